From an optimization exercise on the open Yosys and OpenROAD flow, aimed at small area; shortcuts taken in it are not production practice. At most, simulation tests tie the RTL to the original design; equivalence was not proved. Order is by start time. A run may have started before the one above it ended, and the first run may already hold edits. Some runs may be left out. An edit can pass the tests and still lose a function that they never use. No functional check of the RTL was part of run 1.

`config.mk`:
```
export PLATFORM = sky130hd
export DESIGN_NAME = memGame_Top
export DESIGN_NICKNAME = memGame_Top
export VERILOG_FILES = /design/flow/design.v
export SDC_FILE = /design/flow/constraint.sdc
export NUM_CORES = 4
export LEC_CHECK = 0
export CAP_MARGIN = 20
export CORE_MARGIN = 2
export CORE_UTILIZATION = 40
export SLEW_MARGIN = 20
```
`constraint.sdc`:
```
create_clock -name core_clock -period 20.0 [get_ports {Clk}]
set_input_delay 4.0000 -clock core_clock [delete_from_list [all_inputs] [get_ports {Clk}]]
set_output_delay 4.0000 -clock core_clock [all_outputs]
set_load 0.01 [all_outputs]
```
`design.v`:
```
module buttonShaper(Clk, Rst, b_in, out);
   input Clk, Rst, b_in;
   output reg out;
   parameter S_Init = 0, S_Pulse = 1,
              S_Wait = 2;
	reg [1:0] State, StateNext;
	always @ (State, b_in) begin
		out <= 0;
		StateNext <= S_Init;
		case(State)
			S_Init: begin
				out <= 0;
				if (b_in == 0)
					StateNext <= S_Wait;
				else
					StateNext <= S_Init;
			end
      	S_Pulse: begin
				out <= 1;
				StateNext <= S_Init;
			end
			S_Wait: begin
				out <= 0;
				if (b_in == 1)
					StateNext <= S_Pulse;
				else
					StateNext <= S_Wait;
			end
			default: begin
				out <= 0;
				StateNext <= S_Init;
			end
		endcase
	end
	always @ (posedge Clk) begin
		if (Rst == 0)
			State <= S_Init;
		else
			State <= StateNext;
	end
endmodule
module counter(Clk, Rst, start, count);
	input Clk, Rst, start;
	output reg [3:0] count;
	always @ (posedge Clk)
	begin
		if(Rst == 0)
			count <= 0;
		else if(start == 1)
		begin
			if (count > 15)
				count<=1;
			count <= count + 1;
		end
	end
endmodule
module rng(Clk, Rst, button, numOut);
	input Clk, Rst, button;
	output [3:0] numOut;
	wire[3:0] numOut;
	wire B_inverted;
	assign B_inverted = ~button;
	counter countRNG(Clk, Rst, B_inverted, numOut);
endmodule
module oneMS(Clk, Rst, enable, pulseOut);
   input Clk, Rst, enable;
   output reg pulseOut;
   reg[15:0] count;
   always @ (posedge Clk)
   begin
      if ( (Rst == 0) || (enable != 1) )
         begin
         count <= 1;
         pulseOut <= 0;
         end
      else if(count < 5)
         begin
         count <= count + 1;
         pulseOut <= 0;
         end
      else if(count >= 5)
         begin
         pulseOut <= 1;
         count <= 1;
         end
   end
endmodule
module countTo100(Clk, Rst, pulseIn, pulseOut);
   input Clk, Rst, pulseIn;
   output reg pulseOut;
   reg [6:0] count;
   always @ (posedge Clk)
   begin
      if (Rst == 0)
      begin
        count <= 1;
        pulseOut <= 0;
      end
		else if (pulseIn == 1)
		begin
			if(count == 4)
			begin
				pulseOut <= 1;
				count <= 1;
			end
			else if(count < 4)
				count <= count + 1;
		end
		else
			pulseOut <= 0;
	end
endmodule
module countTo10(Clk, Rst, pulseIn, pulseOut);
   input Clk, Rst, pulseIn;
   output reg pulseOut;
   reg [3:0] count;
   always @ (posedge Clk)
   begin
      if (Rst == 0)
      begin
        count <= 1;
        pulseOut <= 0;
      end
		else if (pulseIn == 1)
		begin
			if(count == 2)
			begin
				pulseOut <= 1;
				count <= 1;
			end
			else if(count < 2)
				count <= count + 1;
		end
		else
			pulseOut <= 0;
	end
endmodule
module timer100ms(Clk, Rst, enable, pulseOut);
   input Clk, Rst, enable;
   output pulseOut;
   wire pulse1ms;
   oneMS oneMsTimer(Clk, Rst, enable, pulse1ms);
   countTo100 ct100(Clk, Rst, pulse1ms, pulseOut);
endmodule
module timerOneSecond(Clk, Rst, enable, pulseOut);
   input Clk, Rst, enable;
   output pulseOut;
   wire pulse1ms;
   timer100ms hunnitMsTimer(Clk, Rst, enable, pulse1ms);
   countTo10 ct10(Clk, Rst, pulse1ms, pulseOut);
endmodule
module sevenSegDecoder (
  decoder_in,
  decoder_out);
  input [4:0] decoder_in;
  output [6:0] decoder_out;
  reg [6:0] decoder_out;
  always @ (decoder_in)
    begin
      case(decoder_in)
        4'b0000 :  decoder_out = 7'b1000000;
        4'b0001 :  decoder_out = 7'b1111001;
        4'b0010 :  decoder_out = 7'b0100100;
        4'b0011 :  decoder_out = 7'b0110000;
        4'b0100 :  decoder_out = 7'b0011001;
        4'b0101 :  decoder_out = 7'b0010010;
        4'b0110 :  decoder_out = 7'b0000010;
        4'b0111 :  decoder_out = 7'b1111000;
        4'b1000 :  decoder_out = 7'b0000000;
        4'b1001 :  decoder_out = 7'b0011000;
        4'b1010 :  decoder_out = 7'b0100000;
        4'b1011 :  decoder_out = 7'b0000011;
        4'b1100 :  decoder_out = 7'b0100111;
        4'b1101 :  decoder_out = 7'b0100001;
        4'b1110 :  decoder_out = 7'b0000110;
        4'b1111 :  decoder_out = 7'b0001110;
        5'b10000 :  decoder_out = 7'b1111111;
        default : decoder_out = 7'b1111111;
      endcase
    end
endmodule
module gameController(
  Clk, Rst, gameButton_in, randNum, p_button, p_input, pulse1sTimer,
  p1_numOut, enableTimer, points, level, num2display, r_LED, g_LED);
  input Clk, Rst, gameButton_in, p_button, pulse1sTimer;
  input [3:0] randNum, p_input;
  output reg enableTimer;
  output [4:0] num2display, points, level, p1_numOut;
  reg [4:0] num2display, points, level, p1_numOut;
  output [17:0] r_LED;
  reg [17:0] r_LED;
  output [3:0] g_LED;
  reg [3:0] g_LED;
  reg [3:0] State, inputCt, prevNum;
  reg [63:0] verify, p_seq;  
  reg [31:0] stage1, stage2, stage3, stage4;  
  parameter S_Init = 0, S_GetNum = 1, S_Shift = 2, S_Stage1 = 3, S_Generate = 4, S_WaitForPush = 5, S_Mod = 6, 
            S_InputSeq = 7, S_Verify= 8, S_Add = 9;
  always @ (posedge Clk)
  begin 
    if (Rst == 0) begin
      p1_numOut <= 5'b10000;  
        stage1 <= 32'b01110001100111010100101001011110;
		  stage2 <= 32'b01101111001100101001100011001011;
		  stage3 <= 32'b10101001010010110111000010011110;
		  stage4 <= 32'b01100100001100011001001101111011;
      r_LED <= 18'b010101010101010101;
      g_LED <= 4'b0000;
      num2display <= 5'b10000;  
      level <= 1;
      inputCt <= 1;  
      prevNum <= 0; 
      verify <= 0;  
      p_seq <= 0;  
      points <= 0;  
      enableTimer <= 0;  
      State <= S_Init;
    end
    else begin
      case(State)
        S_Init:  begin
            stage1 <= 32'b01110010100111010100101001011110;
		      stage2 <= 32'b01101111001100100001100011001011;
		      stage3 <= 32'b10101001010010110111000010011110;
		      stage4 <= 32'b01100100001100011001001101111011;
          p_seq <= 0; 
          verify <= 0;
			 if(points < 15) begin
            level <= points + 1;  
          end                    
			 else
			   level <= 15;
          inputCt <= level;  
          if(gameButton_in == 1) begin  
            State <= S_GetNum;
          end
        end
        S_GetNum: begin  
          if(randNum != 0)
            State <= S_Shift;
        end
        S_Shift: begin  
			    stage1 <= (stage1 >> (randNum*10));
			    stage2 <= stage2 >> (randNum*4);
			    stage3 <= stage3 >> (randNum*4);
			    stage4 <= stage4 >> (randNum*8);
          r_LED <= 18'b000000000000000000;
			    g_LED <= 4'b0000;  
          verify <= 0;
          enableTimer <= 1;  
          State <= S_Stage1;
        end
        S_Stage1: begin
          prevNum <= num2display;
          if(inputCt == 0)begin
            State <= S_WaitForPush;
          end
          else if(pulse1sTimer == 1) begin  
            r_LED <= (r_LED * 2) + 1;  
			      if(stage1 == 0) begin   
              if(stage2 != 0)begin  
                stage1 <= stage2;
                stage2 <= 0;
              end
              else if(stage3 != 0)begin
                stage1 <= stage3;
                stage3 <= 0;
              end
              else if(stage4 != 0)begin
                stage1 <= stage4;
                stage4 <= 0;
              end
            end 
            State <= S_Mod;
          end
			  end
        S_Mod: begin  
          num2display <= stage1 % 16;  
          State <= S_Generate;
        end
        S_Generate: begin
          if(num2display == prevNum)  
            num2display <= num2display + level;
          else if(num2display == 0)  
            num2display <= ((points * level * inputCt) % 15) + 1;
				  stage1 <= (stage1 >> ((randNum%3)+1));
          inputCt <= inputCt - 1;
          State <= S_Add;
        end
        S_Add: begin  
          verify <= (verify * 16) + num2display;  
          State <= S_Stage1;
        end
        S_WaitForPush: begin  
          if(pulse1sTimer == 1) begin
            num2display <= 5'b10000;  
            g_LED <= 4'b0001; 
            inputCt <= level;  
            p1_numOut <= p_input;
            State <= S_InputSeq; 
          end
        end 
        S_InputSeq: begin
		      p1_numOut <= p_input;  
          enableTimer <= 0;  
          if(inputCt == 0)  
            State <= S_Verify;
          else if(p_button == 1) begin
            if(g_LED == 4'b1111)  
              g_LED <= 4'b0001;
            else
              g_LED <= (g_LED * 2) + 1;  
            p_seq <= (p_seq * 16) + p_input;  
            inputCt <= inputCt - 1;
          end
        end
        S_Verify: begin
          p1_numOut <= 5'b10000;  
          if(p_seq == verify) begin   
				    g_LED <= 4'b1111;
				    r_LED <= 18'b000000000000000000;
            points <= points + 1;
            State <= S_Init;
          end
          else begin   
				    g_LED <= 4'b0000; 
				    r_LED <= 18'b111111111111111111;
				    points <= points - 1;
            State <= S_Init;
          end
        end  
        default: begin
          State <= S_Init;
        end
      endcase
    end 
  end
endmodule
module memGame_Top(Clk, Rst, game_b, p1_b, p1_inputNum, seqDisp, p1Disp, pointDisp, r_LED, g_LED);
  input Clk, Rst, 
        game_b,  
        p1_b;  
  input [3:0] p1_inputNum;  
  output [17:0] r_LED;  
  output [3:0] g_LED;  
  output [6:0] seqDisp,  
               p1Disp,  
               pointDisp;  
  wire game_b_shaped,  
       p1__shaped,   
       enable,  
       timerPulse;  
  wire [3:0] randNum;  
  wire [4:0] num2display,  
             points,  
             level,  
             p1_numOut;  
  buttonShaper simon_button(Clk, Rst, game_b, game_b_shaped);
  buttonShaper p1_button(Clk, Rst, p1_b, p1__shaped);
  rng generateSeed(Clk, Rst, game_b, randNum);
  gameController controller(
    Clk, Rst, game_b_shaped, randNum, p1__shaped, p1_inputNum, timerPulse,
    p1_numOut, enable, points, level, num2display, r_LED, g_LED);
  timerOneSecond timerSequence(Clk, Rst, enable, timerPulse);
  sevenSegDecoder disp_Sequence(num2display,seqDisp);
  sevenSegDecoder disp_p1(p1_numOut,p1Disp);
  sevenSegDecoder disp_points(points,pointDisp);
endmodule
```
`run.sh`:
```
#!/bin/bash
# synth_recipe.tcl (not shown) runs the flow's synth.tcl, then flattens the netlist and writes it again
# the make line also repeats each setting of config.mk as NAME=value (left out here)
make -C /OpenROAD-flow-scripts/flow DESIGN_CONFIG=/design/flow/config.mk WORK_HOME=/design/flow/orfs CLKGATE_MAP_FILE= SYNTH_SCRIPT=/design/flow/synth_recipe.tcl finish
```
==> summary.txt, run 1 <==
Crit-path slowest cell: xnor2_1
CTS hold repair buffers: 0
Initial antenna violation count: 0
Reg-to-Reg End: seqDisp[0]$_SDFF_PP1_
I/O Buffers: 50
CTS sink cnt: 370
Max-Cap Viols: 0
RePlAce Congestion: 0.955
Most numerous cell on the critical path: ha_1
Fin cells: 4017
Commonest non-fill, non-tap cell in the layout: nand2_1
Vias per cell: 5.92
Overall routing resource usage: 0.236
Synthesized flop and latch total: 370
Die Y: 254 um
Tcrit/Tclk final: 0.759
CP endpoint kind: register
Via Count: 23800
CP Data Arrival Time: 15600 ps
Dpl hpwl: 55100 um
Hold path depth: 1
Mapped Cells: 3209
Fmax: 65.9 MHz
Die ar.: 64700 um^2
Syn_area_per_cell: 7.81 um^2
Nets@finish: 3265
IO Pins: 51
Critical Path RT: 20430 ps
CP max stage delay: 770 ps
Min-delay worst type: reg2reg
Worst Setup Path Type: reg2reg
Initial DRC Count: 2524
Number of flops mapped to enable cells by yosys: 0
Rel. slew slack: 0.214
Worst Max-Slew Pin Slew: 1170 ps
Most frequent cells in the layout: 382 x nand2_1, 368 x dfxtp_1, 299 x nor2_1, 276 x a21oi_1, 160 x mux2i_1
Clock-pin slew on the worst setup and hold paths: 60 ps
Drt total wl: 78400 um
Gates resized, CTS repair: 0
Worst Hold Path EP: timerSequence.hunnitMsTimer.oneMsTimer.count[0]$_SDFFE_PP1P_
CTS Root Cell: clkbuf_16
# rows: 91
Post-CTS Setup Inserts: 0
Final Setup Violations: 0
Final TNS setup: 0 ps
Async S/R FF share, synth: 0
Htree depth: 2
Yosys Warn Count: 7
Register area share after synthesis: 0.295
R2R Setup Slk: 4830 ps
Max FO, Critical Path: 13
Total gr overflow: 0
Placed cells: 3938
Initial core utilization: 0.406
R2r worst-path depth: 56
Outcome: complete, no violations
Unrepaired setup endpoints after global routing: false
Syn-to-layout area delta: 10.6%
Pin count of the biggest net entering global routing: 98
Clk_skew: 40.8 ps
Antenna viol nets, final: 0
First-pass GRT wire length: 124000 um
Pins Over Slew Limit: 0
CTS Buf Count: 44
Vias in the first global route: 21900
Clock buffer depth: 3
Die W: 254 um
Synth Cell Area: 25100 um^2
Post-route DRC: 0
Post-layout min period: 15170 ps
Worst setup SP type: register
Diode count: 0
Ratio of cells with drive above 1 in the final layout: 0.0673
CTS tree: yes
Skew-Pair Late Insertion Delay: 610 ps
Hold_sp: timerSequence.hunnitMsTimer.oneMsTimer.count[0]$_SDFFE_PP1P_
Origin of the critical flop-to-flop path: controller.points[0]$_SDFFE_PN0P_
DR pass1 iterations: 6
Top FF cell, synth: dfxtp_1
Core Footprint: 61800 um^2
Final hold vios: 0
Avg WL per Cell: 19.5 um
Synth unique cells: 107
==> cells by family after synthesis <==
group / count (synthesis) / share of synthesized area
multiplexers: 183 / 0.0760
AO/OA/AOI/OAI: 891 / 0.237
other: 1 / 0.000150
XOR/XNOR: 172 / 0.0611
flip-flops: 370 / 0.295
buffers and inverters: 299 / 0.0456
adder cells (fa/ha/maj): 111 / 0.0634
AND/OR/NAND/NOR: 1182 / 0.221
==> cell usage after synthesis, types with 63 or more instances <==
cell / n / area (um^2)
nand2_1: 384 / 1440
dfxtp_1: 370 / 7410
nor2_1: 303 / 1140
a21oi_1: 277 / 1390
clkbuf_1: 173 / 649
mux2i_1: 161 / 1610
o21ai_0: 149 / 746
xnor2_1: 136 / 1190
nand3_1: 135 / 676
a22oi_1: 90 / 676
inv_1: 88 / 330
ha_1: 83 / 1040
and2_1: 63 / 394
==> routing by layer <==
layer	wire, um	vias up	GRT usage
met1	36500	11500	0.333
met2	35000	796	0.372
met4	1870	0	0.0672
met3	5010	129	0.0334
li1	-	11400	-
met5	0	-	0
==> state kept, by name (all words and copies together) (netlist names), 5 cells and up <==
register / count
timerSequence.hunnitMsTimer.oneMsTimer.count: 16
seqDisp: 7
controller.points: 5
controller.stage3: 32
controller.verify: 64
controller.p_seq: 64
p1Disp: 7
controller.p1_numOut: 5
controller.num2display: 5
controller.level: 5
controller.stage4: 32
controller.r_LED: 18
pointDisp: 7
controller.stage2: 32
timerSequence.hunnitMsTimer.ct100.count: 7
controller.stage1: 32
==> cell type report <==
class / count / area, um^2
clock inverters: 18 / 228
multi-input cells: 2551 / 16600
flip-flops and latches: 370 / 7410
inverters: 93 / 354
well taps: 837 / 1050
repair buffers: 87 / 776
clock buffers: 61 / 1280
fillers: 6087 / 34100
==> per-stage QoR <==
step,instance area [um^2],hold slack (ps),utilization,worst slack (ps)
detailed placement,26200,411,0.424,5040
finish,27700,432,0.449,4830
floorplan,25100,388,-,6710
global route,27700,457,0.449,3690
CTS,27700,431,0.449,4920
global placement,26200,398,0.424,5360
==> worst max-delay path: cells and delay by family (launching register included) <==
kind	cells	cell delay (ps)
flops	1	550
buf+inv	4	440
simple gates	17	3370
xor+xnor	3	1170
mux	1	270
compound gates	20	4840
fa+ha+maj	11	4320
==> how the worst max path moves through the flow <==
stage	from	to	slack [ps]	cells after the start
finish	controller.points[0]$_SDFFE_PN0P_	seqDisp[0]$_SDFF_PP1_	4830	56
global route	controller.points[0]$_SDFFE_PN0P_	seqDisp[0]$_SDFF_PP1_	3690	55
CTS	controller.points[0]$_SDFFE_PN0P_	seqDisp[0]$_SDFF_PP1_	4920	56
detailed placement	controller.points[0]$_SDFFE_PN0P_	seqDisp[0]$_SDFF_PP1_	5040	56
global placement	controller.points[0]$_SDFFE_PN0P_	seqDisp[0]$_SDFF_PP1_	5360	56
floorplan	controller.points[0]$_SDFFE_PN0P_	seqDisp[0]$_SDFF_PP1_	6710	58
Power of run 1 is not shown: the default activity estimate is doubtful for this run.
==> run 2, diff against run 1 <==
==> design.v (replaced) <==
module memGame_Top(Clk, Rst, game_b, p1_b, p1_inputNum, seqDisp, p1Disp, pointDisp, r_LED, g_LED);
  input Clk, Rst, game_b, p1_b;
  input [3:0] p1_inputNum;
  output [17:0] r_LED;
  output [3:0] g_LED;
  output [6:0] seqDisp, p1Disp, pointDisp;
  localparam [3:0] S_Init = 4'd0, S_Init0 = 4'd1, S_GetNum = 4'd2, S_Shift = 4'd3,
                   S_Stage1 = 4'd4, S_Mod = 4'd5, S_Generate = 4'd6, S_Add = 4'd7,
                   S_WaitForPush = 4'd8, S_InputSeq = 4'd9, S_Verify = 4'd10;
  localparam [31:0] C1 = 32'b01110010100111010100101001011110;
  localparam [31:0] C2 = 32'b01101111001100100001100011001011;
  localparam [31:0] C3 = 32'b10101001010010110111000010011110;
  localparam [31:0] C4 = 32'b01100100001100011001001101111011;
  reg gw, gp, pw, pp;
  always @(posedge Clk) begin
    gw <= Rst & ~game_b & ~gp;
    gp <= Rst & gw & game_b;
    pw <= Rst & ~p1_b & ~pp;
    pp <= Rst & pw & p1_b;
  end
  wire gameButton = gp;
  wire pButton = pp;
  reg [3:0] randNum;
  always @(posedge Clk)
    if (!Rst) randNum <= 4'd0;
    else if (!game_b) randNum <= randNum + 4'd1;
  reg [3:0] State;
  reg [4:0] points;
  reg [3:0] inputCt;
  reg [4:0] num2display;
  reg [3:0] p1n;
  reg [3:0] prev;
  reg [3:0] rsv;
  reg [1:0] src;
  reg [5:0] sh;
  reg [3:0] kled;
  reg rA, rB;
  reg [3:0] g;
  reg [27:0] trace;
  reg alive, neg;
  wire inDisp = (State == S_Stage1) | (State == S_Mod) | (State == S_Generate) |
                (State == S_Add) | (State == S_WaitForPush);
  reg [5:0] tcnt;
  always @(posedge Clk)
    if (!inDisp) tcnt <= 6'd0;
    else if (tcnt == 6'd42) tcnt <= 6'd3;
    else tcnt <= tcnt + 6'd1;
  wire pulse = (tcnt == 6'd42);
  wire [3:0] level = (points < 5'd15) ? points[3:0] + 4'd1 : 4'd15;
  wire [8:0] pc = {points, inputCt};
  wire [3:0] prodTerm =
    (pc == 9'd24 || pc == 9'd123 || pc == 9'd216) ? 4'd2 :
    (pc == 9'd17 || pc == 9'd119 || pc == 9'd209) ? 4'd3 :
    (pc == 9'd25 || pc == 9'd35 || pc == 9'd40 || pc == 9'd45 || pc == 9'd52 || pc == 9'd57 || pc == 9'd62 || pc == 9'd100 || pc == 9'd105 || pc == 9'd110 || pc == 9'd115 || pc == 9'd132 || pc == 9'd137 || pc == 9'd142 || pc == 9'd180 || pc == 9'd185 || pc == 9'd190 || pc == 9'd195 || pc == 9'd200 || pc == 9'd205 || pc == 9'd217) ? 4'd4 :
    (pc == 9'd18 || pc == 9'd126 || pc == 9'd210) ? 4'd5 :
    (pc == 9'd26 || pc == 9'd65 || pc == 9'd68 || pc == 9'd71 || pc == 9'd74 || pc == 9'd77 || pc == 9'd122 || pc == 9'd161 || pc == 9'd164 || pc == 9'd167 || pc == 9'd170 || pc == 9'd173 || pc == 9'd218) ? 4'd6 :
    (pc == 9'd19 || pc == 9'd33 || pc == 9'd38 || pc == 9'd43 || pc == 9'd51 || pc == 9'd56 || pc == 9'd61 || pc == 9'd99 || pc == 9'd104 || pc == 9'd109 || pc == 9'd118 || pc == 9'd131 || pc == 9'd136 || pc == 9'd141 || pc == 9'd179 || pc == 9'd184 || pc == 9'd189 || pc == 9'd193 || pc == 9'd198 || pc == 9'd203 || pc == 9'd211) ? 4'd7 :
    (pc == 9'd27 || pc == 9'd114 || pc == 9'd219) ? 4'd8 :
    (pc == 9'd20 || pc == 9'd125 || pc == 9'd212) ? 4'd9 :
    (pc == 9'd28 || pc == 9'd36 || pc == 9'd41 || pc == 9'd46 || pc == 9'd50 || pc == 9'd55 || pc == 9'd60 || pc == 9'd98 || pc == 9'd103 || pc == 9'd108 || pc == 9'd121 || pc == 9'd130 || pc == 9'd135 || pc == 9'd140 || pc == 9'd178 || pc == 9'd183 || pc == 9'd188 || pc == 9'd196 || pc == 9'd201 || pc == 9'd206 || pc == 9'd220) ? 4'd10 :
    (pc == 9'd21 || pc == 9'd66 || pc == 9'd69 || pc == 9'd72 || pc == 9'd75 || pc == 9'd78 || pc == 9'd117 || pc == 9'd162 || pc == 9'd165 || pc == 9'd168 || pc == 9'd171 || pc == 9'd174 || pc == 9'd213) ? 4'd11 :
    (pc == 9'd29 || pc == 9'd113 || pc == 9'd221) ? 4'd12 :
    (pc == 9'd22 || pc == 9'd34 || pc == 9'd39 || pc == 9'd44 || pc == 9'd49 || pc == 9'd54 || pc == 9'd59 || pc == 9'd97 || pc == 9'd102 || pc == 9'd107 || pc == 9'd124 || pc == 9'd129 || pc == 9'd134 || pc == 9'd139 || pc == 9'd177 || pc == 9'd182 || pc == 9'd187 || pc == 9'd194 || pc == 9'd199 || pc == 9'd204 || pc == 9'd214) ? 4'd13 :
    (pc == 9'd30 || pc == 9'd120 || pc == 9'd222) ? 4'd14 :
    (pc == 9'd23 || pc == 9'd116 || pc == 9'd215) ? 4'd15 :
    4'd1;
  wire [31:0] cur = (src == 2'd0) ? C1 : (src == 2'd1) ? C2 : (src == 2'd2) ? C3 : C4;
  wire isZero = sh[5] | (&sh[4:0] & (src != 2'd2));
  reg [1:0] src1;
  reg [5:0] sh1;
  always @* begin
    src1 = src; sh1 = sh;
    if (isZero) begin
      if (src == 2'd0 && !rsv[3]) begin src1 = 2'd1; sh1 = {rsv[2:0], 2'b00}; end
      else if (src == 2'd1 && !rsv[3]) begin src1 = 2'd2; sh1 = {rsv[2:0], 2'b00}; end
      else if (src == 2'd2 && rsv[3:2] == 2'b00) begin src1 = 2'd3; sh1 = {rsv[1:0], 3'b000}; end
    end
  end
  wire [31:0] cur1 = (src1 == 2'd0) ? C1 : (src1 == 2'd1) ? C2 : (src1 == 2'd2) ? C3 : C4;
  wire [34:0] curX = {3'b000, cur1};
  reg [3:0] nib;
  integer j;
  always @* begin
    nib = 4'd0;
    for (j = 0; j < 32; j = j + 1)
      if (sh1 == j) nib = curX[j +: 4];
  end
  wire [4:0] digit = (nib == prev) ? {1'b0, nib} + {1'b0, level} :
                     (nib == 4'd0) ? {1'b0, prodTerm} : {1'b0, nib};
  wire [1:0] cLive = (randNum == 4'd1 || randNum == 4'd4 || randNum == 4'd7 || randNum == 4'd10 || randNum == 4'd13) ? 2'd1 :
                    (randNum == 4'd2 || randNum == 4'd5 || randNum == 4'd8 || randNum == 4'd11 || randNum == 4'd14) ? 2'd2 : 2'd0;
  reg [1:0] cRec;
  always @* begin
    cRec = 2'd0;
    for (j = 0; j < 14; j = j + 1)
      if (inputCt == j + 2) cRec = trace[2*j +: 2];
  end
  wire replay = (State == S_InputSeq);
  wire [1:0] c = replay ? cRec : cLive;
  wire [5:0] shNext = sh1[5] ? sh1 : sh1 + {4'd0, c} + 6'd1;
  function [5:0] shStart(input [3:0] r);
    shStart = (r[3:2] != 2'b00) ? 6'd32 : (r[1:0] == 2'd0) ? 6'd0 : (r[1:0] == 2'd1) ? 6'd10 : (r[1:0] == 2'd2) ? 6'd20 : 6'd30;
  endfunction
  wire [5:0] shInit = shStart(randNum);
  wire [5:0] shInitR = shStart(rsv);
  wire realStep = (inputCt <= kled);
  wire [4:0] n = realStep ? digit : 5'd0;
  wire [6:0] u = {2'b00, n} + (neg ? 7'd0 : 7'd16) - {3'b000, p1_inputNum};
  always @(posedge Clk) begin
    p1n <= p1_inputNum;
    if (!Rst) begin
      State <= S_Init;
      points <= 5'd0;
      num2display <= 5'b10000;
      kled <= 4'd0;
      rA <= 1'b0; rB <= 1'b1;
      g <= 4'b0000;
    end else begin
      case (State)
        S_Init0: begin
          if (gameButton) State <= S_GetNum; else State <= S_Init;
        end
        S_Init: begin
          inputCt <= level;
          if (gameButton) State <= S_GetNum;
        end
        S_GetNum: begin
          if (randNum != 4'd0) State <= S_Shift;
        end
        S_Shift: begin
          rsv <= randNum;
          src <= 2'd0;
          sh <= shInit;
          prev <= 4'd0;
          kled <= 4'd0; rA <= 1'b0; rB <= 1'b0;
          g <= 4'b0000;
          State <= S_Stage1;
        end
        S_Stage1: begin
          if (inputCt == 4'd0) State <= S_WaitForPush;
          else if (pulse) begin
            kled <= kled + 4'd1;
            State <= S_Mod;
          end
        end
        S_Mod: begin
          num2display <= {1'b0, nib};
          State <= S_Generate;
        end
        S_Generate: begin
          num2display <= digit;
          prev <= digit[3:0];
          src <= src1;
          sh <= shNext;
          if (inputCt != 4'd1) trace <= {trace[25:0], cLive};
          inputCt <= inputCt - 4'd1;
          State <= S_Add;
        end
        S_Add: State <= S_Stage1;
        S_WaitForPush: begin
          if (pulse) begin
            num2display <= 5'b10000;
            g <= 4'b0001;
            inputCt <= level;
            src <= 2'd0;
            sh <= shInitR;
            prev <= 4'd0;
            alive <= (kled <= level);
            neg <= 1'b0;
            State <= S_InputSeq;
          end
        end
        S_InputSeq: begin
          if (inputCt == 4'd0) State <= S_Verify;
          else if (pButton) begin
            g <= (g == 4'b1111) ? 4'b0001 : {g[2:0], 1'b1};
            inputCt <= inputCt - 4'd1;
            if (realStep) begin
              prev <= digit[3:0];
              src <= src1;
              sh <= shNext;
            end
            alive <= alive & ((u == 7'd16) | (u == 7'd15));
            neg <= (u == 7'd15);
          end
        end
        S_Verify: begin
          inputCt <= level;
          kled <= 4'd0;
          if (alive & ~neg) begin
            g <= 4'b1111; rA <= 1'b0; rB <= 1'b0;
            points <= points + 5'd1;
          end else begin
            g <= 4'b0000; rA <= 1'b1; rB <= 1'b1;
            points <= points - 5'd1;
          end
          State <= S_Init0;
        end
        default: State <= S_Init;
      endcase
    end
  end
  wire [15:0] thermX = ~(16'hffff << kled);
  wire [14:0] therm = thermX[14:0];
  assign r_LED[14:0] = therm | {rB, rA, rB, rA, rB, rA, rB, rA, rB, rA, rB, rA, rB, rA, rB};
  assign r_LED[15] = rA;
  assign r_LED[16] = rB;
  assign r_LED[17] = rA;
  assign g_LED = g;
  wire showP = (State == S_InputSeq) | (State == S_Verify);
  sevenSegDecoder disp_Sequence(num2display, seqDisp);
  sevenSegDecoder disp_p1({~showP, showP ? p1n : 4'd0}, p1Disp);
  sevenSegDecoder disp_points(points, pointDisp);
endmodule
module sevenSegDecoder(decoder_in, decoder_out);
  input [4:0] decoder_in;
  output [6:0] decoder_out;
  assign decoder_out =
    (decoder_in == 5'd0) ? 7'b1000000 :
    (decoder_in == 5'd1) ? 7'b1111001 :
    (decoder_in == 5'd2) ? 7'b0100100 :
    (decoder_in == 5'd3) ? 7'b0110000 :
    (decoder_in == 5'd4) ? 7'b0011001 :
    (decoder_in == 5'd5) ? 7'b0010010 :
    (decoder_in == 5'd6) ? 7'b0000010 :
    (decoder_in == 5'd7) ? 7'b1111000 :
    (decoder_in == 5'd8) ? 7'b0000000 :
    (decoder_in == 5'd9) ? 7'b0011000 :
    (decoder_in == 5'd10) ? 7'b0100000 :
    (decoder_in == 5'd11) ? 7'b0000011 :
    (decoder_in == 5'd12) ? 7'b0100111 :
    (decoder_in == 5'd13) ? 7'b0100001 :
    (decoder_in == 5'd14) ? 7'b0000110 :
    (decoder_in == 5'd15) ? 7'b0001110 :
    7'b1111111;
endmodule
--- a/config.mk
+++ b/config.mk
@@ -7,2 +7,3 @@
 export LEC_CHECK = 0
+export ABC_AREA = 1
 export CAP_MARGIN = 20
==> run 2 against run 1 <==
  * Still clean on timing, DRC and antenna
  * Clock skew decreased by 29 ps
  * Synthesized cell count decreased by 62%
  * Die area decreased by 67%
  * Clock-buffer cell count decreased by 50
  * Fmax increased by 110%
  * Sequential cell count decreased by 278
  * Core utilization increased by 1.5 points
  * Area after synthesis decreased by 68%
  * Register-to-register slack improved by 8500 ps
  * Worst setup slack improved by 7800 ps
  * Sequential share of layout area decreased by 0.85 points
  * Final cell count decreased by 62%
  * Largest cell class unchanged
==> summary.txt, run 2 <==
Die W: 146 um
Post-CTS Setup Inserts: 0
Vias in the first global route: 7443
CTS Root Cell: clkbuf_16
Syn-to-layout area delta: 13.0%
Die Y: 146 um
Max-Cap Viols: 0
CTS Buf Count: 9
Clk_skew: 11.6 ps
Top reg by flops: trace
Post-route DRC: 0
Core Footprint: 19500 um^2
Dpl hpwl: 16500 um
Synth unique cells: 52
Via Count: 8047
Final TNS setup: 0 ps
DR pass1 iterations: 7
Async S/R FF share, synth: 0
Synthesized flop and latch total: 92
Critical Path RT: 16000 ps
Unrepaired setup endpoints after global routing: false
M1 GR Usage: 0.285
Worst Setup Path Type: reg2out
Placed cells: 1525
Syn_area_per_cell: 6.53 um^2
Avg WL per Cell: 13.7 um
R2r worst-path depth: 43
Cell taking the most area after synthesis: edfxtp_1
Vias per cell: 5.22
Worst Max-Slew Pin Slew: 920 ps
Pin count of the biggest net entering global routing: 29
Top FF cell, synth: edfxtp_1
Worst setup SP type: register
Pins Over Slew Limit: 0
Number of flops mapped to enable cells by yosys: 50
Commonest non-fill, non-tap cell in the layout: nand2_1
Register area share after synthesis: 0.292
Final hold vios: 0
Largest register FFs: 28
Tcrit/Tclk final: 0.367
# rows: 51
Outcome: complete, no violations
Mapped Cells: 1227
Met3 GRT Util: 0.0266
Fmax: 136 MHz
Skew-Pair Late Insertion Delay: 350 ps
Hold path depth: 2
Antenna viol nets, final: 0
Most frequent cells in the layout: 246 x nand2_1, 211 x inv_1, 198 x nor2_1, 77 x o21ai_0, 71 x a21oi_1
Synth Cell Area: 8010 um^2
I/O Buffers: 50
CTS sink cnt: 92
Drt total wl: 21100 um
Initial core utilization: 0.410
CTS tree: yes
CTS hold repair buffers: 0
GRT busiest layer: met2
Rel. slew slack: 0.384
Yosys Warn Count: 1
Initial antenna violation count: 0
Clock-pin slew on the worst setup and hold paths: 70 ps
Ratio of cells with drive above 1 in the final layout: 0.0478
Max FO, Critical Path: 7
Most common cell in the netlist: nand2_1
Fin cells: 1541
Overall routing resource usage: 0.199
RePlAce Congestion: 0.956
Htree depth: 3
Top cells by area, synth: edfxtp_1 19%, nand2_1 12%, dfxtp_1 10%
IO Pins: 51
Die ar.: 21200 um^2
Top flop regs: trace x28, sh x6, tcnt x6
Nets@finish: 1329
Total gr overflow: 0
Min-delay worst type: reg2reg
Commonest cells post-synth: 246 x nand2_1, 211 x inv_1, 199 x nor2_1
Clock buffer depth: 2
CP Data Arrival Time: 3350 ps
First-pass GRT wire length: 35600 um
Initial DRC Count: 665
Diode count: 0
Gates resized, CTS repair: 0
CP endpoint kind: output pin
Area share of the largest cell type after synthesis: 0.187
Final Setup Violations: 0
GR Layer Usage met2: 0.319
Post-layout min period: 7350 ps
-- run 2: changes by cell type after synthesis, sizes merged, moves of 128 or more --
cell / previous run / this run
a21oi: 279 / 72
mux2i: 162 / 0
clkbuf: 174 / 11
dfxtp: 370 / 42
xnor2: 136 / 1
inv: 91 / 219
-- run 2: cell families (layout without fill, tap and decap cells) --
logic type / Yosys count / in the layout / synth area share
adder cells (fa/ha/maj): 50 / 50 / 0.0809
flip-flops: 92 / 92 / 0.292
XOR/XNOR: 7 / 7 / 0.00765
buffers and inverters: 239 / 288 / 0.116
AND/OR/NAND/NOR: 610 / 610 / 0.335
AO/OA/AOI/OAI: 229 / 229 / 0.168
-- run 2: layout make-up --
| cell class | count | area [um^2] |
|---|---|---|
| inverter | 221 | 832 |
| clock inverter | 5 | 40.0 |
| timing repair buffer | 51 | 508 |
| tap | 265 | 332 |
| sequential | 92 | 2340 |
| multi-input combinational | 896 | 4740 |
| clock buffer | 11 | 254 |
| fill | 2084 | 10500 |
-- run 2: worst paths after layout --
| path | end | slack, ps | from |
|---|---|---|---|
| max | p1Disp[4] | 12650 | State[3]$_SDFFE_PN0P_ |
| min | gp$_DFF_P_ | 420 | gw$_DFF_P_ |
| max reg2reg | alive$_DFFE_PP_ | 13370 | src[1]$_SDFFCE_PP0P_ |
| min reg2reg | gp$_DFF_P_ | 420 | gw$_DFF_P_ |
-- run 2: stage by stage --
step                hold WS [ps]  utilization  setup slack [ps]  area [um^2]
finish                       421        0.464             12650         9050
global route                 461        0.464             12200         9050
CTS                          422        0.463             12650         9050
detailed placement           412        0.448             13080         8760
global placement             411        0.448             13090         8760
floorplan                    393            -             12530         8010
-- run 2: metal layers --
layer / vias to the layer above / share of wire
li1: 4154 / -
met1: 3618 / 0.50
met2: 245 / 0.44
met3: 30 / 0.049
met4: 0 / 0.017
met5: - / 0
-- run 2: worst max-delay path, cell delays in order (launching register included) --
cell,delay [ps]
dfxtp_1,350
inv_1,60
nor2_1,160
inv_1,110
nor2_1,240
inv_1,200
nand2_1,150
inv_1,130
nor2_1,220
nor2_1,120
inv_1,80
nor2_1,80
inv_1,80
nor2_1,50
a2111oi_0,330
clkdlybuf4s50_1,620
Power of run 2 is not shown: the default activity estimate is doubtful for this run.
==> run 3, diff against run 2 <==
==> flow/run.sh (new file) <==
#!/bin/bash
# Own layout flow: the standard synthesis, then its combinational logic re-mapped with a
# stronger, area-oriented ABC script (flip-flops are left exactly as synthesis made them), then
# the standard layout steps, with the port buffers made with the smallest buffer cell.
set -euo pipefail
W=$(pwd)
R=$W/orfs/results/$FLOW_PLATFORM/memGame_Top/base
F=$W/flow
YOSYS=$(command -v yosys || echo "$FLOW_HOME/../tools/install/yosys/bin/yosys")
PDK=$FLOW_HOME/platforms/$FLOW_PLATFORM

# 1. standard synthesis
bash standard.sh synth > "$W/run_synth.log" 2>&1

# 2. re-map the combinational logic
cp "$R/1_2_yosys.v" "$W/1_2_yosys_standard.v"
export REOPT_LIB=$PDK/lib/sky130_fd_sc_hd__tt_025C_1v80.lib
export REOPT_DONT_USE="$(sed -n '/^export DONT_USE_CELLS/,/^$/p' "$PDK/config.mk" | grep -o 'sky130_fd_sc_hd__[a-z0-9_]*' | tr '\n' ' ')"
export REOPT_IN=$W/1_2_yosys_standard.v
export REOPT_OUT=$W/1_2_yosys_reopt.v
export REOPT_ABC=$F/area.abc
"$YOSYS" -c "$F/reopt.tcl" > "$W/run_reopt.log" 2>&1
cp "$REOPT_OUT" "$R/1_2_yosys.v"
rm -f "$R/1_synth.odb" "$R/1_synth.sdc"

# 3. standard layout from the re-mapped netlist
export BUFFER_PORTS_ARGS="-buffer_cell sky130_fd_sc_hd__buf_1"
bash standard.sh > "$W/run_layout.log" 2>&1
==> flow/area.abc (new file) <==
strash
&get -n
&deepsyn -T 30
&put
dch -f
amap
topo
==> flow/reopt.tcl (new file) <==
# Re-map the combinational logic of the standard synthesis netlist with a stronger ABC script.
# Flip-flops stay as they are: same instances, names and cell types.
yosys -import
set lib $::env(REOPT_LIB)
set dont_use {}
foreach c $::env(REOPT_DONT_USE) { lappend dont_use -dont_use $c }
read_liberty -overwrite -setattr liberty_cell -ignore_miss_func $lib
read_verilog $::env(REOPT_IN)
hierarchy -top memGame_Top
blackbox sky130_fd_sc_hd__*df* sky130_fd_sc_hd__*dl* sky130_fd_sc_hd__conb_*
flatten
opt_clean -purge
tee -o $::env(REOPT_OUT).before.txt stat
abc -script $::env(REOPT_ABC) -liberty $lib {*}$dont_use
read_liberty -lib -overwrite $lib
opt_clean -purge
setundef -zero
splitnets
opt_clean -purge
hilomap -singleton -hicell sky130_fd_sc_hd__conb_1 HI -locell sky130_fd_sc_hd__conb_1 LO
insbuf -buf sky130_fd_sc_hd__buf_1 A X
tee -o $::env(REOPT_OUT).stat.txt stat -liberty $lib
check -assert -mapped
write_verilog -noattr -nohex -nodec $::env(REOPT_OUT)
==> standard.sh (new file) <==
#!/bin/bash
# synth_recipe.tcl (not shown) runs the flow's synth.tcl, then flattens the netlist and writes it again
# the make line also repeats each setting of config.mk as NAME=value (left out here)
make -C /OpenROAD-flow-scripts/flow DESIGN_CONFIG=/design/flow/config.mk WORK_HOME=/design/flow/orfs CLKGATE_MAP_FILE= SYNTH_SCRIPT=/design/flow/synth_recipe.tcl "${@:-finish}"
removed: run.sh
==> run 3 against run 2 <==
  * First-iteration DRC count is 27% higher
  * Clock skew decreased by 4.1 ps
  * Sequential cell count is the same
  * Sequential share of layout area up 9.8 points
  * Still clean on timing, DRC and antenna
  * Non-clock buffer count is 1 higher
  * Synthesized cell count shrank 33%
  * Largest cell class unchanged
  * Critical path depth increased by 13
  * Area after synthesis decreased by 25%
==> summary.txt, run 3 <==
Outcome: complete, no violations
Syn_area_per_cell: 7.25 um^2
Syn-to-layout area delta: 9.83%
Final Setup Violations: 0
Die W: 126 um
CP Buf/Inv Count: 4
Die Y: 126 um
Tcrit/Tclk final: 0.384
Clock buffer depth: 2
Post-layout min period: 7690 ps
Hold_sp: pp$_DFF_P_
Initial antenna violation count: 0
CP max stage delay: 640 ps
Min-delay worst type: reg2reg
Pin count of the biggest net entering global routing: 27
Top flop regs: trace x28, sh x6, tcnt x6
Crit-path slowest cell: o32ai_1
Top reg by flops: trace
Worst Setup Path Type: reg2reg
Max-Cap Viols: 0
Post-route DRC: 0
Clock-pin slew on the worst setup and hold paths: 70 ps
Max FO, Critical Path: 11
Overall routing resource usage: 0.213
CTS tree: yes
Final TNS setup: 0 ps
Origin of the critical flop-to-flop path: src[0]$_SDFFCE_PP0P_
DR pass1 iterations: 5
Vias in the first global route: 5531
I/O Buffers: 50
CP top delay family: compound AO/OA/AOI/OAI gates
Diode count: 0
CP Data Arrival Time: 7860 ps
First-pass GRT wire length: 27800 um
Pins Over Slew Limit: 0
Core Footprint: 14500 um^2
Clk_skew: 7.50 ps
Initial core utilization: 0.411
Die ar.: 15900 um^2
# rows: 44
Hold path depth: 1
Critical Path RT: 20180 ps
CTS Root Cell: clkbuf_16
Commonest non-fill, non-tap cell in the layout: nor2_1
Place WS: 12580 ps
Drt total wl: 17000 um
Worst Max-Slew Pin Slew: 831 ps
Final hold vios: 0
CP endpoint kind: register
Fmax: 130 MHz
RePlAce Congestion: 0.992
R2r worst-path depth: 28
Total gr overflow: 0
Antenna viol nets, final: 0
R2R Setup Slk: 12310 ps
Nets@finish: 851
Worst Hold Path EP: pw$_DFF_P_
Avg WL per Cell: 16.4 um
PnR worst setup slack: 12310 ps
Via Count: 6069
Largest register FFs: 28
Htree depth: 3
Dpl hpwl: 13100 um
Post-CTS Setup Inserts: 0
Initial DRC Count: 844
Mapped Cells: 824
Ratio of cells with drive above 1 in the final layout: 0.0224
CTS Buf Count: 9
CTS hold repair buffers: 0
IO Pins: 51
Worst setup SP type: register
Gates resized, CTS repair: 0
Rel. slew slack: 0.440
CTS sink cnt: 92
Most frequent cells in the layout: 192 x nor2_1, 112 x clkinv_1, 54 x o21ai_0, 52 x nand2_1
Reg-to-Reg End: alive$_DFFE_PP_
Final core occ: 0.451
Yosys Warn Count: 1
Skew-Pair Late Insertion Delay: 350 ps
Unrepaired setup endpoints after global routing: false
Vias per cell: 5.88
Synth Cell Area: 5970 um^2
-- run 3: how the worst max path moves through the flow --
stage          cells past startpoint  slack [ps]              startpoint         endpoint
2_1_floorplan                     12       13850  points[0]$_SDFFE_PN0P_     pointDisp[1]
3_3_place_gp                      29       12490    src[0]$_SDFFCE_PP0P_  alive$_DFFE_PP_
3_5_place_dp                      28       12580    src[0]$_SDFFCE_PP0P_  alive$_DFFE_PP_
4_1_cts                           30       12520         sh[0]$_DFFE_PP_  alive$_DFFE_PP_
5_1_grt                           31       11540         sh[0]$_DFFE_PP_  alive$_DFFE_PP_
6_report                          28       12310    src[0]$_SDFFCE_PP0P_  alive$_DFFE_PP_
-- run 3: final cells by class --
cell class                 count  area (um^2)
fill                        1508         7980
multi-input combinational    576         3040
sequential                    92         2340
inverter                     112          420
tap                          184          230
clock buffer                   9          225
timing repair buffer          52          203
clock inverter                 7         96.3
-- run 3: metal layers --
| metal | GRT usage | share of wire |
|---|---|---|
| met1 | 0.294 | 0.46 |
| met2 | 0.336 | 0.45 |
| met3 | 0.0378 | 0.065 |
| met4 | 0.0782 | 0.026 |
| met5 | 0 | 0 |
-- run 3: per-stage QoR --
step	instance area [um^2]	hold slack, ps	instances
after global placement	6240	419	1016
after CTS	6560	435	1032
after floorplan	5970	391	824
after detailed placement	6240	424	1016
final	6560	432	1032
after global routing	6560	454	1032
-- run 3: worst reg2reg max path, delay by kind of cell, from the launching register on --
kind | cells | cell delay (ps)
buffers and inverters | 4 | 810
AO/OA/AOI/OAI | 16 | 3880
flip-flops | 1 | 560
AND/OR/NAND/NOR | 8 | 2280
Power of run 3 is not shown: the default activity estimate is doubtful for this run.
==> run 4, diff against run 3 <==
--- a/design.v
+++ b/design.v
@@ -29,3 +29,3 @@
   reg [3:0] inputCt;
-  reg [4:0] num2display;
+  reg d4;             
   reg [3:0] p1n;
@@ -37,3 +37,3 @@
   reg rA, rB;
-  reg [3:0] g;
+  reg ga, gb, gx;     
   reg [27:0] trace;
@@ -91,8 +91,3 @@
                     (randNum == 4'd2 || randNum == 4'd5 || randNum == 4'd8 || randNum == 4'd11 || randNum == 4'd14) ? 2'd2 : 2'd0;
-  reg [1:0] cRec;
-  always @* begin
-    cRec = 2'd0;
-    for (j = 0; j < 14; j = j + 1)
-      if (inputCt == j + 2) cRec = trace[2*j +: 2];
-  end
+  wire [1:0] cRec = trace[27:26];
   wire replay = (State == S_InputSeq);
@@ -113,6 +108,5 @@
       points <= 5'd0;
-      num2display <= 5'b10000;
       kled <= 4'd0;
       rA <= 1'b0; rB <= 1'b1;
-      g <= 4'b0000;
+      ga <= 1'b0; gb <= 1'b0; gx <= 1'b0;
     end else begin
@@ -135,3 +129,3 @@
           kled <= 4'd0; rA <= 1'b0; rB <= 1'b0;
-          g <= 4'b0000;
+          ga <= 1'b0; gb <= 1'b0; gx <= 1'b0;
           State <= S_Stage1;
@@ -139,3 +133,6 @@
         S_Stage1: begin
-          if (inputCt == 4'd0) State <= S_WaitForPush;
+          if (inputCt == 4'd0) begin
+            inputCt <= ~kled;    
+            State <= S_WaitForPush;
+          end
           else if (pulse) begin
@@ -146,3 +143,2 @@
         S_Mod: begin
-          num2display <= {1'b0, nib};
           State <= S_Generate;
@@ -150,3 +146,3 @@
         S_Generate: begin
-          num2display <= digit;
+          d4 <= digit[4];
           prev <= digit[3:0];
@@ -160,5 +156,8 @@
         S_WaitForPush: begin
+          if (!pulse && inputCt != 4'd0) begin
+            trace <= {trace[25:0], cLive};
+            inputCt <= inputCt - 4'd1;
+          end
           if (pulse) begin
-            num2display <= 5'b10000;
-            g <= 4'b0001;
+            ga <= 1'b1; gb <= 1'b0; gx <= 1'b0;
             inputCt <= level;
@@ -175,5 +174,6 @@
           else if (pButton) begin
-            g <= (g == 4'b1111) ? 4'b0001 : {g[2:0], 1'b1};
+            {gb, gx} <= {gb, gx} + 2'd1;
             inputCt <= inputCt - 4'd1;
             if (realStep) begin
+              trace <= {trace[25:0], cLive};
               prev <= digit[3:0];
@@ -190,6 +190,6 @@
           if (alive & ~neg) begin
-            g <= 4'b1111; rA <= 1'b0; rB <= 1'b0;
+            ga <= 1'b1; gb <= 1'b1; gx <= 1'b1; rA <= 1'b0; rB <= 1'b0;
             points <= points + 5'd1;
           end else begin
-            g <= 4'b0000; rA <= 1'b1; rB <= 1'b1;
+            ga <= 1'b0; gb <= 1'b0; gx <= 1'b0; rA <= 1'b1; rB <= 1'b1;
             points <= points - 5'd1;
@@ -208,4 +208,7 @@
   assign r_LED[17] = rA;
-  assign g_LED = g;
+  assign g_LED = {gb & gx, gb, gb | gx, ga};
   wire showP = (State == S_InputSeq) | (State == S_Verify);
+  wire showDig = ((State == S_Stage1) | (State == S_Add) | (State == S_WaitForPush)) & (kled != 4'd0) |
+                 (State == S_Mod) & (kled[3:1] != 3'd0);
+  wire [4:0] num2display = (State == S_Generate) ? {1'b0, nib} : showDig ? {d4, prev} : 5'b10000;
   sevenSegDecoder disp_Sequence(num2display, seqDisp);
--- a/flow/reopt.tcl
+++ b/flow/reopt.tcl
@@ -11,2 +11,4 @@
 flatten
+# wires that flattening the library cells created are internal
+yosys rename -hide w:_*_.*
 opt_clean -purge
==> run 4 against run 3 <==
  * Critical endpoint is now seqDisp[0]
  * Sequential share of layout area down 0.096 points
  * Global-route usage up 2.1 points
  * Clock skew up 4.1 ps
  * Critical path depth down 1
  * Via count down 2.3%
  * Highest routed layer unchanged
  * Sequential cell count down 5
  * Still clean on timing, DRC and antenna
  * Clock-buffer cell count unchanged
  * Synthesized cell count down 6.8%
==> summary.txt, run 4 <==
Outcome: complete, no violations
Nets@finish: 837
Clk_skew: 11.6 ps
Initial core utilization: 0.406
Htree depth: 3
Routed wl met2: 7500 um
Pin count of the biggest net entering global routing: 29
Synth Cell Area: 5590 um^2
Min-delay worst type: reg2reg
Pins Over Slew Limit: 0
Post-CTS Setup Inserts: 0
Diode count: 0
Post-layout min period: 10440 ps
Register area: 2250 um^2
Met3 routed WL: 1200 um
CTS tree: yes
Initial DRC Count: 720
CP Data Arrival Time: 6440 ps
Clock buffer depth: 2
Die W: 122 um
DR pass1 iterations: 5
Most frequent cells in the layout: 190 x nor2_1, 106 x clkinv_1, 69 x o21ai_0, 61 x nand2_1, 51 x edfxtp_1
Critical Path RT: 16000 ps
Drt total wl: 17200 um
Via Count: 5927
Vias in the first global route: 5395
# rows: 43
Antenna viol nets, final: 0
Worst Hold Margin: 416 ps
Fmax: 95.8 MHz
RePlAce Congestion: 0.995
Tcrit/Tclk final: 0.522
DP Area: 6030 um^2
Initial antenna violation count: 0
Top reg by flops: trace
IO Pins: 51
Commonest non-fill, non-tap cell in the layout: nor2_1
CP endpoint kind: output pin
Total gr overflow: 0
Final Setup Violations: 0
Top flop regs: trace x28, sh x6, tcnt x6
Unrepaired setup endpoints after global routing: false
Wire length on met1: 7930 um
Max FO, Critical Path: 12
Ratio of cells with drive above 1 in the final layout: 0.0264
Mapped Cells: 768
Syn_area_per_cell: 7.28 um^2
Max-Cap Viols: 0
CTS Buf Count: 9
Worst Max-Slew Pin Slew: 994 ps
Rel. slew slack: 0.330
Worst Setup Path Type: reg2out
Layout fillers: 1413
Overall routing resource usage: 0.234
Worst setup SP type: register
Core Footprint: 13800 um^2
Gates resized, CTS repair: 0
Die Y: 122 um
Multi-input logic area: 2930 um^2
CTS hold repair buffers: 0
I/O Buffers: 50
CTS Root Cell: clkbuf_16
Final TNS setup: 0 ps
First-pass GRT wire length: 27400 um
CTS sink cnt: 87
Uppermost layer routed: met4
Vias per cell: 5.85
Skew-Pair Late Insertion Delay: 350 ps
Dpl hpwl: 13400 um
Final hold vios: 0
Avg WL per Cell: 17.0 um
R2R Setup Slk: 12480 ps
Die ar.: 14900 um^2
Fin area: 6320 um^2
Largest register FFs: 28
Post-route DRC: 0
Clock-pin slew on the worst setup and hold paths: 70 ps
Syn-to-layout area delta: 13.1%
Yosys Warn Count: 1
[run 4: cell count changes in the layout (fill, tap and decap cells not counted), moves of 5 or more]
cell      previous run  this run
nor3_1              46        29
o21ai_0             54        69
nand3_1              6        19
nand2_1             52        61
a211oi_1            12        20
a221oi_1            13         5
o32ai_1              9         2
a31o_1               6         0
clkinv_1           112       106
dfxtp_1             42        36
a21oi_1             43        38
o22ai_1             22        27
o32a_1               0         5
or3_1                9         4
[run 4: layout make-up]
type	instances	area share
multi-input cells	570	0.463
flip-flops and latches	87	0.356
inverters	106	0.0629
clock buffers	9	0.0356
repair buffers	55	0.0356
well taps	180	0.0356
clock inverters	7	0.0113
[run 4: worst paths after layout]
path / end / startpoint / depth (start not counted)
worst max-delay path: seqDisp[0] / sh[1]$_DFFE_PP_ / 27
worst min-delay path: trace[18]$_DFFE_PP_ / trace[16]$_DFFE_PP_ / 0
worst max register to register: alive$_DFFE_PP_ / sh[1]$_DFFE_PP_ / 31
worst min register to register: trace[18]$_DFFE_PP_ / trace[16]$_DFFE_PP_ / 0
[run 4: per-layer routing]
metal / global-route usage / vias to the layer above
met5: 0 / -
met3: 0.0390 / 48
met4: 0.116 / 0
met2: 0.344 / 268
met1: 0.333 / 2724
li1: - / 2887
[run 4: stage by stage]
| step | cells | utilization | worst slack, ps |
|---|---|---|---|
| floorplan | 768 | - | 11160 |
| global placement | 998 | 0.438 | 10490 |
| global route | 1014 | 0.459 | 8990 |
| finish | 1014 | 0.459 | 9560 |
| detailed placement | 998 | 0.438 | 10150 |
| CTS | 1014 | 0.459 | 9760 |
[run 4: worst max-delay path: stages (launching register included)]
cell,delay [ps]
edfxtp_1,400
and4_1,190
nand3_1,90
a21oi_1,220
clkinv_1,110
nor2_1,350
clkinv_1,230
o22ai_1,530
clkinv_1,450
nor2_1,360
clkinv_1,270
o22ai_1,320
nor2_1,120
o32a_1,190
o21ai_0,130
nor3_1,100
nor4_1,190
nor3_1,80
nand2_1,140
clkinv_1,150
o22ai_1,340
or2_0,250
nor2_1,70
a211oi_1,220
o21ai_0,180
a21oi_1,170
o21ai_0,100
buf_1,140
Power of run 4 is not shown: the default activity estimate is doubtful for this run.
==> run 5, diff against run 4 <==
--- a/config.mk
+++ b/config.mk
@@ -11,2 +11,3 @@
 export CORE_UTILIZATION = 40
+export CTS_BUF_LIST = sky130_fd_sc_hd__clkbuf_4 sky130_fd_sc_hd__clkbuf_8
 export SLEW_MARGIN = 20
==> run 5 against run 4 <==
  * Wire length increased by 0.37%
  * Die area unchanged
  * Sequential share of layout area increased by 0.58 points
  * Clock skew increased by 0.92 ps
  * Core utilization decreased by 0.74 points
  * Worst setup slack got worse by 96 ps
  * Non-clock buffer count unchanged
  * Synthesized cell count unchanged
  * Via count decreased by 0.10%
  * Sequential cell count unchanged
  * Clock-buffer cell count unchanged
==> summary.txt, run 5 <==
Overall routing resource usage: 0.234
Worst setup SP type: register
Die Y: 122 um
Pins Over Slew Limit: 0
Commonest non-fill, non-tap cell in the layout: nor2_1
Post-layout min period: 10540 ps
Avg WL per Cell: 17.0 um
Initial antenna violation count: 0
Mapped Cells: 768
Tcrit/Tclk final: 0.527
CTS Root Cell: clkbuf_8
Core Footprint: 13800 um^2
Clock buffer depth: 2
Gates resized, CTS repair: 0
Largest register FFs: 28
Hold path depth: 1
Post-CTS Setup Inserts: 0
Most numerous cell on the critical path: clkinv_1
DR pass1 iterations: 5
CP Data Arrival Time: 6540 ps
Htree depth: 3
Max-Cap Viols: 0
Top reg by flops: trace
Clock-pin slew on the worst setup and hold paths: 100 ps
Final TNS setup: 0 ps
Diode count: 0
I/O Buffers: 50
IO Pins: 51
Pin count of the biggest net entering global routing: 29
Syn-to-layout area delta: 11.3%
Post-route DRC: 0
RePlAce Congestion: 0.995
CTS tree: yes
Min-delay worst type: reg2reg
Clk_skew: 12.5 ps
Initial DRC Count: 678
CP endpoint kind: output pin
Dpl hpwl: 13400 um
Fmax: 94.9 MHz
Synth Cell Area: 5590 um^2
Worst Setup Path Type: reg2out
Antenna viol nets, final: 0
Layout fillers: 1417
First-pass GRT wire length: 27400 um
Final hold vios: 0
CTS Buf Count: 9
Worst Max-Slew Pin Slew: 1020 ps
Final Setup Violations: 0
CTS sink cnt: 87
Top flop regs: trace x28, sh x6, tcnt x6
Nets@finish: 837
Skew-Pair Late Insertion Delay: 370 ps
Levels on crit path: 27
Syn_area_per_cell: 7.28 um^2
Die W: 122 um
Drt total wl: 17300 um
# rows: 43
R2r worst-path depth: 31
CTS hold repair buffers: 0
Vias in the first global route: 5423
Rel. slew slack: 0.319
Yosys Warn Count: 1
Most frequent cells in the layout: 190 x nor2_1, 106 x clkinv_1, 69 x o21ai_0, 61 x nand2_1, 51 x edfxtp_1
CP Buf/Inv Count: 6
Unrepaired setup endpoints after global routing: false
Max FO, Critical Path: 12
Outcome: complete, no violations
CP max stage delay: 540 ps
Vias per cell: 5.84
Via Count: 5921
Total gr overflow: 0
Ratio of cells with drive above 1 in the final layout: 0.0264
Critical Path RT: 16000 ps
CP top delay family: compound AO/OA/AOI/OAI gates
Die ar.: 14900 um^2
Initial core utilization: 0.406
Crit-path slowest cell: o22ai_1
## run 5: path summary, 6_finish.rpt
| kind | startpoint | end | slack [ps] |
|---|---|---|---|
| setup / recovery | sh[1]$_DFFE_PP_ | seqDisp[0] | 9460 |
| setup reg to reg | sh[1]$_DFFE_PP_ | alive$_DFFE_PP_ | 12410 |
| hold reg to reg | gp$_DFF_P_ | gw$_DFF_P_ | 420 |
| hold / removal | gp$_DFF_P_ | gw$_DFF_P_ | 420 |
## run 5: layout make-up
type / instances / area, um^2 / area share
clock inverters: 7 / 71.3 / 0.0115
flip-flops and latches: 87 / 2250 / 0.362
multi-input cells: 570 / 2930 / 0.470
repair buffers: 55 / 225 / 0.0362
inverters: 106 / 398 / 0.0640
well taps: 180 / 225 / 0.0362
clock buffers: 9 / 124 / 0.0199
## run 5: per-stage QoR
stage / instance area [um^2] / setup WS [ps] / instances / utilization / hold WS, ps
detailed placement: 6030 / 10150 / 998 / 0.438 / 406
finish: 6220 / 9460 / 1014 / 0.452 / 421
floorplan: 5590 / 11160 / 768 / - / 391
global placement: 6030 / 10490 / 998 / 0.438 / 400
global route: 6220 / 8950 / 1014 / 0.452 / 435
CTS: 6220 / 9720 / 1014 / 0.452 / 425
## run 5: layer usage
layer | global-route usage | wire length [um]
met2 | 0.342 | 7450
met1 | 0.334 | 7850
met4 | 0.120 | 691
met5 | 0 | 0
met3 | 0.0376 | 1280
## run 5: worst register-to-register path: cells and delay by family (launching register included)
kind | cells | cell delay, ps
compound gates | 12 | 3700
buf+inv | 6 | 1320
flops | 1 | 410
simple gates | 13 | 1880
Power of run 5 is not shown: the default activity estimate is doubtful for this run.
==> run 6, diff against run 5 <==
--- a/design.v
+++ b/design.v
@@ -43,25 +43,20 @@
   reg [5:0] tcnt;
+  wire pulse = (tcnt == 6'd41);
   always @(posedge Clk)
     if (!inDisp) tcnt <= 6'd0;
-    else if (tcnt == 6'd42) tcnt <= 6'd3;
-    else tcnt <= tcnt + 6'd1;
-  wire pulse = (tcnt == 6'd42);
+    else if (pulse) tcnt <= 6'd7;
+    else tcnt <= {tcnt[4:0], ~(tcnt[5] ^ tcnt[4])};
   wire [3:0] level = (points < 5'd15) ? points[3:0] + 4'd1 : 4'd15;
-  wire [8:0] pc = {points, inputCt};
-  wire [3:0] prodTerm =
-    (pc == 9'd24 || pc == 9'd123 || pc == 9'd216) ? 4'd2 :
-    (pc == 9'd17 || pc == 9'd119 || pc == 9'd209) ? 4'd3 :
-    (pc == 9'd25 || pc == 9'd35 || pc == 9'd40 || pc == 9'd45 || pc == 9'd52 || pc == 9'd57 || pc == 9'd62 || pc == 9'd100 || pc == 9'd105 || pc == 9'd110 || pc == 9'd115 || pc == 9'd132 || pc == 9'd137 || pc == 9'd142 || pc == 9'd180 || pc == 9'd185 || pc == 9'd190 || pc == 9'd195 || pc == 9'd200 || pc == 9'd205 || pc == 9'd217) ? 4'd4 :
-    (pc == 9'd18 || pc == 9'd126 || pc == 9'd210) ? 4'd5 :
-    (pc == 9'd26 || pc == 9'd65 || pc == 9'd68 || pc == 9'd71 || pc == 9'd74 || pc == 9'd77 || pc == 9'd122 || pc == 9'd161 || pc == 9'd164 || pc == 9'd167 || pc == 9'd170 || pc == 9'd173 || pc == 9'd218) ? 4'd6 :
-    (pc == 9'd19 || pc == 9'd33 || pc == 9'd38 || pc == 9'd43 || pc == 9'd51 || pc == 9'd56 || pc == 9'd61 || pc == 9'd99 || pc == 9'd104 || pc == 9'd109 || pc == 9'd118 || pc == 9'd131 || pc == 9'd136 || pc == 9'd141 || pc == 9'd179 || pc == 9'd184 || pc == 9'd189 || pc == 9'd193 || pc == 9'd198 || pc == 9'd203 || pc == 9'd211) ? 4'd7 :
-    (pc == 9'd27 || pc == 9'd114 || pc == 9'd219) ? 4'd8 :
-    (pc == 9'd20 || pc == 9'd125 || pc == 9'd212) ? 4'd9 :
-    (pc == 9'd28 || pc == 9'd36 || pc == 9'd41 || pc == 9'd46 || pc == 9'd50 || pc == 9'd55 || pc == 9'd60 || pc == 9'd98 || pc == 9'd103 || pc == 9'd108 || pc == 9'd121 || pc == 9'd130 || pc == 9'd135 || pc == 9'd140 || pc == 9'd178 || pc == 9'd183 || pc == 9'd188 || pc == 9'd196 || pc == 9'd201 || pc == 9'd206 || pc == 9'd220) ? 4'd10 :
-    (pc == 9'd21 || pc == 9'd66 || pc == 9'd69 || pc == 9'd72 || pc == 9'd75 || pc == 9'd78 || pc == 9'd117 || pc == 9'd162 || pc == 9'd165 || pc == 9'd168 || pc == 9'd171 || pc == 9'd174 || pc == 9'd213) ? 4'd11 :
-    (pc == 9'd29 || pc == 9'd113 || pc == 9'd221) ? 4'd12 :
-    (pc == 9'd22 || pc == 9'd34 || pc == 9'd39 || pc == 9'd44 || pc == 9'd49 || pc == 9'd54 || pc == 9'd59 || pc == 9'd97 || pc == 9'd102 || pc == 9'd107 || pc == 9'd124 || pc == 9'd129 || pc == 9'd134 || pc == 9'd139 || pc == 9'd177 || pc == 9'd182 || pc == 9'd187 || pc == 9'd194 || pc == 9'd199 || pc == 9'd204 || pc == 9'd214) ? 4'd13 :
-    (pc == 9'd30 || pc == 9'd120 || pc == 9'd222) ? 4'd14 :
-    (pc == 9'd23 || pc == 9'd116 || pc == 9'd215) ? 4'd15 :
-    4'd1;
+  wire big = points[4] | (&points[3:0]);
+  wire [3:0] ptl = points[3:0];
+  wire p1m3 = (ptl == 4'd1) | (ptl == 4'd4) | (ptl == 4'd7) | (ptl == 4'd10) | (ptl == 4'd13);
+  wire [1:0] k5 = ((ptl == 4'd1) | (ptl == 4'd3) | (ptl == 4'd6) | (ptl == 4'd8) | (ptl == 4'd11) | (ptl == 4'd13)) ? 2'd2 :
+                  ((ptl == 4'd2) | (ptl == 4'd7) | (ptl == 4'd12)) ? 2'd1 : 2'd0;
+  wire [1:0] c3 = inputCt % 3;
+  wire [2:0] c5 = inputCt % 5;
+  wire [1:0] x3 = (!p1m3 || big) ? 2'd0 : (c3 == 2'd1) ? 2'd2 : (c3 == 2'd2) ? 2'd1 : 2'd0;
+  wire [3:0] m5 = (k5 == 2'd2) ? {c5, 1'b0} : (k5 == 2'd1) ? {1'b0, c5} : 4'd0;
+  wire [2:0] x5 = big ? 3'd0 : (m5 >= 4'd5) ? m5 - 4'd5 : m5[2:0];
+  wire [4:0] x15 = (10 * x3 + 6 * x5) % 15;
+  wire [3:0] prodTerm = x15[3:0] + 4'd1;
   wire [31:0] cur = (src == 2'd0) ? C1 : (src == 2'd1) ? C2 : (src == 2'd2) ? C3 : C4;
@@ -78,11 +73,10 @@
   end
-  wire [31:0] cur1 = (src1 == 2'd0) ? C1 : (src1 == 2'd1) ? C2 : (src1 == 2'd2) ? C3 : C4;
-  wire [34:0] curX = {3'b000, cur1};
-  reg [3:0] nib;
-  integer j;
-  always @* begin
-    nib = 4'd0;
-    for (j = 0; j < 32; j = j + 1)
-      if (sh1 == j) nib = curX[j +: 4];
-  end
+  localparam [127:0] CALL = {C4, C3, C2, C1};
+  wire [2:0] q = sh1[4:2];
+  wire [3:0] nA = CALL >> {src1, q, 2'b00};
+  wire [127:0] nBx = (q == 3'd7) ? 128'd0 : (CALL >> {src1, q + 3'd1, 2'b00});
+  wire [6:0] nW = {nBx[2:0], nA};
+  wire [3:0] nibS = (sh1[1:0] == 2'd0) ? nW[3:0] : (sh1[1:0] == 2'd1) ? nW[4:1] :
+                    (sh1[1:0] == 2'd2) ? nW[5:2] : nW[6:3];
+  wire [3:0] nib = sh1[5] ? 4'd0 : nibS;
   wire [4:0] digit = (nib == prev) ? {1'b0, nib} + {1'b0, level} :
==> run 6 against run 5 <==
  * Worst setup slack gained 140 ps
  * Final cell count fell by 8.2%
  * Synthesized cell count decreased by 9.5%
  * Area after synthesis fell by 6.9%
  * Final area is 6.2% lower
  * Register-to-register slack about the same
  * Core utilization increased by 0.87 points
  * First-iteration DRC count is 38% lower
  * Via count shrank 12%
  * Critical endpoint unchanged
  * Largest cell class unchanged
==> summary.txt, run 6 <==
Outcome: complete, no violations
Hold path depth: 0
Worst Max-Slew Pin Slew: 958 ps
Initial DRC Count: 418
Mapped Cells: 695
Gates resized, CTS repair: 0
Largest register FFs: 28
Core Footprint: 12700 um^2
Rel. slew slack: 0.344
GRT busiest layer: met2
R2r worst-path depth: 24
Met3 GRT Util: 0.0446
CTS hold repair buffers: 0
CTS Root Cell: clkbuf_8
Top reg by flops: trace
Die W: 118 um
Final core occ: 0.460
Layout fillers: 1284
Final Setup Violations: 0
Syn-to-layout area delta: 12.0%
First-pass GRT wire length: 23300 um
Most frequent cells in the layout: 170 x nor2_1, 112 x clkinv_1, 57 x o21ai_0, 54 x nand2_1, 51 x edfxtp_1
Final TNS setup: 0 ps
Unrepaired setup endpoints after global routing: false
Antenna viol nets, final: 0
Worst Setup Path Type: reg2out
Vias in the first global route: 4720
Critical Path RT: 16000 ps
Die ar.: 13900 um^2
Min-delay worst type: reg2reg
CP endpoint kind: output pin
Dpl hpwl: 10900 um
Commonest non-fill, non-tap cell in the layout: nor2_1
Max-Cap Viols: 0
CTS sink cnt: 87
CTS Buf Count: 9
Htree depth: 3
Vias per cell: 5.62
M1 GR Usage: 0.288
Die Y: 118 um
Ratio of cells with drive above 1 in the final layout: 0.0264
Top flop regs: trace x28, sh x6, tcnt x6
Avg WL per Cell: 15.3 um
RePlAce Congestion: 0.891
Post-layout min period: 10400 ps
CTS tree: yes
CP Data Arrival Time: 6400 ps
Clock buffer depth: 2
Pin count of the biggest net entering global routing: 29
Max FO, Critical Path: 8
GR Layer Usage met2: 0.319
Synth Cell Area: 5210 um^2
Initial core utilization: 0.411
Syn_area_per_cell: 7.49 um^2
Via Count: 5232
IO Pins: 51
Initial antenna violation count: 0
Yosys Warn Count: 1
Skew-Pair Late Insertion Delay: 390 ps
Total gr overflow: 0
Clock-pin slew on the worst setup and hold paths: 100 ps
# rows: 41
Drt total wl: 14300 um
Overall routing resource usage: 0.205
Final hold vios: 0
Worst Hold Margin: 427 ps
Diode count: 0
Fmax: 96.1 MHz
Worst setup SP type: register
I/O Buffers: 50
Nets@finish: 762
Post-CTS Setup Inserts: 0
Pins Over Slew Limit: 0
DR pass1 iterations: 5
Tcrit/Tclk final: 0.520
Clk_skew: 20.5 ps
Post-route DRC: 0
-- run 6: path summary, 6_finish.rpt --
check / start / end / slack, ps
setup reg to reg: sh[0]$_DFFE_PP_ / alive$_DFFE_PP_ / 12410
hold / removal: trace[22]$_DFFE_PP_ / trace[24]$_DFFE_PP_ / 430
hold reg to reg: trace[22]$_DFFE_PP_ / trace[24]$_DFFE_PP_ / 430
setup / recovery: sh[0]$_DFFE_PP_ / seqDisp[0] / 9600
-- run 6: stage by stage --
step                      std cells  setup slack [ps]  area, um^2
final                           931              9600        5830
after global routing            931              8980        5830
after CTS                       930              9710        5830
after detailed placement        914             10190        5610
after global placement          914             10500        5610
after floorplan                 695             11300        5210
-- run 6: cell type report --
type / instances / area, um^2 / area share
inverters: 112 / 420 / 0.0721
well taps: 172 / 215 / 0.0369
clock inverters: 7 / 91.3 / 0.0157
clock buffers: 9 / 124 / 0.0212
repair buffers: 53 / 208 / 0.0356
multi-input cells: 491 / 2520 / 0.432
flip-flops and latches: 87 / 2250 / 0.386
-- run 6: critical path: stages (launching register included) --
cell	delay, ps
edfxtp_1	430
nand2_1	100
nor2_1	110
nor2_1	40
nor3_1	390
nor2_1	220
a222oi_1	830
clkinv_1	510
nor3_1	350
nor2_1	100
a2111oi_0	870
nor2_1	90
nor4_1	170
o21ai_0	340
a21oi_1	460
clkinv_1	170
nor2_1	170
a21oi_1	70
nor2_1	190
nor2_1	60
o221ai_1	150
buf_1	170
-- run 6: per-layer routing --
metal / part of all wire / up-vias
li1: - / 2590
met1: 0.47 / 2416
met2: 0.45 / 209
met3: 0.068 / 17
met4: 0.012 / 0
met5: 0 / -
Power of run 6 is not shown: the default activity estimate is doubtful for this run.
==> run 7, diff against run 6 <==
--- a/flow/run.sh
+++ b/flow/run.sh
@@ -27,2 +27,3 @@
 export BUFFER_PORTS_ARGS="-buffer_cell sky130_fd_sc_hd__buf_1"
+export CTS_ARGS="-sink_clustering_enable -repair_clock_nets -buf_list {sky130_fd_sc_hd__clkbuf_4 sky130_fd_sc_hd__clkbuf_8} -dont_use_dummy_load"
 bash standard.sh > "$W/run_layout.log" 2>&1
==> flow/area.abc (replaced) <==
strash
&get -n
&deepsyn -T 60
&put
dch -f
amap
topo
==> run 7 against run 6 <==
  * Still clean
  * Register-to-register slack better by 100 ps
  * Wire length down 0.30%
  * Critical path depth up 5
  * Final area down 2.3%
  * Hold slack worse by 26 ps
  * Synthesized cell count down 1.9%
  * Sequential cell count unchanged
  * Fmax down 2.3%
  * Critical path type unchanged
  * Critical endpoint is now seqDisp[6]
  * Highest routed layer unchanged
==> summary.txt, run 7 <==
Via Count: 5232
Hold_sp: trace[13]$_DFFE_PP_
CP Data Arrival Time: 6640 ps
First-pass GRT wire length: 23100 um
Total gr overflow: 0
Clk_skew: 37.4 ps
Skew-Pair Late Insertion Delay: 380 ps
Mapped Cells: 682
# rows: 41
Worst Max-Slew Pin Slew: 977 ps
Dpl hpwl: 10900 um
Most frequent cells in the layout: 165 x nor2_1, 105 x clkinv_1, 51 x edfxtp_1, 50 x nand2_1, 50 x buf_1
DR pass1 iterations: 5
Outcome: complete, no violations
Top flop regs: trace x28, sh x6, tcnt x6
CTS hold repair buffers: 0
Placed cells: 902
Initial antenna violation count: 0
Commonest non-fill, non-tap cell in the layout: nor2_1
Fin cells: 911
Gates resized, CTS repair: 0
Die W: 118 um
Initial core utilization: 0.409
Syn_area_per_cell: 7.57 um^2
CP endpoint kind: output pin
Vias per cell: 5.74
Nets@finish: 749
Final core occ: 0.452
Setup crit start: sh[4]$_DFFE_PP_
Vias in the first global route: 4779
Initial DRC Count: 480
Post-layout min period: 10640 ps
Most numerous cell on the critical path: clkinv_1
Post-route DRC: 0
Max-Cap Viols: 0
Post-CTS Setup Inserts: 0
Yosys Warn Count: 1
Drt total wl: 14200 um
CP Buf/Inv Count: 7
Die ar.: 13800 um^2
IO Pins: 51
Critical Path RT: 16000 ps
Min-delay worst type: reg2reg
Pins Over Slew Limit: 0
Overall routing resource usage: 0.204
RePlAce Congestion: 0.978
CTS Buf Count: 9
Fmax: 94.0 MHz
Core Footprint: 12600 um^2
DP Area: 5580 um^2
Unrepaired setup endpoints after global routing: false
Synth Cell Area: 5160 um^2
Die Y: 118 um
Fin area: 5700 um^2
Worst setup SP type: register
Clock buffer depth: 2
Rel. slew slack: 0.340
Diode count: 0
Ratio of cells with drive above 1 in the final layout: 0.0176
CTS Root Cell: clkbuf_8
I/O Buffers: 50
Largest register FFs: 28
Worst Setup Path Type: reg2out
Htree depth: 3
Pin count of the biggest net entering global routing: 29
Final hold vios: 0
Syn-to-layout area delta: 10.4%
Origin of the critical flop-to-flop path: sh[4]$_DFFE_PP_
Avg WL per Cell: 15.6 um
CP max stage delay: 610 ps
Crit-path slowest cell: o22ai_1
Antenna viol nets, final: 0
Final TNS setup: 0 ps
Top reg by flops: trace
Clock-pin slew on the worst setup and hold paths: 100 ps
CTS tree: yes
Max FO, Critical Path: 9
Tcrit/Tclk final: 0.532
Final Setup Violations: 0
CP top delay family: compound AO/OA/AOI/OAI gates
CTS sink cnt: 87
run 7: cell count changes in the layout (fill, tap and decap cells not counted), moves of 4 or more:
cell       previous run  this run
a21oi_1              28        33
a2111oi_0             5         1
o21ai_0              57        48
clkinv_8              4         0
clkinv_1            112       105
o21a_1               12         8
nor2_1              170       165
nand2_1              54        50
o221ai_1              5         9
o22ai_1              18        25
run 7: worst paths after layout:
kind | endpoint | slack (ps) | cells past startpoint
hold reg to reg | trace[15]$_DFFE_PP_ | 400 | 0
hold / removal | trace[15]$_DFFE_PP_ | 400 | 0
setup reg to reg | alive$_DFFE_PP_ | 12510 | 33
setup / recovery | seqDisp[6] | 9360 | 26
run 7: metrics by stage:
| step | hold WS [ps] | worst slack, ps |
|---|---|---|
| 2_1_floorplan | 392 | 11120 |
| 3_3_place_gp | 406 | 10300 |
| 4_1_cts | 404 | 9470 |
| 3_5_place_dp | 405 | 9930 |
| 5_1_grt | 415 | 8690 |
| 6_report | 401 | 9360 |
run 7: area by class of cell:
| cell class | instances | area [um^2] |
|---|---|---|
| clock buffers | 9 | 124 |
| fillers | 1351 | 6920 |
| inverters | 105 | 394 |
| multi-input cells | 485 | 2500 |
| flip-flops and latches | 87 | 2250 |
| well taps | 172 | 215 |
| repair buffers | 53 | 210 |
run 7: metal layers:
metal,global-route usage,vias up,share of wire
met4,0.0602,0,0.012
met5,0,-,0
met2,0.313,186,0.44
li1,-,2570,-
met1,0.286,2459,0.48
met3,0.0484,17,0.064
Power of run 7 is not shown: the default activity estimate is doubtful for this run.
==> run 8, diff against run 7 <==
--- a/flow/run.sh
+++ b/flow/run.sh
@@ -27,3 +27,3 @@
 export BUFFER_PORTS_ARGS="-buffer_cell sky130_fd_sc_hd__buf_1"
-export CTS_ARGS="-sink_clustering_enable -repair_clock_nets -buf_list {sky130_fd_sc_hd__clkbuf_4 sky130_fd_sc_hd__clkbuf_8} -dont_use_dummy_load"
+export CTS_ARGS="-sink_clustering_enable -repair_clock_nets -buf_list {sky130_fd_sc_hd__clkbuf_4 sky130_fd_sc_hd__clkbuf_8} -sink_clustering_size 12 -sink_clustering_max_diameter 100 -dont_use_dummy_load"
 bash standard.sh > "$W/run_layout.log" 2>&1
==> run 8 against run 7 <==
  * Synthesized cell count is the same
  * Largest cell class unchanged
  * Core utilization is the same
  * Critical endpoint unchanged
  * Fmax is the same
  * Clock skew is the same
  * Via count is the same
  * Sequential share of layout area is the same
  * Die area is the same
  * Still clean
==> summary.txt, run 8 <==
Total gr overflow: 0
Vias in the first global route: 4779
Worst Setup Path Type: reg2out
Register area: 2250 um^2
Outcome: complete, no violations
Overall routing resource usage: 0.204
Fin area: 5700 um^2
R2r worst-path depth: 33
Initial core utilization: 0.409
Mapped Cells: 682
I/O Buffers: 50
Initial DRC Count: 480
Largest register FFs: 28
Diode count: 0
CP endpoint kind: output pin
Antenna viol nets, final: 0
Critical Path RT: 16000 ps
Fmax: 94.0 MHz
Met3 GRT Util: 0.0484
R2R Setup Slk: 12510 ps
Vias per cell: 5.74
Worst Max-Slew Pin Slew: 977 ps
Syn_area_per_cell: 7.57 um^2
Rel. slew slack: 0.340
Pins Over Slew Limit: 0
Max FO, Critical Path: 9
Gates resized, CTS repair: 0
Drt total wl: 14200 um
DP Area: 5580 um^2
Yosys Warn Count: 1
CTS sink cnt: 87
Core Footprint: 12600 um^2
Via Count: 5232
GR Layer Usage met2: 0.313
Top flop regs: trace x28, sh x6, tcnt x6
Max-Cap Viols: 0
Origin of the critical flop-to-flop path: sh[4]$_DFFE_PP_
Clock-pin slew on the worst setup and hold paths: 100 ps
Post-layout min period: 10640 ps
Die ar.: 13800 um^2
Die Y: 118 um
Final TNS setup: 0 ps
# rows: 41
CTS Buf Count: 9
Setup crit start: sh[4]$_DFFE_PP_
Reg-to-Reg End: alive$_DFFE_PP_
Unrepaired setup endpoints after global routing: false
M1 GR Usage: 0.286
CP Data Arrival Time: 6640 ps
Pin count of the biggest net entering global routing: 29
Synth Cell Area: 5160 um^2
Most frequent cells in the layout: 165 x nor2_1, 105 x clkinv_1, 51 x edfxtp_1, 50 x nand2_1, 50 x buf_1
First-pass GRT wire length: 23100 um
DR pass1 iterations: 5
Avg WL per Cell: 15.6 um
IO Pins: 51
Final Setup Violations: 0
CTS tree: yes
Hold path depth: 0
Worst setup SP type: register
Clk_skew: 37.4 ps
Syn-to-layout area delta: 10.4%
GRT busiest layer: met2
Htree depth: 3
Clock buffer depth: 2
Min-delay worst type: reg2reg
CTS Root Cell: clkbuf_8
Top reg by flops: trace
Multi-input logic area: 2500 um^2
Die W: 118 um
CTS hold repair buffers: 0
Final hold vios: 0
RePlAce Congestion: 0.978
Nets@finish: 749
Initial antenna violation count: 0
Layout fillers: 1351
Ratio of cells with drive above 1 in the final layout: 0.0176
Tcrit/Tclk final: 0.532
Hold_sp: trace[13]$_DFFE_PP_
Post-CTS Setup Inserts: 0
Worst Hold Path EP: trace[15]$_DFFE_PP_
Dpl hpwl: 10900 um
Post-route DRC: 0
Commonest non-fill, non-tap cell in the layout: nor2_1
Skew-Pair Late Insertion Delay: 380 ps
[run 8: per-layer routing]
metal,part of all wire,routed length (um)
met1,0.48,6820
met2,0.44,6300
met3,0.064,909
met4,0.012,174
met5,0,0
[run 8: worst max-delay path, cell delays in order (launching register included)]
cell and delay, ps:
edfxtp_1 440, clkinv_1 190, nor2_1 170, clkinv_1 100
nor2_1 150, a31oi_1 110, nor3_1 350, clkinv_1 270
o22ai_1 610, clkinv_1 370, nor2_1 160, o21ai_0 110
nor2_1 110, a21oi_1 50, o21a_1 220, a31oi_1 360
a222oi_1 160, or3_1 370, o2111ai_1 200, clkinv_1 270
o22ai_1 320, clkinv_1 210, a21oi_1 280, o21ai_0 190
nor2b_1 180, o22ai_1 130, buf_1 170
[run 8: metrics by stage]
stage               std cells  hold WS (ps)  utilization  worst slack, ps
floorplan                 682           392            -            11120
global placement          902           406        0.442            10300
detailed placement        902           405        0.442             9930
CTS                       911           404        0.452             9470
global route              911           415        0.452             8690
finish                    911           401        0.452             9360
[run 8: final cells by class]
type	instances	area share
timing repair buffer	53	0.0369
multi-input combinational	485	0.439
sequential	87	0.395
inverter	105	0.0691
tap	172	0.0378
clock buffer	9	0.0217
[run 8: worst max-delay path by stage]
stage / to / slack [ps] / depth (start not counted)
finish: seqDisp[6] / 9360 / 26
floorplan: seqDisp[6] / 11120 / 25
CTS: seqDisp[6] / 9470 / 26
global placement: seqDisp[6] / 10300 / 26
detailed placement: seqDisp[6] / 9930 / 26
global route: seqDisp[6] / 8690 / 26
Power of run 8 is not shown: the default activity estimate is doubtful for this run.
==> run 9, diff against run 8 <==
--- a/flow/run.sh
+++ b/flow/run.sh
@@ -27,3 +27,3 @@
 export BUFFER_PORTS_ARGS="-buffer_cell sky130_fd_sc_hd__buf_1"
-export CTS_ARGS="-sink_clustering_enable -repair_clock_nets -buf_list {sky130_fd_sc_hd__clkbuf_4 sky130_fd_sc_hd__clkbuf_8} -sink_clustering_size 12 -sink_clustering_max_diameter 100 -dont_use_dummy_load"
+export CTS_ARGS="-sink_clustering_enable -repair_clock_nets -buf_list {sky130_fd_sc_hd__clkbuf_8} -sink_clustering_size 25 -sink_clustering_max_diameter 300 -dont_use_dummy_load"
 bash standard.sh > "$W/run_layout.log" 2>&1
==> run 9 against run 8 <==
  * Worst setup slack unchanged
  * Area after synthesis unchanged
  * Synthesized cell count did not move
  * Clock-buffer cell count did not move
  * Critical path depth did not move
  * Fmax stayed put
  * Clock skew unchanged
  * Hold slack is the same
  * Critical path type unchanged
  * Largest cell class unchanged
==> summary.txt, run 9 <==
End point of the critical path: seqDisp[6]
Worst Setup Path Type: reg2out
CP Buf/Inv Count: 7
Vias in the first global route: 4779
Post-CTS Setup Inserts: 0
Top flop regs: trace x28, sh x6, tcnt x6
Crit-path slowest cell: o22ai_1
Total gr overflow: 0
Critical Path RT: 16000 ps
R2R Setup Slk: 12510 ps
Levels on crit path: 26
Syn-to-layout area delta: 10.4%
Most frequent cells in the layout: 165 x nor2_1, 105 x clkinv_1, 51 x edfxtp_1, 50 x nand2_1, 50 x buf_1
Dpl hpwl: 10900 um
IO Pins: 51
CP Data Arrival Time: 6640 ps
Commonest non-fill, non-tap cell in the layout: nor2_1
Skew-Pair Late Insertion Delay: 380 ps
CTS hold repair buffers: 0
Yosys Warn Count: 1
CTS Buf Count: 9
Origin of the critical flop-to-flop path: sh[4]$_DFFE_PP_
Fmax: 94.0 MHz
Htree depth: 3
Initial antenna violation count: 0
First-pass GRT wire length: 23100 um
Fin cells: 911
Rel. slew slack: 0.340
Die W: 118 um
Most numerous cell on the critical path: clkinv_1
Die ar.: 13800 um^2
Tcrit/Tclk final: 0.532
Worst setup SP type: register
Gates resized, CTS repair: 0
Top reg by flops: trace
Reg-to-Reg End: alive$_DFFE_PP_
Initial core utilization: 0.409
Placed cells: 902
Synth Cell Area: 5160 um^2
# rows: 41
Clock buffer depth: 2
Setup crit start: sh[4]$_DFFE_PP_
I/O Buffers: 50
Final core occ: 0.452
Final Setup Violations: 0
CTS Root Cell: clkbuf_8
Die Y: 118 um
CP max stage delay: 610 ps
Post-route DRC: 0
Pins Over Slew Limit: 0
R2r worst-path depth: 33
Ratio of cells with drive above 1 in the final layout: 0.0176
Initial DRC Count: 480
Overall routing resource usage: 0.204
CP top delay family: compound AO/OA/AOI/OAI gates
Min-delay worst type: reg2reg
Diode count: 0
Mapped Cells: 682
Largest register FFs: 28
Nets@finish: 749
Pin count of the biggest net entering global routing: 29
Max FO, Critical Path: 9
Avg WL per Cell: 15.6 um
Final hold vios: 0
Core Footprint: 12600 um^2
Post-layout min period: 10640 ps
Syn_area_per_cell: 7.57 um^2
Via Count: 5232
RePlAce Congestion: 0.978
Outcome: complete, no violations
Vias per cell: 5.74
DR pass1 iterations: 5
CP endpoint kind: output pin
CTS tree: yes
Final TNS setup: 0 ps
Max-Cap Viols: 0
CTS sink cnt: 87
Clk_skew: 37.4 ps
Unrepaired setup endpoints after global routing: false
Clock-pin slew on the worst setup and hold paths: 100 ps
Antenna viol nets, final: 0
Worst Max-Slew Pin Slew: 977 ps
Drt total wl: 14200 um
run 9: cell counts in the layout (fill, tap and decap cells not counted):
Identical to the previous run, type by type.
run 9: how the worst min path moves through the flow:
stage | start | end | slack [ps] | cells after the start
finish | trace[13]$_DFFE_PP_ | trace[15]$_DFFE_PP_ | 400 | 0
global route | trace[13]$_DFFE_PP_ | trace[15]$_DFFE_PP_ | 410 | 0
CTS | trace[13]$_DFFE_PP_ | trace[15]$_DFFE_PP_ | 400 | 0
detailed placement | trace[8]$_DFFE_PP_ | trace[10]$_DFFE_PP_ | 410 | 0
global placement | trace[21]$_DFFE_PP_ | trace[23]$_DFFE_PP_ | 410 | 0
floorplan | gp$_DFF_P_ | gw$_DFF_P_ | 390 | 1
run 9: final cells by class:
type,instances,area (um^2)
repair buffers,53,210
inverters,105,394
fillers,1351,6920
multi-input cells,485,2500
well taps,172,215
flip-flops and latches,87,2250
clock buffers,9,124
run 9: through the flow:
step / instance area [um^2] / worst slack (ps) / hold slack [ps]
after floorplan: 5160 / 11120 / 392
after global placement: 5580 / 10300 / 406
after detailed placement: 5580 / 9930 / 405
after CTS: 5700 / 9470 / 404
after global routing: 5700 / 8690 / 415
final: 5700 / 9360 / 401
run 9: metal layers:
layer	routed length (um)	vias to the layer above	GRT usage
met4	174	0	0.0602
li1	-	2570	-
met2	6300	186	0.313
met1	6820	2459	0.286
met3	909	17	0.0484
met5	0	-	0
Power of run 9 is not shown: the default activity estimate is doubtful for this run.
==> run 10, diff against run 9 <==
--- a/design.v
+++ b/design.v
@@ -34,3 +34,3 @@
   reg [1:0] src;
-  reg [5:0] sh;
+  reg [4:0] sh;       
   reg [3:0] kled;
@@ -42,8 +42,7 @@
                 (State == S_Add) | (State == S_WaitForPush);
-  reg [5:0] tcnt;
+  reg [1:0] tcntH;
+  wire [5:0] tcnt = {tcntH, p1n};
   wire pulse = (tcnt == 6'd41);
-  always @(posedge Clk)
-    if (!inDisp) tcnt <= 6'd0;
-    else if (pulse) tcnt <= 6'd7;
-    else tcnt <= {tcnt[4:0], ~(tcnt[5] ^ tcnt[4])};
+  wire [5:0] tcntNext = !inDisp ? 6'd0 : pulse ? 6'd7 : {tcnt[4:0], ~(tcnt[5] ^ tcnt[4])};
+  always @(posedge Clk) tcntH <= tcntNext[5:4];
   wire [3:0] level = (points < 5'd15) ? points[3:0] + 4'd1 : 4'd15;
@@ -62,5 +61,5 @@
   wire [31:0] cur = (src == 2'd0) ? C1 : (src == 2'd1) ? C2 : (src == 2'd2) ? C3 : C4;
-  wire isZero = sh[5] | (&sh[4:0] & (src != 2'd2));
+  wire isZero = (&sh) & (src != 2'd2);
   reg [1:0] src1;
-  reg [5:0] sh1;
+  reg [4:0] sh1;
   always @* begin
@@ -80,3 +79,3 @@
                     (sh1[1:0] == 2'd2) ? nW[5:2] : nW[6:3];
-  wire [3:0] nib = sh1[5] ? 4'd0 : nibS;
+  wire [3:0] nib = nibS;
   wire [4:0] digit = (nib == prev) ? {1'b0, nib} + {1'b0, level} :
@@ -88,8 +87,12 @@
   wire [1:0] c = replay ? cRec : cLive;
-  wire [5:0] shNext = sh1[5] ? sh1 : sh1 + {4'd0, c} + 6'd1;
-  function [5:0] shStart(input [3:0] r);
-    shStart = (r[3:2] != 2'b00) ? 6'd32 : (r[1:0] == 2'd0) ? 6'd0 : (r[1:0] == 2'd1) ? 6'd10 : (r[1:0] == 2'd2) ? 6'd20 : 6'd30;
+  wire [5:0] shAdd = {1'b0, sh1} + {4'd0, c} + 6'd1;
+  wire c3Out = (src1 == 2'd2) & shAdd[5];
+  wire [1:0] srcNext = c3Out ? 2'd3 : src1;
+  wire [4:0] shNext = c3Out ? ((rsv[3:2] == 2'b00) ? {rsv[1:0], 3'b000} : 5'd31) :
+                      ((src1 != 2'd2) & (shAdd[5] | (&shAdd[4:0]))) ? 5'd31 : shAdd[4:0];
+  function [4:0] shStart(input [3:0] r);
+    shStart = (r[3:2] != 2'b00) ? 5'd31 : (r[1:0] == 2'd0) ? 5'd0 : (r[1:0] == 2'd1) ? 5'd10 : (r[1:0] == 2'd2) ? 5'd20 : 5'd30;
   endfunction
-  wire [5:0] shInit = shStart(randNum);
-  wire [5:0] shInitR = shStart(rsv);
+  wire [4:0] shInit = shStart(randNum);
+  wire [4:0] shInitR = shStart(rsv);
   wire realStep = (inputCt <= kled);
@@ -98,3 +101,4 @@
   always @(posedge Clk) begin
-    p1n <= p1_inputNum;
+    if ((State == S_InputSeq) | (State == S_WaitForPush) & pulse) p1n <= p1_inputNum;
+    else p1n <= tcntNext[3:0];
     if (!Rst) begin
@@ -142,3 +146,3 @@
           prev <= digit[3:0];
-          src <= src1;
+          src <= srcNext;
           sh <= shNext;
@@ -173,3 +177,3 @@
               prev <= digit[3:0];
-              src <= src1;
+              src <= srcNext;
               sh <= shNext;
--- a/flow/run.sh
+++ b/flow/run.sh
@@ -27,3 +27,3 @@
 export BUFFER_PORTS_ARGS="-buffer_cell sky130_fd_sc_hd__buf_1"
-export CTS_ARGS="-sink_clustering_enable -repair_clock_nets -buf_list {sky130_fd_sc_hd__clkbuf_8} -sink_clustering_size 25 -sink_clustering_max_diameter 300 -dont_use_dummy_load"
+export CTS_ARGS="-sink_clustering_enable -repair_clock_nets -buf_list {sky130_fd_sc_hd__clkbuf_4 sky130_fd_sc_hd__clkbuf_8} -dont_use_dummy_load"
 bash standard.sh > "$W/run_layout.log" 2>&1
==> run 10 against run 9 <==
  * First-iteration DRC count is 6.0% higher
  * Critical path depth is 7 lower
  * Die area is 3.1% lower
  * Via count is 2.9% lower
  * Clock skew is 13 ps lower
  * Register-to-register slack better by 420 ps
  * Sequential cell count is 5 lower
  * Wire length is 3.8% lower
  * Synthesized cell count is 2.9% lower
==> summary.txt, run 10 <==
Top flop regs: trace x28, points x5, sh x5
Nets@finish: 730
CTS Root Cell: clkbuf_8
Max-Cap Viols: 0
Yosys Warn Count: 1
DR pass1 iterations: 6
Top reg by flops: trace
Met3 GRT Util: 0.0397
Mapped Cells: 662
Ratio of cells with drive above 1 in the final layout: 0.0194
Post-layout min period: 9440 ps
Outcome: complete, no violations
Pins Over Slew Limit: 0
Pin count of the biggest net entering global routing: 29
# rows: 40
Hold path depth: 0
Max FO, Critical Path: 8
CTS tree: yes
Layout fillers: 1232
GR Layer Usage met2: 0.311
Commonest non-fill, non-tap cell in the layout: nor2_1
Total gr overflow: 0
Worst Setup Path Type: reg2out
First-pass GRT wire length: 22100 um
I/O Buffers: 50
Die ar.: 13400 um^2
Worst setup SP type: register
Initial DRC Count: 509
CP endpoint kind: output pin
Syn_area_per_cell: 7.55 um^2
Origin of the critical flop-to-flop path: sh[1]$_DFFE_PP_
Clock-pin slew on the worst setup and hold paths: 70 ps
Synth Cell Area: 5000 um^2
Gates resized, CTS repair: 0
Unrepaired setup endpoints after global routing: false
IO Pins: 51
Final Setup Violations: 0
CTS hold repair buffers: 0
Post-CTS Setup Inserts: 0
Htree depth: 3
Worst Max-Slew Pin Slew: 772 ps
Initial antenna violation count: 0
CP Data Arrival Time: 5440 ps
Largest register FFs: 28
M1 GR Usage: 0.304
Final TNS setup: 0 ps
GRT busiest layer: met2
CTS sink cnt: 82
R2r worst-path depth: 29
Clk_skew: 24.5 ps
Most frequent cells in the layout: 154 x nor2_1, 97 x clkinv_1, 62 x o21ai_0, 54 x nand2_1
Syn-to-layout area delta: 10.7%
Via Count: 5080
Die W: 116 um
Critical Path RT: 16000 ps
Overall routing resource usage: 0.208
Dpl hpwl: 10600 um
Initial core utilization: 0.413
Clock buffer depth: 2
Final core occ: 0.457
Vias per cell: 5.72
Reg-to-Reg End: alive$_DFFE_PP_
Skew-Pair Late Insertion Delay: 360 ps
CTS Buf Count: 9
Fmax: 106 MHz
R2R Setup Slk: 12930 ps
Min-delay worst type: reg2reg
Diode count: 0
Vias in the first global route: 4536
Hold_sp: trace[16]$_DFFE_PP_
Final hold vios: 0
Post-route DRC: 0
Rel. slew slack: 0.472
Avg WL per Cell: 15.4 um
Drt total wl: 13700 um
Core Footprint: 12100 um^2
Tcrit/Tclk final: 0.472
Die Y: 116 um
RePlAce Congestion: 0.883
Worst Hold Path EP: trace[18]$_DFFE_PP_
Antenna viol nets, final: 0
## run 10: how the worst max path moves through the flow
stage / from / end / slack, ps / depth (start not counted)
floorplan: Rst / trace[0]$_DFFE_PP_ / 10670 / 3
global placement: sh[1]$_DFFE_PP_ / seqDisp[5] / 10930 / 23
detailed placement: sh[1]$_DFFE_PP_ / seqDisp[5] / 10640 / 23
CTS: sh[1]$_DFFE_PP_ / seqDisp[5] / 10270 / 23
global route: src[1]$_SDFFCE_PP0P_ / seqDisp[5] / 9890 / 19
finish: sh[1]$_DFFE_PP_ / seqDisp[6] / 10560 / 19
## run 10: routing by layer
| metal | up-vias | wire length, um |
|---|---|---|
| met2 | 206 | 5970 |
| met4 | 0 | 284 |
| li1 | 2502 | - |
| met1 | 2342 | 6540 |
| met3 | 30 | 875 |
| met5 | - | 0 |
## run 10: final cells by class
cell class                      instances  area [um^2]  share of cell area
Timing Repair Buffer                   54          215              0.0389
Multi-Input combinational cell        478         2480               0.448
Tap cell                              168          210              0.0380
Inverter                               97          364              0.0658
Sequential cell                        82         2140               0.387
Clock buffer                            9          124              0.0224
## run 10: critical path, stage by stage (launching register included)
cell,delay [ps]
edfxtp_1,430
clkinv_1,170
nor3_1,190
nand4_1,200
o21ai_0,500
clkinv_1,360
a21oi_1,290
nor2_1,60
a211oi_1,400
clkinv_1,190
a21oi_1,200
o21ai_0,180
o31a_1,370
o21ai_0,540
clkinv_1,240
nor2_1,190
nor2_1,70
o21ai_0,220
a21o_1,160
buf_1,140
## run 10: through the flow
| stage | instance area (um^2) | hold WS, ps | instances | worst slack, ps |
|---|---|---|---|---|
| 2_1_floorplan | 5000 | 400 | 662 | 10670 |
| 3_3_place_gp | 5410 | 406 | 878 | 10930 |
| 3_5_place_dp | 5410 | 405 | 878 | 10640 |
| 4_1_cts | 5530 | 422 | 887 | 10270 |
| 5_1_grt | 5540 | 433 | 888 | 9890 |
| 6_report | 5540 | 422 | 888 | 10560 |
Power of run 10 is not shown: the default activity estimate is doubtful for this run.
==> run 11, diff against run 10 <==
--- a/flow/run.sh
+++ b/flow/run.sh
@@ -27,3 +27,3 @@
 export BUFFER_PORTS_ARGS="-buffer_cell sky130_fd_sc_hd__buf_1"
-export CTS_ARGS="-sink_clustering_enable -repair_clock_nets -buf_list {sky130_fd_sc_hd__clkbuf_4 sky130_fd_sc_hd__clkbuf_8} -dont_use_dummy_load"
+export CTS_ARGS="-sink_clustering_enable -repair_clock_nets -buf_list {sky130_fd_sc_hd__clkbuf_16} -dont_use_dummy_load"
 bash standard.sh > "$W/run_layout.log" 2>&1
==> run 11 against run 10 <==
  * Final cell count unchanged
  * Global-route usage up 0.18 points
  * Critical endpoint unchanged
  * Core utilization up 0.84 points
  * Clock skew down 5.6 ps
  * Non-clock buffer count unchanged
  * Still clean on timing, DRC and antenna
==> summary.txt, run 11 <==
Outcome: complete, no violations
Synth Cell Area: 5000 um^2
Tcrit/Tclk final: 0.473
Final TNS setup: 0 ps
Ratio of cells with drive above 1 in the final layout: 0.0194
Die ar.: 13400 um^2
Htree depth: 3
CP endpoint kind: output pin
CTS sink cnt: 82
Post-layout min period: 9450 ps
Diode count: 0
DR pass1 iterations: 5
Nets@finish: 730
Fmax: 106 MHz
Critical Path RT: 16000 ps
Clock buffer depth: 2
Commonest non-fill, non-tap cell in the layout: nor2_1
Yosys Warn Count: 1
Rel. slew slack: 0.457
Top flop regs: trace x28, points x5, sh x5
Skew-Pair Late Insertion Delay: 340 ps
Vias in the first global route: 4524
Overall routing resource usage: 0.210
First-pass GRT wire length: 22300 um
Max-Cap Viols: 0
Pin count of the biggest net entering global routing: 29
IO Pins: 51
Largest register FFs: 28
Dpl hpwl: 10600 um
Most frequent cells in the layout: 154 x nor2_1, 97 x clkinv_1, 62 x o21ai_0, 54 x nand2_1
Worst setup SP type: register
CTS Root Cell: clkbuf_16
CTS tree: yes
Worst Max-Slew Pin Slew: 806 ps
Top reg by flops: trace
Core Footprint: 12100 um^2
Post-route DRC: 0
Max FO, Critical Path: 8
Vias per cell: 5.76
Final hold vios: 0
Drt total wl: 13600 um
Die Y: 116 um
Worst Setup Path Type: reg2out
Placed cells: 878
# rows: 40
Post-CTS Setup Inserts: 0
Total gr overflow: 0
Unrepaired setup endpoints after global routing: false
Mapped Cells: 662
Syn-to-layout area delta: 12.8%
Min-delay worst type: reg2reg
I/O Buffers: 50
Clock-pin slew on the worst setup and hold paths: 50 ps
Die W: 116 um
CP Data Arrival Time: 5450 ps
CTS hold repair buffers: 0
Initial core utilization: 0.413
Fin cells: 888
Avg WL per Cell: 15.4 um
Initial antenna violation count: 0
Clk_skew: 19.0 ps
Initial DRC Count: 498
Antenna viol nets, final: 0
R2R Setup Slk: 12910 ps
Pins Over Slew Limit: 0
RePlAce Congestion: 0.883
Layout fillers: 1220
Syn_area_per_cell: 7.55 um^2
Gates resized, CTS repair: 0
CTS Buf Count: 9
Via Count: 5116
Final Setup Violations: 0
==> run 11: final timing paths <==
| check | from | depth (start not counted) | to |
|---|---|---|---|
| worst min-delay path | trace[16]$_DFFE_PP_ | 0 | trace[18]$_DFFE_PP_ |
| worst max register to register | sh[1]$_DFFE_PP_ | 29 | alive$_DFFE_PP_ |
| worst max-delay path | sh[1]$_DFFE_PP_ | 19 | seqDisp[6] |
| worst min register to register | trace[16]$_DFFE_PP_ | 0 | trace[18]$_DFFE_PP_ |
==> run 11: stage by stage <==
step / setup WS [ps] / utilization / hold slack [ps] / instance area (um^2)
after global routing: 9930 / 0.465 / 429 / 5640
final: 10550 / 0.465 / 417 / 5640
after CTS: 10290 / 0.465 / 418 / 5630
after detailed placement: 10640 / 0.446 / 405 / 5410
after global placement: 10930 / 0.446 / 406 / 5410
after floorplan: 10670 / - / 400 / 5000
==> run 11: per-layer routing <==
metal	vias up	wire length (um)	global-route usage
met3	34	721	0.0303
met5	-	0	0
met2	208	6010	0.314
met1	2366	6570	0.304
met4	0	348	0.0889
li1	2508	-	-
==> run 11: worst max-delay path, cell delays in order, from the launching register on <==
cell and delay (ps):
edfxtp_1 420, clkinv_1 160, nor3_1 190, nand4_1 200, o21ai_0 520, clkinv_1 370
a21oi_1 290, nor2_1 60, a211oi_1 400, clkinv_1 200, a21oi_1 200, o21ai_0 180
o31a_1 360, o21ai_0 540, clkinv_1 240, nor2_1 190, nor2_1 70, o21ai_0 220
a21o_1 160, buf_1 140
==> run 11: final cells by class <==
type	count	area (um^2)	share of cell area
Clock buffer	9	225	0.0400
Inverter	97	364	0.0646
Multi-Input combinational cell	478	2480	0.440
Sequential cell	82	2140	0.380
Tap cell	168	210	0.0373
Timing Repair Buffer	54	215	0.0382
Power of run 11 is not shown: the default activity estimate is doubtful for this run.
==> run 12, diff against run 11 <==
--- a/design.v
+++ b/design.v
@@ -36,4 +36,4 @@
   reg [3:0] kled;
-  reg rA, rB;
-  reg ga, gb, gx;     
+  reg rB;
+  reg gb, gx;
   reg [27:0] trace;
@@ -42,7 +42,5 @@
                 (State == S_Add) | (State == S_WaitForPush);
-  reg [1:0] tcntH;
-  wire [5:0] tcnt = {tcntH, p1n};
+  wire [5:0] tcnt = {alive, neg, p1n};
   wire pulse = (tcnt == 6'd41);
   wire [5:0] tcntNext = !inDisp ? 6'd0 : pulse ? 6'd7 : {tcnt[4:0], ~(tcnt[5] ^ tcnt[4])};
-  always @(posedge Clk) tcntH <= tcntNext[5:4];
   wire [3:0] level = (points < 5'd15) ? points[3:0] + 4'd1 : 4'd15;
@@ -107,4 +105,4 @@
       kled <= 4'd0;
-      rA <= 1'b0; rB <= 1'b1;
-      ga <= 1'b0; gb <= 1'b0; gx <= 1'b0;
+      rB <= 1'b1;
+      gb <= 1'b0; gx <= 1'b0;
     end else begin
@@ -125,5 +123,6 @@
           sh <= shInit;
+          {alive, neg} <= 2'b00;
           prev <= 4'd0;
-          kled <= 4'd0; rA <= 1'b0; rB <= 1'b0;
-          ga <= 1'b0; gb <= 1'b0; gx <= 1'b0;
+          kled <= 4'd0; rB <= 1'b0;
+          gb <= 1'b0; gx <= 1'b0;
           State <= S_Stage1;
@@ -131,2 +130,3 @@
         S_Stage1: begin
+          {alive, neg} <= tcntNext[5:4];
           if (inputCt == 4'd0) begin
@@ -141,2 +141,3 @@
         S_Mod: begin
+          {alive, neg} <= tcntNext[5:4];
           State <= S_Generate;
@@ -144,2 +145,3 @@
         S_Generate: begin
+          {alive, neg} <= tcntNext[5:4];
           d4 <= digit[4];
@@ -152,4 +154,8 @@
         end
-        S_Add: State <= S_Stage1;
+        S_Add: begin
+          {alive, neg} <= tcntNext[5:4];
+          State <= S_Stage1;
+        end
         S_WaitForPush: begin
+          {alive, neg} <= tcntNext[5:4];
           if (!pulse && inputCt != 4'd0) begin
@@ -159,3 +165,3 @@
           if (pulse) begin
-            ga <= 1'b1; gb <= 1'b0; gx <= 1'b0;
+            gb <= 1'b0; gx <= 1'b0;
             inputCt <= level;
@@ -186,8 +192,9 @@
           inputCt <= level;
-          kled <= 4'd0;
           if (alive & ~neg) begin
-            ga <= 1'b1; gb <= 1'b1; gx <= 1'b1; rA <= 1'b0; rB <= 1'b0;
+            kled <= 4'd0;
+            gb <= 1'b1; gx <= 1'b1; rB <= 1'b0;
             points <= points + 5'd1;
           end else begin
-            ga <= 1'b0; gb <= 1'b0; gx <= 1'b0; rA <= 1'b1; rB <= 1'b1;
+            kled <= 4'd15;
+            gb <= 1'b0; gx <= 1'b0; rB <= 1'b1;
             points <= points - 5'd1;
@@ -202,7 +209,10 @@
   wire [14:0] therm = thermX[14:0];
-  assign r_LED[14:0] = therm | {rB, rA, rB, rA, rB, rA, rB, rA, rB, rA, rB, rA, rB, rA, rB};
-  assign r_LED[15] = rA;
+  wire between = (State == S_Init) | (State == S_Init0) | (State == S_GetNum) | (State == S_Shift);
+  wire lost = between & (&kled);
+  assign r_LED[14:0] = therm | {rB, 1'b0, rB, 1'b0, rB, 1'b0, rB, 1'b0, rB, 1'b0, rB, 1'b0, rB, 1'b0, rB};
+  assign r_LED[15] = lost;
   assign r_LED[16] = rB;
-  assign r_LED[17] = rA;
-  assign g_LED = {gb & gx, gb, gb | gx, ga};
+  assign r_LED[17] = lost;
+  wire gOn = (State == S_InputSeq) | (State == S_Verify) | between & ~rB;
+  assign g_LED = {gb & gx, gb, gb | gx, gOn};
   wire showP = (State == S_InputSeq) | (State == S_Verify);
--- a/flow/run.sh
+++ b/flow/run.sh
@@ -27,3 +27,3 @@
 export BUFFER_PORTS_ARGS="-buffer_cell sky130_fd_sc_hd__buf_1"
-export CTS_ARGS="-sink_clustering_enable -repair_clock_nets -buf_list {sky130_fd_sc_hd__clkbuf_16} -dont_use_dummy_load"
+export CTS_ARGS="-sink_clustering_enable -repair_clock_nets -buf_list {sky130_fd_sc_hd__clkbuf_4 sky130_fd_sc_hd__clkbuf_8} -dont_use_dummy_load"
 bash standard.sh > "$W/run_layout.log" 2>&1
==> run 12 against run 11 <==
  * Sequential share of layout area down 0.78 points
  * Still clean
  * First-iteration DRC count up 2.6%
  * Final area down 1.7%
  * Global-route usage up 0.19 points
  * Register-to-register slack about the same
  * Fmax down 6.2%
==> summary.txt, run 12 <==
Top flop regs: trace x28, points x5, sh x5
Antenna viol nets, final: 0
CTS tree: yes
Die ar.: 13400 um^2
CTS Buf Count: 9
Overall routing resource usage: 0.212
Worst Max-Slew Pin Slew: 879 ps
Drt total wl: 13900 um
Post-CTS Setup Inserts: 0
Most numerous cell on the critical path: clkinv_1
Initial DRC Count: 511
Clock-pin slew on the worst setup and hold paths: 80 ps
# rows: 40
Vias in the first global route: 4666
Htree depth: 3
Initial core utilization: 0.414
Yosys Warn Count: 1
Dpl hpwl: 10900 um
Most frequent cells in the layout: 152 x nor2_1, 107 x clkinv_1, 59 x o21ai_0, 56 x nand2_1
Gates resized, CTS repair: 0
CTS sink cnt: 78
Wire length on met1: 6700 um
RePlAce Congestion: 0.933
IO Pins: 51
Routed wl met2: 6250 um
Final TNS setup: 0 ps
Via Count: 5223
DR pass1 iterations: 7
Pins Over Slew Limit: 0
Diode count: 0
Synth Cell Area: 5010 um^2
CP Data Arrival Time: 6080 ps
Final Setup Violations: 0
Commonest non-fill, non-tap cell in the layout: nor2_1
Max FO, Critical Path: 6
CTS hold repair buffers: 0
Initial antenna violation count: 0
Skew-Pair Late Insertion Delay: 360 ps
Met3 routed WL: 730 um
CTS Root Cell: clkbuf_8
Clk_skew: 23.7 ps
CP top delay family: compound AO/OA/AOI/OAI gates
Worst Setup Path Type: reg2out
Critical Path RT: 16000 ps
Fmax: 99.2 MHz
I/O Buffers: 50
First-pass GRT wire length: 22600 um
Die Y: 116 um
Final hold vios: 0
Crit-path slowest cell: a221oi_1
Outcome: complete, no violations
Uppermost layer routed: met4
Ratio of cells with drive above 1 in the final layout: 0.0176
Post-layout min period: 10080 ps
Largest register FFs: 28
Mapped Cells: 683
Max-Cap Viols: 0
Unrepaired setup endpoints after global routing: false
Tcrit/Tclk final: 0.504
Core Footprint: 12100 um^2
Pin count of the biggest net entering global routing: 29
Cell Chain, Critical Path: clkinv_1, nor2_1, nand2_1, nor3_1, nand3_1, o21ai_0, clkinv_1, a21oi_1, nor3_1, a2111oi_0, nor2_1, clkinv_1, a31oi_1, a221oi_1, clkinv_1, o22ai_1, clkinv_1, nand3_1, a31oi_1, nor3_1, nor3_1, o21ai_0, buf_1
Rel. slew slack: 0.408
Syn-to-layout area delta: 10.5%
CP max stage delay: 640 ps
Die W: 116 um
CP endpoint kind: output pin
Top reg by flops: trace
Worst setup SP type: register
Syn_area_per_cell: 7.34 um^2
Post-route DRC: 0
Nets@finish: 749
CP Buf/Inv Count: 6
Vias per cell: 5.76
Clock buffer depth: 2
Layout fillers: 1264
Avg WL per Cell: 15.4 um
Min-delay worst type: reg2reg
Total gr overflow: 0
[run 12: area by class of cell]
| type | instances | area [um^2] | share of cell area |
|---|---|---|---|
| multi-input combinational | 492 | 2530 | 0.457 |
| clock buffer | 9 | 124 | 0.0224 |
| timing repair buffer | 53 | 210 | 0.0379 |
| sequential | 78 | 2060 | 0.372 |
| inverter | 107 | 402 | 0.0725 |
| tap | 168 | 210 | 0.0379 |
[run 12: metal layers]
layer  GRT usage  vias to the layer above
met4      0.0651                        0
met2       0.334                      203
met5           0                        -
met3      0.0267                       32
met1       0.304                     2439
li1            -                     2549
[run 12: stage by stage]
step	setup slack [ps]	util	hold WS, ps	instance area [um^2]	instances
finish	9920	0.457	424	5540	907
global route	9070	0.457	432	5540	907
CTS	10030	0.457	426	5540	907
detailed placement	10440	0.447	405	5420	898
global placement	10770	0.447	407	5420	898
floorplan	11530	-	383	5010	683
[run 12: worst paths after layout]
check                       from                   to  slack, ps  cells past startpoint
max              sh[2]$_DFFE_PP_           seqDisp[0]       9920                     23
min reg2reg  trace[20]$_DFFE_PP_  trace[22]$_DFFE_PP_        420                      0
min          trace[20]$_DFFE_PP_  trace[22]$_DFFE_PP_        420                      0
max reg2reg      sh[2]$_DFFE_PP_      alive$_DFFE_PP_      12920                     28
Power of run 12 is not shown: the default activity estimate is doubtful for this run.
==> run 13, diff against run 12 <==
--- a/flow/run.sh
+++ b/flow/run.sh
@@ -19,6 +19,17 @@
 export REOPT_IN=$W/1_2_yosys_standard.v
-export REOPT_OUT=$W/1_2_yosys_reopt.v
-export REOPT_ABC=$F/area.abc
-"$YOSYS" -c "$F/reopt.tcl" > "$W/run_reopt.log" 2>&1
-cp "$REOPT_OUT" "$R/1_2_yosys.v"
+# four ABC runs with different random seeds, in parallel; the smallest result is kept
+for S in 0 1 2 3; do
+  REOPT_OUT=$W/1_2_yosys_reopt$S.v REOPT_ABC=$F/area$S.abc \
+    "$YOSYS" -c "$F/reopt.tcl" > "$W/run_reopt$S.log" 2>&1 &
+done
+wait
+BEST=
+BESTA=
+for S in 0 1 2 3; do
+  A=$(grep -o "Chip area for module '.memGame_Top': [0-9.]*" "$W/1_2_yosys_reopt$S.v.stat.txt" | awk '{print $NF}' || true)
+  [[ -s "$W/1_2_yosys_reopt$S.v" && -n "$A" ]] || continue
+  if [[ -z "$BEST" ]] || awk -v a="$A" -v b="$BESTA" 'BEGIN{exit !(a < b)}'; then BEST=$S; BESTA=$A; fi
+done
+echo "kept ABC run $BEST, area $BESTA" > "$W/run_reopt_choice.log"
+cp "$W/1_2_yosys_reopt$BEST.v" "$R/1_2_yosys.v"
 rm -f "$R/1_synth.odb" "$R/1_synth.sdc"
==> flow/area0.abc (new file) <==
strash
&get -n
&deepsyn -T 60 -S 0
&put
dch -f
amap
topo
==> flow/area1.abc (new file) <==
strash
&get -n
&deepsyn -T 60 -S 1
&put
dch -f
amap
topo
==> flow/area2.abc (new file) <==
strash
&get -n
&deepsyn -T 60 -S 2
&put
dch -f
amap
topo
==> flow/area3.abc (new file) <==
strash
&get -n
&deepsyn -T 60 -S 3
&put
dch -f
amap
topo
removed: flow/area.abc
==> run 13 against run 12 <==
  * Fmax grew 4.9%
  * Final cell count down 0.99%
  * Clock skew fell by 1.6 ps
  * Wire length is 1.5% higher
  * Die area shrank 0.39%
  * Core utilization fell by 0.22 points
  * Still clean
  * Sequential cell count did not move
  * First-iteration DRC count fell by 20%
  * Largest cell class unchanged
  * Area after synthesis fell by 0.40%
  * Synthesized cell count down 1.2%
==> summary.txt, run 13 <==
Outcome: complete, no violations
Commonest non-fill, non-tap cell in the layout: nor2_1
Unrepaired setup endpoints after global routing: false
Multi-input logic area: 2570 um^2
Top reg by flops: trace
Layout fillers: 1305
CP Buf/Inv Count: 4
Post-CTS Setup Inserts: 0
CTS hold repair buffers: 0
Clock buffer depth: 2
Cell Chain, Critical Path: nand2_1, nor2_1, a21oi_1, nor2_1, nand2_1, o21ai_0, clkinv_1, nor2_1, nor2_1, nand2_1, nor3_1, a2111oi_0, a31oi_1, a211oi_1, clkinv_1, o22ai_1, clkinv_1, nor3_1, nor2_1, nand3_1, o211ai_1, buf_1
CP Data Arrival Time: 5610 ps
Final TNS setup: 0 ps
Rel. slew slack: 0.406
Drt total wl: 14100 um
Fmax: 104 MHz
Initial core utilization: 0.412
Syn-to-layout area delta: 10.4%
Synth Cell Area: 4990 um^2
Clock-pin slew on the worst setup and hold paths: 90 ps
Min-delay worst type: reg2reg
Pins Over Slew Limit: 0
Final hold vios: 0
Post-layout min period: 9610 ps
First-pass GRT wire length: 22800 um
Pin count of the biggest net entering global routing: 29
Top flop regs: trace x28, points x5, sh x5
Max FO, Critical Path: 8
Die Y: 116 um
IO Pins: 51
CP max stage delay: 630 ps
CTS Buf Count: 9
Avg WL per Cell: 15.7 um
Most numerous cell on the critical path: nor2_1
Final Setup Violations: 0
CP top delay family: compound AO/OA/AOI/OAI gates
Crit-path slowest cell: a2111oi_0
Die ar.: 13400 um^2
CTS tree: yes
Worst Setup Path Type: reg2out
Gates resized, CTS repair: 0
Die W: 116 um
CTS Root Cell: clkbuf_8
Yosys Warn Count: 1
Initial antenna violation count: 0
Vias in the first global route: 4544
Initial DRC Count: 409
Overall routing resource usage: 0.218
Via Count: 5123
Critical Path RT: 16000 ps
Clk_skew: 22.2 ps
Htree depth: 3
Worst setup SP type: register
Skew-Pair Late Insertion Delay: 360 ps
Nets@finish: 740
DR pass1 iterations: 5
Worst Max-Slew Pin Slew: 882 ps
Vias per cell: 5.70
Syn_area_per_cell: 7.40 um^2
Mapped Cells: 675
I/O Buffers: 50
Diode count: 0
CTS sink cnt: 78
Total gr overflow: 0
DP Area: 5390 um^2
Tcrit/Tclk final: 0.480
Fin area: 5510 um^2
Max-Cap Viols: 0
Placed cells: 889
Post-route DRC: 0
RePlAce Congestion: 0.886
# rows: 40
Ratio of cells with drive above 1 in the final layout: 0.0164
Antenna viol nets, final: 0
Dpl hpwl: 11100 um
Register area: 2060 um^2
Fin cells: 898
Core Footprint: 12100 um^2
Largest register FFs: 28
Most frequent cells in the layout: 166 x nor2_1, 92 x clkinv_1, 62 x o21ai_0, 52 x nand2_1
CP endpoint kind: output pin
run 13: worst reg2reg max path, delay by kind of cell, from the launching register on:
family	cells	cell delay, ps
compound gates	12	3410
buf+inv	2	310
flops	1	510
simple gates	16	2650
run 13: worst paths after layout:
check,from,to,slack (ps),cells past startpoint
setup / recovery,sh[4]$_DFFE_PP_,seqDisp[1],10390,22
hold / removal,trace[12]$_DFFE_PP_,trace[14]$_DFFE_PP_,420,0
setup reg to reg,sh[4]$_DFFE_PP_,neg$_DFFE_PP_,12960,30
hold reg to reg,trace[12]$_DFFE_PP_,trace[14]$_DFFE_PP_,420,0
run 13: area by class of cell:
type,count,area share
clock buffer,9,0.0225
inverter,92,0.0626
multi-input combinational,499,0.466
sequential,78,0.374
tap,168,0.0381
timing repair buffer,52,0.0368
run 13: routing by layer:
metal  global-route usage  share of wire  up-vias
li1                     -              -     2546
met4               0.0810          0.022        0
met3               0.0272          0.049       21
met1                0.318           0.49     2399
met5                    0              0        -
met2                0.334           0.44      157
run 13: stage by stage:
stage | setup WS, ps | utilization | hold slack (ps)
floorplan | 11920 | - | 391
global placement | 11090 | 0.445 | 402
detailed placement | 10840 | 0.445 | 405
CTS | 10460 | 0.455 | 426
global route | 9630 | 0.455 | 433
finish | 10390 | 0.455 | 419
Power of run 13 is not shown: the default activity estimate is doubtful for this run.
==> run 14, diff against run 13 <==
==> flow/area0.abc (replaced) <==
strash
&get -n
&deepsyn -T 150 -S 0
&put
dch -f
amap
topo
==> flow/area1.abc (replaced) <==
strash
&get -n
&deepsyn -T 150 -S 1
&put
dch -f
amap
topo
==> flow/area2.abc (replaced) <==
strash
&get -n
&deepsyn -T 150 -S 2
&put
dch -f
amap
topo
==> flow/area3.abc (replaced) <==
strash
&get -n
&deepsyn -T 150 -S 3
&put
dch -f
amap
topo
==> run 14 against run 13 <==
  * Still clean on timing, DRC and antenna
  * Register-to-register slack worse by 330 ps
  * Final area down 1.7%
  * Via count down 0.20%
  * Wire length down 3.4%
  * Non-clock buffer count up 2
  * Sequential cell count unchanged
  * First-iteration DRC count up 0.73%
  * Core utilization down 0.42 points
  * Worst setup slack worse by 130 ps
==> summary.txt, run 14 <==
Outcome: complete, no violations
Most frequent cells in the layout: 161 x nor2_1, 96 x clkinv_1, 62 x o21ai_0, 50 x edfxtp_1, 50 x buf_1
Met3 GRT Util: 0.0358
Nets@finish: 727
Max-Cap Viols: 0
Largest register FFs: 28
CP top delay family: compound AO/OA/AOI/OAI gates
Final hold vios: 0
Final Setup Violations: 0
Pin count of the biggest net entering global routing: 29
Ratio of cells with drive above 1 in the final layout: 0.0195
Syn-to-layout area delta: 10.4%
Worst setup SP type: register
CTS sink cnt: 78
Skew-Pair Late Insertion Delay: 360 ps
Core Footprint: 12000 um^2
Hold_sp: trace[18]$_DFFE_PP_
CTS tree: yes
R2r worst-path depth: 28
CP max stage delay: 650 ps
Cell Chain, Critical Path: nand2_1, nor3_1, nand3_1, nor2_1, clkinv_1, o21ai_0, clkinv_1, a31oi_1, nor2_1, a21oi_1, o21ai_0, a221oi_1, clkinv_1, a21oi_1, nor2_1, nor2_1, nor2_1, nor3_1, clkinv_1, a22o_1, buf_1
First-pass GRT wire length: 22100 um
Overall routing resource usage: 0.210
Gates resized, CTS repair: 0
Die W: 115 um
DR pass1 iterations: 5
Clock-pin slew on the worst setup and hold paths: 70 ps
GR Layer Usage met2: 0.315
Vias in the first global route: 4550
CP endpoint kind: output pin
Crit-path slowest cell: o21ai_0
Critical Path RT: 16000 ps
Most numerous cell on the critical path: nor2_1
Rel. slew slack: 0.361
Worst Max-Slew Pin Slew: 949 ps
Post-layout min period: 9740 ps
Initial DRC Count: 412
Synth Cell Area: 4910 um^2
Total gr overflow: 0
Antenna viol nets, final: 0
# rows: 40
Syn_area_per_cell: 7.44 um^2
Drt total wl: 13700 um
Layout fillers: 1208
Top flop regs: trace x28, points x5, sh x5
Post-route DRC: 0
Post-CTS Setup Inserts: 0
Via Count: 5113
Die ar.: 13200 um^2
Max FO, Critical Path: 7
Top reg by flops: trace
Diode count: 0
Hold path depth: 0
Vias per cell: 5.92
R2R Setup Slk: 12630 ps
CTS hold repair buffers: 0
Clk_skew: 13.6 ps
Initial core utilization: 0.409
Final TNS setup: 0 ps
Fmax: 103 MHz
Mapped Cells: 660
Dpl hpwl: 10400 um
Die Y: 115 um
Htree depth: 3
Pins Over Slew Limit: 0
Origin of the critical flop-to-flop path: sh[4]$_DFFE_PP_
CTS Buf Count: 9
Min-delay worst type: reg2reg
Tcrit/Tclk final: 0.487
CP Data Arrival Time: 5740 ps
Avg WL per Cell: 15.8 um
IO Pins: 51
Commonest non-fill, non-tap cell in the layout: nor2_1
Worst Hold Path EP: trace[20]$_DFFE_PP_
I/O Buffers: 50
Worst Setup Path Type: reg2out
Reg-to-Reg End: alive$_DFFE_PP_
CTS Root Cell: clkbuf_8
Initial antenna violation count: 0
CP Buf/Inv Count: 5
RePlAce Congestion: 0.946
Yosys Warn Count: 1
Clock buffer depth: 2
GRT busiest layer: met2
Unrepaired setup endpoints after global routing: false
M1 GR Usage: 0.300
[run 14: through the flow]
| step | hold WS [ps] | setup WS (ps) | instances | utilization | cell area, um^2 |
|---|---|---|---|---|---|
| 3_3_place_gp | 407 | 11110 | 855 | 0.441 | 5290 |
| 3_5_place_dp | 405 | 10760 | 855 | 0.441 | 5290 |
| 6_report | 408 | 10260 | 864 | 0.451 | 5420 |
| 4_1_cts | 406 | 10360 | 864 | 0.451 | 5420 |
| 5_1_grt | 426 | 9460 | 864 | 0.451 | 5420 |
| 2_1_floorplan | 391 | 11480 | 660 | - | 4910 |
[run 14: routing by layer]
layer	vias to the layer above	routed length, um
li1	2502	-
met1	2374	6500
met2	199	5930
met3	38	829
met4	0	401
met5	-	0
[run 14: how the worst max path moves through the flow]
stage / start / endpoint / slack (ps) / depth (start not counted)
detailed placement: sh[4]$_DFFE_PP_ / seqDisp[6] / 10760 / 21
global placement: sh[4]$_DFFE_PP_ / seqDisp[6] / 11110 / 23
CTS: sh[4]$_DFFE_PP_ / seqDisp[6] / 10360 / 21
finish: sh[4]$_DFFE_PP_ / seqDisp[6] / 10260 / 21
floorplan: sh[4]$_DFFE_PP_ / seqDisp[6] / 11480 / 20
global route: sh[4]$_DFFE_PP_ / seqDisp[6] / 9460 / 23
[run 14: cell type report]
cell class | instances | area [um^2] | share of cell area
tap | 147 | 184 | 0.0339
sequential | 78 | 2060 | 0.381
multi-input combinational | 480 | 2470 | 0.456
timing repair buffer | 54 | 218 | 0.0402
clock buffer | 9 | 124 | 0.0229
inverter | 96 | 360 | 0.0665
Power of run 14 is not shown: the default activity estimate is doubtful for this run.
==> run 15, diff against run 14 <==
==> flow/area0.abc (replaced) <==
strash
&get -n
&deepsyn -T 600 -S 0
&put
dch -f
amap
topo
==> flow/area1.abc (replaced) <==
strash
&get -n
&deepsyn -T 600 -S 1
&put
dch -f
amap
topo
==> flow/area2.abc (replaced) <==
strash
&get -n
&deepsyn -T 600 -S 2
&put
dch -f
amap
topo
==> flow/area3.abc (replaced) <==
strash
&get -n
&deepsyn -T 600 -S 3
&put
dch -f
amap
topo
==> run 15 against run 14 <==
  * Still clean
  * First-iteration DRC count decreased by 10%
  * Sequential share of layout area increased by 0.17 points
  * Final cell count decreased by 1.7%
  * Critical endpoint unchanged
  * Highest routed layer unchanged
==> summary.txt, run 15 <==
Diode count: 0
Worst Setup Path Type: reg2out
Skew-Pair Late Insertion Delay: 360 ps
Final TNS setup: 0 ps
Rel. slew slack: 0.395
Die W: 115 um
Top reg by flops: trace
CTS Buf Count: 9
Critical Path RT: 16000 ps
Initial antenna violation count: 0
Mapped Cells: 647
DR pass1 iterations: 5
Worst Hold Margin: 410 ps
CP Data Arrival Time: 5430 ps
Ratio of cells with drive above 1 in the final layout: 0.0171
Tcrit/Tclk final: 0.471
Max FO, Critical Path: 7
Avg WL per Cell: 16.0 um
Total gr overflow: 0
Nets@finish: 712
Fmax: 106 MHz
Gates resized, CTS repair: 0
Min-delay worst type: reg2reg
Clock-pin slew on the worst setup and hold paths: 70 ps
DP Area: 5270 um^2
RePlAce Congestion: 0.971
Vias per cell: 5.99
CTS sink cnt: 78
Outcome: complete, no violations
Initial core utilization: 0.410
Core Footprint: 12000 um^2
Top flop regs: trace x28, points x5, sh x5
Yosys Warn Count: 1
Initial DRC Count: 371
Clock buffer depth: 2
Via Count: 5087
Dpl hpwl: 10400 um
Die Y: 115 um
Die ar.: 13200 um^2
Final hold vios: 0
Largest register FFs: 28
Worst Max-Slew Pin Slew: 904 ps
IO Pins: 51
Post-route DRC: 0
Htree depth: 3
Fin area: 5390 um^2
Unrepaired setup endpoints after global routing: false
Overall routing resource usage: 0.209
Layout fillers: 1186
Most frequent cells in the layout: 133 x nor2_1, 93 x clkinv_1, 58 x o21ai_0, 58 x nand2_1
CTS hold repair buffers: 0
# rows: 40
Pin count of the biggest net entering global routing: 29
CTS Root Cell: clkbuf_8
Antenna viol nets, final: 0
Pins Over Slew Limit: 0
Syn_area_per_cell: 7.57 um^2
Commonest non-fill, non-tap cell in the layout: nor2_1
First-pass GRT wire length: 21800 um
Post-CTS Setup Inserts: 0
CTS tree: yes
Final Setup Violations: 0
Post-layout min period: 9430 ps
Vias in the first global route: 4418
Drt total wl: 13600 um
Worst setup SP type: register
Synth Cell Area: 4900 um^2
Place WS: 11060 ps
PnR worst setup slack: 10570 ps
CP endpoint kind: output pin
Max-Cap Viols: 0
Syn-to-layout area delta: 10.1%
I/O Buffers: 50
Clk_skew: 19.4 ps
run 15: cell count changes in the layout (fill, tap and decap cells not counted), moves of 5 or more:
| cell | before | now |
|---|---|---|
| nor3_1 | 22 | 33 |
| or2_0 | 7 | 12 |
| nand3_1 | 12 | 6 |
| a31oi_1 | 15 | 8 |
| nor2_1 | 161 | 133 |
| nand2_1 | 46 | 58 |
run 15: critical path: stages, from the launching register on:
cell and delay (ps):
edfxtp_1 470, clkinv_1 160, nor4_1 360, nand4_1 280
o21ai_0 720, nand2_1 100, o21ai_0 130, clkinv_1 140
a21oi_1 210, o22ai_1 160, o22a_1 240, o21ai_0 390
clkinv_1 230, o22ai_1 390, nand2_1 130, nor2_1 140
or2_0 170, a31oi_1 70, a21oi_1 210, clkinv_1 110
nand2_1 60, o21ai_0 80, buf_1 130
run 15: cell type report:
type	instances	area [um^2]	share of cell area
Clock buffer	9	124	0.0230
Inverter	93	349	0.0647
Multi-Input combinational cell	470	2470	0.458
Sequential cell	78	2060	0.382
Tap cell	147	184	0.0341
Timing Repair Buffer	52	203	0.0376
run 15: per-stage QoR:
step           cells   util
6_report         849  0.451
5_1_grt          849  0.451
4_1_cts          849  0.451
3_5_place_dp     840  0.441
3_3_place_gp     840  0.441
2_1_floorplan    647      -
run 15: path summary, 6_finish.rpt:
| path | depth (start not counted) | end | slack (ps) | from |
|---|---|---|---|---|
| max | 22 | seqDisp[6] | 10570 | sh[1]$_DFFE_PP_ |
| min | 0 | trace[18]$_DFFE_PP_ | 410 | trace[16]$_DFFE_PP_ |
| max reg2reg | 29 | neg$_DFFE_PP_ | 13180 | sh[1]$_DFFE_PP_ |
| min reg2reg | 0 | trace[18]$_DFFE_PP_ | 410 | trace[16]$_DFFE_PP_ |
run 15: layer usage:
layer,global-route usage,wire length (um),part of all wire
met1,0.304,6440,0.47
met2,0.312,5970,0.44
met3,0.0413,935,0.069
met4,0.0691,242,0.018
met5,0,0,0
Power of run 15 is not shown: the default activity estimate is doubtful for this run.
==> run 16, diff against run 15 <==
--- a/flow/run.sh
+++ b/flow/run.sh
@@ -18,18 +18,24 @@
 export REOPT_DONT_USE="$(sed -n '/^export DONT_USE_CELLS/,/^$/p' "$PDK/config.mk" | grep -o 'sky130_fd_sc_hd__[a-z0-9_]*' | tr '\n' ' ')"
-export REOPT_IN=$W/1_2_yosys_standard.v
-# four ABC runs with different random seeds, in parallel; the smallest result is kept
-for S in 0 1 2 3; do
-  REOPT_OUT=$W/1_2_yosys_reopt$S.v REOPT_ABC=$F/area$S.abc \
-    "$YOSYS" -c "$F/reopt.tcl" > "$W/run_reopt$S.log" 2>&1 &
+# two rounds of four ABC runs with different random seeds, in parallel; each round starts from
+# the smallest netlist so far, and the smallest result is kept
+BESTV=$W/1_2_yosys_standard.v
+BESTA=
+for ROUND in 0 1; do
+  for K in 0 1 2 3; do
+    S=$((ROUND * 4 + K))
+    REOPT_IN=$BESTV REOPT_OUT=$W/1_2_yosys_reopt$S.v REOPT_ABC=$F/area$S.abc \
+      "$YOSYS" -c "$F/reopt.tcl" > "$W/run_reopt$S.log" 2>&1 &
+  done
+  wait
+  for K in 0 1 2 3; do
+    S=$((ROUND * 4 + K))
+    A=$(grep -o "Chip area for module '.memGame_Top': [0-9.]*" "$W/1_2_yosys_reopt$S.v.stat.txt" 2>/dev/null | awk '{print $NF}' || true)
+    [[ -s "$W/1_2_yosys_reopt$S.v" && -n "$A" ]] || continue
+    if [[ -z "$BESTA" ]] || awk -v a="$A" -v b="$BESTA" 'BEGIN{exit !(a < b)}'; then
+      BESTV=$W/1_2_yosys_reopt$S.v; BESTA=$A
+    fi
+  done
 done
-wait
-BEST=
-BESTA=
-for S in 0 1 2 3; do
-  A=$(grep -o "Chip area for module '.memGame_Top': [0-9.]*" "$W/1_2_yosys_reopt$S.v.stat.txt" | awk '{print $NF}' || true)
-  [[ -s "$W/1_2_yosys_reopt$S.v" && -n "$A" ]] || continue
-  if [[ -z "$BEST" ]] || awk -v a="$A" -v b="$BESTA" 'BEGIN{exit !(a < b)}'; then BEST=$S; BESTA=$A; fi
-done
-echo "kept ABC run $BEST, area $BESTA" > "$W/run_reopt_choice.log"
-cp "$W/1_2_yosys_reopt$BEST.v" "$R/1_2_yosys.v"
+echo "kept $BESTV, area $BESTA" > "$W/run_reopt_choice.log"
+cp "$BESTV" "$R/1_2_yosys.v"
 rm -f "$R/1_synth.odb" "$R/1_synth.sdc"
==> flow/area0.abc (replaced) <==
strash
&get -n
&deepsyn -T 300 -S 0
&put
dch -f
amap
topo
==> flow/area1.abc (replaced) <==
strash
&get -n
&deepsyn -T 300 -S 1
&put
dch -f
amap
topo
==> flow/area2.abc (replaced) <==
strash
&get -n
&deepsyn -T 300 -S 2
&put
dch -f
amap
topo
==> flow/area3.abc (replaced) <==
strash
&get -n
&deepsyn -T 300 -S 3
&put
dch -f
amap
topo
==> flow/area4.abc (new file) <==
strash
&get -n
&deepsyn -T 300 -S 4
&put
dch -f
amap
topo
==> flow/area5.abc (new file) <==
strash
&get -n
&deepsyn -T 300 -S 5
&put
dch -f
amap
topo
==> flow/area6.abc (new file) <==
strash
&get -n
&deepsyn -T 300 -S 6
&put
dch -f
amap
topo
==> flow/area7.abc (new file) <==
strash
&get -n
&deepsyn -T 300 -S 7
&put
dch -f
amap
topo
==> run 16 against run 15 <==
  * Still clean on timing, DRC and antenna
  * Area after synthesis stayed put
  * Via count stayed put
  * Register-to-register slack is essentially flat
  * Critical path depth unchanged
  * Sequential cell count stayed put
  * Wire length stayed put
  * First-iteration DRC count is the same
  * Non-clock buffer count unchanged
  * Global-route usage is the same
  * Die area unchanged
  * Core utilization unchanged
  * Clock skew did not move
  * Highest routed layer unchanged
==> summary.txt, run 16 <==
Ratio of cells with drive above 1 in the final layout: 0.0171
Synth Cell Area: 4900 um^2
CTS sink cnt: 78
Worst Setup Path Type: reg2out
Clk_skew: 19.4 ps
Pin count of the biggest net entering global routing: 29
Via Count: 5087
Die W: 115 um
Die ar.: 13200 um^2
Crit-path slowest cell: o21ai_0
Mapped Cells: 647
Register area: 2060 um^2
Levels on crit path: 22
Core Footprint: 12000 um^2
Initial antenna violation count: 0
Critical Path RT: 16000 ps
Clock-pin slew on the worst setup and hold paths: 70 ps
Commonest non-fill, non-tap cell in the layout: nor2_1
Yosys Warn Count: 1
Rel. slew slack: 0.395
Gates resized, CTS repair: 0
Multi-input logic area: 2470 um^2
Largest register FFs: 28
Fmax: 106 MHz
Drt total wl: 13600 um
Final hold vios: 0
RePlAce Congestion: 0.971
Skew-Pair Late Insertion Delay: 360 ps
Final Setup Violations: 0
Hold_sp: trace[16]$_DFFE_PP_
Vias per cell: 5.99
Top flop regs: trace x28, points x5, sh x5
Place WS: 11060 ps
CP Buf/Inv Count: 5
Dpl hpwl: 10400 um
Syn_area_per_cell: 7.57 um^2
Cell Chain, Critical Path: clkinv_1, nor4_1, nand4_1, o21ai_0, nand2_1, o21ai_0, clkinv_1, a21oi_1, o22ai_1, o22a_1, o21ai_0, clkinv_1, o22ai_1, nand2_1, nor2_1, or2_0, a31oi_1, a21oi_1, clkinv_1, nand2_1, o21ai_0, buf_1
Layout fillers: 1186
Origin of the critical flop-to-flop path: sh[1]$_DFFE_PP_
Top reg by flops: trace
DP Area: 5270 um^2
PnR worst setup slack: 10570 ps
Post-route DRC: 0
Initial core utilization: 0.410
Final TNS setup: 0 ps
Setup crit start: sh[1]$_DFFE_PP_
Clock buffer depth: 2
R2r worst-path depth: 29
CP max stage delay: 720 ps
CP Data Arrival Time: 5430 ps
CP top delay family: compound AO/OA/AOI/OAI gates
R2R Setup Slk: 13180 ps
Tcrit/Tclk final: 0.471
Pins Over Slew Limit: 0
Total gr overflow: 0
Worst Max-Slew Pin Slew: 904 ps
Most frequent cells in the layout: 133 x nor2_1, 93 x clkinv_1, 58 x o21ai_0, 58 x nand2_1
Worst setup SP type: register
End point of the critical path: seqDisp[6]
Post-layout min period: 9430 ps
Fin area: 5390 um^2
CTS Root Cell: clkbuf_8
# rows: 40
CTS tree: yes
Antenna viol nets, final: 0
Outcome: complete, no violations
Diode count: 0
Overall routing resource usage: 0.209
Die Y: 115 um
CP endpoint kind: output pin
Syn-to-layout area delta: 10.1%
Avg WL per Cell: 16.0 um
CTS hold repair buffers: 0
Htree depth: 3
First-pass GRT wire length: 21800 um
Vias in the first global route: 4418
Unrepaired setup endpoints after global routing: false
I/O Buffers: 50
Min-delay worst type: reg2reg
IO Pins: 51
Nets@finish: 712
Max FO, Critical Path: 7
Post-CTS Setup Inserts: 0
Max-Cap Viols: 0
Initial DRC Count: 371
CTS Buf Count: 9
Reg-to-Reg End: neg$_DFFE_PP_
Final core occ: 0.451
DR pass1 iterations: 5
run 16: final cells by class:
class,instances,share of cell area
clock buffers,9,0.0230
flip-flops and latches,78,0.382
multi-input cells,470,0.458
inverters,93,0.0647
well taps,147,0.0341
repair buffers,52,0.0376
run 16: worst min-delay path by stage:
stage,cells past startpoint,to,slack [ps]
5_1_grt,0,trace[18]$_DFFE_PP_,420
4_1_cts,0,trace[18]$_DFFE_PP_,410
2_1_floorplan,1,gw$_DFF_P_,390
3_3_place_gp,0,trace[21]$_DFFE_PP_,400
3_5_place_dp,0,trace[17]$_DFFE_PP_,410
6_report,0,trace[18]$_DFFE_PP_,410
run 16: layer usage:
| layer | routed length (um) | share of wire | GRT usage |
|---|---|---|---|
| met5 | 0 | 0 | 0 |
| met4 | 242 | 0.018 | 0.0691 |
| met3 | 935 | 0.069 | 0.0413 |
| met2 | 5970 | 0.44 | 0.312 |
| met1 | 6440 | 0.47 | 0.304 |
run 16: worst register-to-register path: cells and delay by family (launching register included):
family	cells	cell delay, ps
AND/OR/NAND/NOR	13	2800
buffers and inverters	3	480
flip-flops	1	470
AO/OA/AOI/OAI	13	2900
run 16: stage by stage:
stage | cells | hold WS (ps)
finish | 849 | 410
global placement | 840 | 405
floorplan | 647 | 390
global route | 849 | 422
CTS | 849 | 410
detailed placement | 840 | 406
Power of run 16 is not shown: the default activity estimate is doubtful for this run.

==> re-timing with driven ports <==
The results above use ideal ports. As a check the final layouts listed here were re-extracted and re-timed, cells and wires unchanged.
Step 1: set_driving_cell puts a clkbuf_16 on Clk and a buf_2 on each other input, an assumption about the parent block.
Step 2 moves the port delays by t, midway between the first and last clock arrival at a register: inputs arrive t later, outputs are due t later. That takes back most of the time a late clock gives input paths.
Three values: ideal, step 1, step 2; two values: the first two.
run | t (ns) | slack for setup (ns) | worst data-port slew with drivers (ns)
run 1 | 0.651 | 4.828 / 4.828 / 4.828 | 0.08
run 2 | 0.387 | 12.654 / 12.614 / 13.001 | 0.03
run 3 | 0.387 | 12.315 / 12.315 / 12.315 | 0.03
run 4 | 0.376 | 9.558 / 9.521 / 9.897 | 0.04
run 5 | 0.397 | 9.462 / 9.430 / 9.827 | 0.04
run 6 | 0.413 | 9.597 / 9.560 / 9.974 | 0.03
run 7 | 0.400 | 9.357 / 9.321 / 9.722 | 0.03
run 8 | 0.400 | 9.357 / 9.321 / 9.722 | 0.03
run 9 | 0.400 | 9.357 / 9.321 / 9.722 | 0.03
run 10 | 0.386 | 10.559 / 10.525 / 10.911 | 0.04
run 11 | 0.370 | 10.548 / 10.507 / 10.877 | 0.04
run 12 | 0.380 | 9.921 / 9.886 / 10.266 | 0.03
run 13 | 0.380 | 10.390 / 10.355 / 10.734 | 0.03
run 14 | 0.380 | 10.258 / 10.227 / 10.607 | 0.04
run 15 | 0.386 | 10.575 / 10.541 / 10.926 | 0.04
run 16 | 0.386 | 10.575 / 10.541 / 10.926 | 0.04
After both steps every run listed still meets setup and hold.
